This is an optimization exercise on Yosys and OpenROAD, whose aim is small area, a short achievable clock period and few clock cycles, not a production implementation. Where RTL was checked, it was by simulation tests only, not by an equivalence proof against the original. The runs stand in the order in which they began. Some may have run side by side, so a run need not build on the results above it, and the first need not be the original design. Not every run is shown, and edits may drop behaviour that the tests do not exercise. Function not checked in runs 3 to 5: the RTL went through the layout flow alone. No activity file was given, so power comes from the tool's default toggle rates.

$ cat design/flow/design.v
module adder_24b ( Z, COUT, ACK, A, B, CIN, REQ);
  input [23:0] A,B;
  input CIN, REQ;
  output reg [23:0] Z;
  output reg COUT;
  output reg ACK;
always @(*)
begin
  {COUT,Z} = A + B + {23'd0, CIN};
  ACK = REQ;
end
endmodule
module exceptionChecker ( Data, Data_valid, Exc, ACK);
  input [31:0] Data;
  input Data_valid;
  output reg [2:0] Exc;
  output reg ACK;
always @(*)
begin
  Exc = 3'b000;
  if(Data[30:23]==8'hFF && Data[22:0]==0)
    Exc[2:0] = 3'b011; 
  else if(Data[30:23]==8'hFF && Data[22:0]!=0)
    Exc[2:0] = 3'b100; 
  else if(Data[30:23]==8'h00 && Data[22:0]!=0)
    Exc[2:0] = 3'b001; 
  ACK = Data_valid;
end
endmodule
module Adder_cntrl (
    CLK ,
	RSTn ,
	Datain1 ,
	Datain2 ,
	Data_valid ,
	Dataout ,
	Dataout_valid ,
	Exc ,
    Adder_datain1 ,
	Adder_datain2 ,
	Adder_cin ,
	Adder_valid ,
	Adder_dataout ,
	Adder_carryout ,
	Adder_ack  ,
    ExcCheck_valid ,
	ExcCheck_Datain,
	Exc_value,
	Exc_Ack
 ) ;
    input             CLK           ;
	input             RSTn          ;
	input      [31:0] Datain1       ;
	input      [31:0] Datain2       ;
	input             Data_valid    ;
	output reg [31:0] Dataout       ;
	output reg        Dataout_valid ;
	output reg [2:0]  Exc           ;
    output reg [23:0] Adder_datain1 ;
	output reg [23:0] Adder_datain2 ;
	output reg        Adder_cin     ;
	output reg        Adder_valid     ;
	input      [23:0] Adder_dataout   ;
	input             Adder_carryout  ;
	input             Adder_ack       ;
    output reg ExcCheck_valid ;
	output reg[31:0] ExcCheck_Datain;
	input [2:0] Exc_value;
	input Exc_Ack;
localparam [2:0] Idle = 3'd0, AdderState = 3'd1, EvaluateRes = 3'd2, RoundOff = 3'd3,
                 ExceptionChecker = 3'd4, SetOutput = 3'd5 ;
reg [2:0]  StateMC, next_StateMC ;
reg        Op1_Sign, Op1_Sign_reg, Op2_Sign, Op2_Sign_reg ;
reg [7:0]  Final_Exponent, Final_Exponent_reg ;
reg [23:0] Op1_Mantissa, Op1_Mantissa_reg, Op2_Mantissa, Op2_Mantissa_reg ;
reg [2:0]  exc_val, exc_reg ;
reg [26:0] Final_Mantissa, Final_Mantissa_reg ;
reg Final_Sign, Final_Sign_reg ;
reg carry, carry_reg ;
reg G_val, G_reg, R_val, R_reg, S_val, S_reg ;
reg  [31:0] op_big, op_small ;
reg  [7:0]  exp1, exp2, diff ;
reg         nan1, nan2, inf1, inf2 ;
reg  [53:0] aligned ;
reg  [2:0]  low3 ;
reg  [4:0]  lz, sh ;
reg  [7:0]  lim ;
reg  [24:0] rounded ;
wire EOP = Op1_Sign_reg ^ Op2_Sign_reg ;
   always @(posedge CLK) begin
   	if(RSTn!=1) begin
   		StateMC <= Idle ;
		Op1_Sign_reg         <=     0 ;
		Final_Exponent_reg   <=     0 ;
		Op1_Mantissa_reg     <=     0 ;
		Op2_Sign_reg         <=     0 ;
		Op2_Mantissa_reg     <=     0 ;
		exc_reg              <=     0 ;
		Final_Mantissa_reg   <=     0 ;
		Final_Sign_reg       <=     0 ;
		carry_reg            <=     0 ;
		G_reg                <=     0 ;
		R_reg                <=     0 ;
		S_reg                <=     0 ;
   	end
   	else begin
   		StateMC              <=     next_StateMC   ;
		Op1_Sign_reg         <=     Op1_Sign       ;
		Final_Exponent_reg   <=     Final_Exponent ;
		Op1_Mantissa_reg     <=     Op1_Mantissa   ;
		Op2_Sign_reg         <=     Op2_Sign       ;
		Op2_Mantissa_reg     <=     Op2_Mantissa   ;
		exc_reg              <=     exc_val        ;
		Final_Mantissa_reg   <=     Final_Mantissa ;
		Final_Sign_reg       <=     Final_Sign     ;
		carry_reg            <=     carry          ;
		G_reg                <=     G_val          ;
		R_reg                <=     R_val          ;
		S_reg                <=     S_val          ;
   	end
   end
   always@(*) begin
	    next_StateMC    =   StateMC            ;
		Op1_Sign        =   Op1_Sign_reg       ;
		Final_Exponent  =   Final_Exponent_reg ;
		Op1_Mantissa    =   Op1_Mantissa_reg   ;
		Op2_Sign        =   Op2_Sign_reg       ;
		Op2_Mantissa    =   Op2_Mantissa_reg   ;
		exc_val         =   exc_reg            ;
		Final_Mantissa  =   Final_Mantissa_reg ;
		Final_Sign      =   Final_Sign_reg     ;
		carry           =   carry_reg          ;
		G_val           =   G_reg              ;
		R_val           =   R_reg              ;
		S_val           =   S_reg              ;
		ExcCheck_Datain =   0                  ;
		ExcCheck_valid  =   0                  ;
		Dataout         =   0                  ;
		Dataout_valid   =   0                  ;
		Adder_datain1   =   0                  ;
		Adder_datain2   =   0                  ;
		Adder_cin       =   0                  ;
		Adder_valid     =   0                  ;
		Exc             =   0                  ;
		op_big = 0 ; op_small = 0 ; exp1 = 0 ; exp2 = 0 ; diff = 0 ;
		nan1 = 0 ; nan2 = 0 ; inf1 = 0 ; inf2 = 0 ;
		aligned = 0 ; low3 = 0 ; lz = 0 ; sh = 0 ; lim = 0 ; rounded = 0 ;
   	case(StateMC)
		Idle     :   begin
						exc_val  =  0 ;
						G_val    =  0 ;
						R_val    =  0 ;
						S_val    =  0 ;
						Dataout_valid = 0 ;
						if(Data_valid==1) begin  
							exp1 = (Datain1[30:23] == 0) ? 8'd1 : Datain1[30:23] ;
							exp2 = (Datain2[30:23] == 0) ? 8'd1 : Datain2[30:23] ;
							if(exp1 >= exp2) begin
								op_big = Datain1 ; op_small = Datain2 ;
								diff = exp1 - exp2 ;
								Final_Exponent = exp1 ;
							end
							else begin
								op_big = Datain2 ; op_small = Datain1 ;
								diff = exp2 - exp1 ;
								Final_Exponent = exp2 ;
							end
							Op1_Sign       =   op_big[31] ;
							Op2_Sign       =   op_small[31] ;
							Op1_Mantissa   =   {(op_big[30:23] != 0), op_big[22:0]} ;
							if(diff > 8'd27) diff = 8'd27 ;
							aligned        =   {(op_small[30:23] != 0), op_small[22:0], 3'b000, 27'd0} >> diff ;
							Op2_Mantissa   =   aligned[53:30] ;
							G_val          =   aligned[29] ;
							R_val          =   aligned[28] ;
							S_val          =   aligned[27] | (|aligned[26:0]) ;
							nan1 = (Datain1[30:23] == 8'hFF) && (Datain1[22:0] != 0) ;
							nan2 = (Datain2[30:23] == 8'hFF) && (Datain2[22:0] != 0) ;
							inf1 = (Datain1[30:23] == 8'hFF) && (Datain1[22:0] == 0) ;
							inf2 = (Datain2[30:23] == 8'hFF) && (Datain2[22:0] == 0) ;
							if(nan1 || nan2 || (inf1 && inf2 && (Datain1[31] != Datain2[31]))) begin
								exc_val        =   3'b100 ;
								Final_Sign     =   1'b0 ;
								Final_Exponent =   8'hFF ;
								Final_Mantissa =   {2'b11, 25'd0} ;
							end
							else if(inf1 || inf2) begin
								exc_val        =   3'b011 ;
								Final_Sign     =   inf1 ? Datain1[31] : Datain2[31] ;
								Final_Exponent =   8'hFF ;
								Final_Mantissa =   {1'b1, 26'd0} ;
							end
							next_StateMC = AdderState ;  
						end
						else next_StateMC = Idle ;
					 end
	AdderState   :	begin
						Adder_valid  =  1 ;
						Adder_datain1 = Op1_Mantissa_reg ;
						if(EOP == 1) begin
							Adder_datain2 = ~Op2_Mantissa_reg ;
							Adder_cin     = ({G_reg,R_reg,S_reg} == 3'b000) ;
							low3          = (~{G_reg,R_reg,S_reg}) + 1'b1 ;
						end
						else begin
							Adder_datain2 = Op2_Mantissa_reg ;
							low3          = {G_reg,R_reg,S_reg} ;
						end
						if(Adder_ack == 1) begin
							if ( exc_reg != 0 ) next_StateMC = SetOutput ;
							else begin
								Final_Mantissa = {Adder_dataout[23:0], low3} ;
								carry          = Adder_carryout ;
								next_StateMC   = EvaluateRes ;
							end
						end
						else                    next_StateMC = AdderState ;
					end
  EvaluateRes    :  begin
					   if(EOP == 0 && carry_reg == 1) begin
							Final_Sign     = Op1_Sign_reg ;
							Final_Mantissa = {carry_reg, Final_Mantissa_reg[26:2], Final_Mantissa_reg[1] | Final_Mantissa_reg[0]} ;
							if(Final_Exponent_reg == 8'hFE) begin
								exc_val        = 3'b010 ;
								Final_Exponent = 8'hFF ;
								Final_Mantissa = {1'b1, 26'd0} ;
							end
							else Final_Exponent = Final_Exponent_reg + 1'b1 ;
							next_StateMC = RoundOff ;
					   end
					   else if(EOP == 1 && carry_reg == 0) begin
							Final_Mantissa = ~(Final_Mantissa_reg) + 1'b1 ;
							Op1_Sign       = Op2_Sign_reg ;
							Op2_Sign       = Op1_Sign_reg ;
							carry          = 1'b1 ;
							next_StateMC   = EvaluateRes ;
					   end
					   else begin
							lz  = lzc27(Final_Mantissa_reg) ;
							lim = Final_Exponent_reg - 1'b1 ;
							sh  = ({3'd0, lz} <= lim) ? lz : lim[4:0] ;
							Final_Mantissa = Final_Mantissa_reg << sh ;
							Final_Exponent = Final_Exponent_reg - {3'd0, sh} ;
							if(Final_Mantissa_reg == 0) Final_Sign = Op1_Sign_reg & ~EOP ;
							else                        Final_Sign = Op1_Sign_reg ;
							next_StateMC = RoundOff ;
					   end
                    end
	RoundOff    :  begin
						carry = 0 ;
						Final_Mantissa[2:0] = 3'b000 ;
						if(Final_Mantissa_reg[2] & (Final_Mantissa_reg[3] | Final_Mantissa_reg[1] | Final_Mantissa_reg[0])) begin
							rounded = {1'b0, Final_Mantissa_reg[26:3]} + 1'b1 ;
							if(rounded[24]) begin
								Final_Mantissa = {1'b1, 26'd0} ;
								if(Final_Exponent_reg == 8'hFE) begin
									exc_val        = 3'b010 ;
									Final_Exponent = 8'hFF ;
								end
								else Final_Exponent = Final_Exponent_reg + 1'b1 ;
							end
							else Final_Mantissa = {rounded[23:0], 3'b000} ;
						end
						next_StateMC = ExceptionChecker ;
				   end
   ExceptionChecker : begin
						if(Final_Mantissa_reg[26] == 0) Final_Exponent = 8'h00 ;
   						ExcCheck_valid = 1'b1 ;
						ExcCheck_Datain = {Final_Sign_reg, Final_Exponent, Final_Mantissa_reg[25:3]};
						if(Exc_Ack == 1) begin
							if(exc_reg == 0) exc_val = Exc_value ;
						end
						next_StateMC = SetOutput ;
   					  end
	SetOutput   :  begin
						Exc  =  exc_reg ;
						Dataout = {Final_Sign_reg, Final_Exponent_reg, Final_Mantissa_reg[25:3]} ;
						Dataout_valid = 1'b1 ;
						next_StateMC = Idle ;
				   end
	default     :  next_StateMC = Idle ;
	endcase
   end
function automatic [4:0] lzc27(input [26:0] data);
integer i ;
reg found ;
begin
  lzc27 = 5'd27 ;
  found = 1'b0 ;
  for( i=26; i>=0; i=i-1) begin
  	if(!found && data[i]) begin
		lzc27 = 5'd26 - i[4:0] ;
		found = 1'b1 ;
	end
  end
end
endfunction
endmodule
module fpu_add (
    input             CLK ,
    input             RSTn ,
    input      [31:0] Datain1 ,
    input      [31:0] Datain2 ,
    input             Data_valid ,
    output     [31:0] Dataout ,
    output            Dataout_valid ,
    output     [2:0]  Exc
);
wire [23:0] adder_a, adder_b, adder_z ;
wire        adder_cin, adder_req, adder_cout, adder_ack ;
wire        exc_req, exc_ack ;
wire [31:0] exc_data ;
wire [2:0]  exc_value ;
Adder_cntrl u_cntrl (
    .CLK            (CLK),
    .RSTn           (RSTn),
    .Datain1        (Datain1),
    .Datain2        (Datain2),
    .Data_valid     (Data_valid),
    .Dataout        (Dataout),
    .Dataout_valid  (Dataout_valid),
    .Exc            (Exc),
    .Adder_datain1  (adder_a),
    .Adder_datain2  (adder_b),
    .Adder_cin      (adder_cin),
    .Adder_valid    (adder_req),
    .Adder_dataout  (adder_z),
    .Adder_carryout (adder_cout),
    .Adder_ack      (adder_ack),
    .ExcCheck_valid (exc_req),
    .ExcCheck_Datain(exc_data),
    .Exc_value      (exc_value),
    .Exc_Ack        (exc_ack)
);
adder_24b u_adder (
    .Z    (adder_z),
    .COUT (adder_cout),
    .ACK  (adder_ack),
    .A    (adder_a),
    .B    (adder_b),
    .CIN  (adder_cin),
    .REQ  (adder_req)
);
exceptionChecker u_exc (
    .Data       (exc_data),
    .Data_valid (exc_req),
    .Exc        (exc_value),
    .ACK        (exc_ack)
);
endmodule
$ cat design/flow/run.sh
#!/bin/bash
# synth_recipe.tcl (not shown) runs the flow's synth.tcl, then flattens the netlist and writes it again
# the make line also repeats each setting of config.mk as NAME=value (left out here)
make -C /OpenROAD-flow-scripts/flow DESIGN_CONFIG=/design/flow/config.mk WORK_HOME=/design/flow/orfs CLKGATE_MAP_FILE= SYNTH_SCRIPT=/design/flow/synth_recipe.tcl finish
$ cat design/flow/config.mk
export PLATFORM = sky130hd
export DESIGN_NAME = fpu_add
export DESIGN_NICKNAME = fpu_add
export VERILOG_FILES = /design/flow/design.v
export SDC_FILE = /design/flow/constraint.sdc
export NUM_CORES = 4
export LEC_CHECK = 0
export CAP_MARGIN = 20
export CORE_MARGIN = 2
export CORE_UTILIZATION = 40
export SLEW_MARGIN = 20
$ cat design/flow/constraint.sdc
create_clock -name core_clock -period 10.0 [get_ports {CLK}]
set_input_delay 2.0000 -clock core_clock [delete_from_list [all_inputs] [get_ports {CLK}]]
set_output_delay 2.0000 -clock core_clock [all_outputs]
set_load 0.01 [all_outputs]
==> results.txt, run 1 <==
* Status: timing/DRC/antenna clean
* Final Setup Violations at 0
* Clock tree sinks at 96
* Clk root buf: clkbuf_16
* Most common cell after layout, fill and taps aside: nand2_1
* Max Cap Viol at 0
* Drt total wl at 53100 um
* Seq cells post-synth at 96
* First-pass GRT wire length at approximately 80000 um
* Startpoint class of the critical path: primary input
* Setup TNS at 0 ns
* Fin nets at between 2000 and 2500
* Core Area at 33400 um2
* Slew Limit Fails at 0
* Slew @ Worst Pin at 1.02 ns
* Number of vias per cell at ~6.3
* Clock Path Buffers at 2
* Yosys cell types at 101
* Syn Area/Cell at just over 7 um2
* DR pass1 iterations at 6
* Worst-skew pair later-pin latency at ~0.36 ns
* Critical path type: in -> reg
* Leak pwr at 6.05 nW
* Drt wl/cell at ~23 um
* Share of cells above drive strength 1 at between 6 and 7%
* Io pins at just over 100
* Placer Congestion at roughly 0.97
* Share of flip-flops with an asynchronous set or reset at 0%
* Antenna-violating nets left at 0
* Largest net degree at the start of global routing at 82
* Syn Inst Count at 1914
* DRC at 0
* DIE AREA at ~35000 um2
* Ant diodes at 0
* Num CTS Buffers at 9
* Hold Path Class: reg -> reg
* Initial Utilization at about two fifths
* CTS tree: yes
* Area grow syn2layout at 10.8%
* FMAX at roughly 0.13 GHz
* Clock transition at path regs at 0.07 ns
* Die Span Y at between 150 and 200 um
* Placed cells at between 2000 and 2500
* Max reg flops at 27
* Filler instances at about 3400
* H-tree levels at 3
* Syn Nets at around 2000
* Final non-filler cell total at ~2300
* RSZ-0062 raised after global routing: no
* Hold buffer count at cts at 0
* Grt ovf at 0
* Row count at 67
* R2r worst-path depth at 26
* Most frequent cells in the layout: 195 x nand2_1, 182 x nor2_1, 113 x a21oi_1, 110 x mux2i_1, 102 x o21ai_0
* Post-synth EDFFs at 0
* Worst rel slew slack at 32.3%
* Yosys warnings at 3
* Register area share after synthesis at about 14%
* Hold path depth at 1
* DP HPWL at between 40000 and 50000 um
* Final hold violations at 0
* Final hold slack at ~0.50 ns
* Routed vias at ~15000
* Initial antenna violation count at 1
* Post-CTS setup buffers at 0
* Final Critical Period at 7.92 ns
* Crit path capture type: flop
* PortBufs at between 100 and 150
* CP Max Fanout at 19
* Peak VDD IR at 0.648 mV
* Cell taking the most area after synthesis: dfxtp_1
* Die Span X at roughly 190 um
* Top cells by area, synth: dfxtp_1 14%, mux2i_1 8.2%, nand2_1 5.4%, ha_1 5.2%, nor2_1 5.1%
* Pwr Density at 370 nW/um2
* Worst Clk Skew at approximately 0.0095 ns
* Post-synth top flop: dfxtp_1
* Starting DRT DRC Count at 1527
* Fin crit share at between 70% and 80%
* Post-CTS Resized at 0
* Tot GR Track Use at 29.3%
* Vias in the first global route at roughly 14000
* Crit path DAT at between 8 and 9 ns
* Mapped Area at 13500 um2
* Required time of the worst setup path at approximately 10 ns
* Area share of the largest cell type after synthesis at 14.2%
[report_power, final]
part | total [W] | switching, W | internal [W] | leakage, nW
logic | 0.00451 | 0.00287 | 0.00164 | 5.12
clock network | 0.000369 | 0.000172 | 0.000197 | 0.148
registers | 0.000662 | 0.000192 | 0.000469 | 0.784
[layer usage]
layer	track usage [%]	wire, um
met1	38.8	22800
met2	46.9	23900
met3	3.39	3560
met4	15.4	2900
met5	0	0
[Yosys cell counts, types with 23 or more instances]
master and n:
nand2_1 196, clkbuf_1 124, ha_1 56, a22oi_1 28
dfxtp_1 96, xor2_1 23, nor4_1 28, nor3_1 60
nand3_1 40, inv_1 48, a21oi_1 114, a221oi_1 32
nor2b_1 42, nor2_1 182, o211a_1 29, xnor2_1 68
o21ai_0 102, and2_1 43, and3_1 58, mux2i_1 111
[final cells by class]
class	count	area, um2	area share, %
Inverter	52	196	1.31
Tap cell	448	561	3.74
Timing Repair Buffer	136	1270	8.49
Multi-Input combinational cell	1596	10700	71.6
Clock buffer	9	225	1.50
Sequential cell	96	1920	12.8
Clock inverter	7	80.1	0.535
[worst max-delay path: stages]
cell	delay, ns
clkdlybuf4s50_1	0.55
nor4_1	0.32
nand2_1	0.11
nand2b_1	0.13
ha_1	0.19
inv_1	0.06
fa_1	0.41
a21o_1	0.22
a21oi_2	0.27
a211o_1	0.29
a311oi_2	0.16
a311oi_1	0.41
o21a_2	0.25
o211a_1	0.64
nand2_1	0.55
nand2_1	0.28
o22ai_1	0.10
a221o_1	0.30
or4_1	0.51
nor4_1	0.30
o31ai_1	0.10
[metrics by stage]
| step | setup WS [ns] | utilization, % | instance area, um2 | total power, W |
|---|---|---|---|---|
| 2_1_floorplan | 3.54 | - | 13500 | 0.00395 |
| 3_3_place_gp | 1.97 | 43.9 | 14700 | 0.00504 |
| 3_5_place_dp | 1.87 | 43.9 | 14700 | 0.00505 |
| 4_1_cts | 2.22 | 44.8 | 15000 | 0.00544 |
| 5_1_grt | 1.69 | 44.8 | 15000 | 0.00593 |
| 6_report | 2.08 | 44.8 | 15000 | 0.00554 |
[path summary, 6_finish.rpt]
path | endpoint | start | slack (ns)
min reg2reg | u_cntrl.Op1_Mantissa_reg[19] | u_cntrl.Op1_Mantissa_reg[19] | 0.50
min | u_cntrl.Op1_Mantissa_reg[19] | u_cntrl.Op1_Mantissa_reg[19] | 0.50
max | u_cntrl.S_reg | Datain2[24] | 2.08
max reg2reg | u_cntrl.Final_Exponent_reg[7] | u_cntrl.Final_Mantissa_reg[20] | 2.64
[kinds of logic after synthesis]
kind of cell | count (synthesis) | synth area share (%)
AOI/OAI and AO/OA | 567 | 29.9
and+or+nand+nor | 738 | 26.9
xor gates and xnor gates | 91 | 5.89
DFF | 96 | 14.2
muxes | 134 | 10.2
adders and majority gates | 66 | 6.29
buffers and inverters | 222 | 6.68
Testbench counts, summed over its fixed seeds: cycles 121,904.
==> run 2, diff against run 1 <==
==> design/flow/design.v (replaced) <==
module fp_add_align (
    input  [31:0] a ,
    input  [31:0] b ,
    output [27:0] f ,
    output [7:0]  e ,
    output        s ,
    output        zs ,
    output        nan ,
    output        inf ,
    output        infs
);
wire        a_nz = |a[30:23] ;
wire        b_nz = |b[30:23] ;
wire [7:0]  ea   = {a[30:24], a[23] | ~a_nz} ;
wire [7:0]  eb   = {b[30:24], b[23] | ~b_nz} ;
wire [7:0]  d_ab = ea - eb ;
wire [7:0]  d_ba = eb - ea ;
wire        swap = b[30:0] > a[30:0] ;
wire [23:0] mbig = swap ? {b_nz, b[22:0]} : {a_nz, a[22:0]} ;
wire [23:0] msml = swap ? {a_nz, a[22:0]} : {b_nz, b[22:0]} ;
wire [7:0]  d    = swap ? d_ba : d_ab ;
wire        sub  = a[31] ^ b[31] ;
assign e  = swap ? eb : ea ;
assign s  = swap ? b[31] : a[31] ;
assign zs = a[31] & b[31] ;
wire        dbig = |d[7:5] ;
wire [26:0] y0 = {msml, 3'b000} ;
wire [26:0] y1 = d[0] ? {1'd0,  y0[26:1]}  : y0 ;
wire [26:0] y2 = d[1] ? {2'd0,  y1[26:2]}  : y1 ;
wire [26:0] y3 = d[2] ? {4'd0,  y2[26:4]}  : y2 ;
wire [26:0] y4 = d[3] ? {8'd0,  y3[26:8]}  : y3 ;
wire [26:0] y5 = (d[4] | dbig) ? ((d[4] & ~dbig) ? {16'd0, y4[26:16]} : 27'd0) : y4 ;
reg  [23:0] lmask ;
integer i ;
always @(*)
  for (i = 0; i < 24; i = i + 1) lmask[i] = dbig | (d[4:0] > i + 3) ;
wire        lost = |(msml & lmask) ;
wire [26:0] y  = {y5[26:1], y5[0] | lost} ;
wire [26:0] x  = {mbig, 3'b000} ;
wire [27:0] fs = {1'b0, x} + {1'b0, y ^ {27{sub}}} + {27'd0, sub} ;
assign f = {fs[27] & ~sub, fs[26:0]} ;
wire nan_a = (&a[30:23]) & (|a[22:0]) ;
wire nan_b = (&b[30:23]) & (|b[22:0]) ;
wire inf_a = (&a[30:23]) & ~(|a[22:0]) ;
wire inf_b = (&b[30:23]) & ~(|b[22:0]) ;
assign nan  = nan_a | nan_b | (inf_a & inf_b & sub) ;
assign inf  = inf_a | inf_b ;
assign infs = inf_a ? a[31] : b[31] ;
endmodule
module fp_add_round (
    input      [27:0] f ,
    input      [7:0]  e ,
    input             s ,
    input             zs ,
    input             nan ,
    input             inf ,
    input             infs ,
    output reg [31:0] z ,
    output reg [2:0]  exc
);
wire        fr  = f[27] ;
wire        fl  = ~f[27] & ~f[26] & (e != 8'd1) ;
wire [26:0] m   = fr ? {1'b1, f[26:2], f[1] | f[0]} : fl ? {f[25:0], 1'b0} : f[26:0] ;
wire        rup = m[2] & (m[3] | m[1] | m[0]) ;
wire [24:0] r   = {1'b0, m[26:3]} + {24'd0, rup} ;
wire [8:0]  em1 = {1'b0, e} - 9'd1 ;
wire [8:0]  e0  = {1'b0, e} ;
wire [8:0]  ep1 = {1'b0, e} + 9'd1 ;
wire [8:0]  ep2 = {1'b0, e} + 9'd2 ;
wire [8:0]  fe  = r[24] ? (fr ? ep2 : fl ? e0 : ep1) : (fr ? ep1 : fl ? em1 : e0) ;
wire        fovf  = fe >= 9'd255 ;
wire        fnorm = r[24] | r[23] ;
wire        near = ~f[27] & ~f[26] & ~f[25] ;
reg  [24:0] mark ;
integer i ;
always @(*)
  for (i = 0; i < 25; i = i + 1) mark[i] = (e == 8'd25 - i) ;
wire [24:0] n  = f[26:2] ;
wire [31:0] nm = {n | mark, 7'h7F} ;
wire [4:0]  lz = lzc32(nm) ;
wire [24:0] n1 = lz[4] ? {n[8:0],   16'd0} : n ;
wire [24:0] n2 = lz[3] ? {n1[16:0],  8'd0} : n1 ;
wire [24:0] n3 = lz[2] ? {n2[20:0],  4'd0} : n2 ;
wire [24:0] n4 = lz[1] ? {n3[22:0],  2'd0} : n3 ;
wire [24:0] n5 = lz[0] ? {n4[23:0],  1'd0} : n4 ;
wire [7:0]  ne = e - {3'd0, lz} ;
always @(*) begin
  if (nan) begin
    z = 32'h7FC00000 ; exc = 3'b100 ;
  end
  else if (inf) begin
    z = {infs, 8'hFF, 23'd0} ; exc = 3'b011 ;
  end
  else if (near) begin
    z   = {(|n) ? s : zs, n5[24] ? ne : 8'd0, n5[23:1]} ;
    exc = (~n5[24] & (|n5[23:1])) ? 3'b001 : 3'b000 ;
  end
  else if (fovf) begin
    z = {s, 8'hFF, 23'd0} ; exc = 3'b010 ;
  end
  else begin
    z   = {s, fnorm ? fe[7:0] : 8'd0, r[22:0]} ;
    exc = (~fnorm & (|r[22:0])) ? 3'b001 : 3'b000 ;
  end
end
function automatic [4:0] lzc32(input [31:0] v);
  reg [15:0] h ; reg [7:0] q ; reg [3:0] o ; reg [1:0] t ;
  begin
    lzc32[4] = ~(|v[31:16]) ;
    h = lzc32[4] ? v[15:0] : v[31:16] ;
    lzc32[3] = ~(|h[15:8]) ;
    q = lzc32[3] ? h[7:0] : h[15:8] ;
    lzc32[2] = ~(|q[7:4]) ;
    o = lzc32[2] ? q[3:0] : q[7:4] ;
    lzc32[1] = ~(|o[3:2]) ;
    t = lzc32[1] ? o[1:0] : o[3:2] ;
    lzc32[0] = ~t[1] ;
  end
endfunction
endmodule
module fpu_add (
    input             CLK ,
    input             RSTn ,
    input      [31:0] Datain1 ,
    input      [31:0] Datain2 ,
    input             Data_valid ,
    output     [31:0] Dataout ,
    output            Dataout_valid ,
    output     [2:0]  Exc
);
wire [27:0] f_d ;
wire [7:0]  e_d ;
wire        s_d, zs_d, nan_d, inf_d, infs_d ;
reg  [27:0] f_q ;
reg  [7:0]  e_q ;
reg         s_q, zs_q, nan_q, inf_q, infs_q ;
reg         valid_q ;
fp_add_align u_align (
    .a     (Datain1),
    .b     (Datain2),
    .f     (f_d),
    .e     (e_d),
    .s     (s_d),
    .zs    (zs_d),
    .nan   (nan_d),
    .inf   (inf_d),
    .infs  (infs_d)
);
always @(posedge CLK) begin
  valid_q <= Data_valid & RSTn ;
  f_q     <= f_d ;
  e_q     <= e_d ;
  s_q     <= s_d ;
  zs_q    <= zs_d ;
  nan_q   <= nan_d ;
  inf_q   <= inf_d ;
  infs_q  <= infs_d ;
end
fp_add_round u_round (
    .f     (f_q),
    .e     (e_q),
    .s     (s_q),
    .zs    (zs_q),
    .nan   (nan_q),
    .inf   (inf_q),
    .infs  (infs_q),
    .z     (Dataout),
    .exc   (Exc)
);
assign Dataout_valid = valid_q ;
endmodule
==> results.txt, run 2 <==
* Antenna-violating nets left at 0 (unchanged)
* Ant diodes at 0 (unchanged)
* Clock Path Buffers at 2 (unchanged)
* Num CTS Buffers at 5 (-4)
* Syn Inst Count at 1712 (-11%)
* Fin crit share at 92.7% (+14 points)
* Crit path capture type: output pin
* Syn Nets at 1863 (-8.8%)
* DP Area at 12800 um2 (-13%)
* Routed vias at 13400 (-9.8%)
* Core Area at 28000 um2 (-16%)
* Hold Path Class: in -> reg
* Drt total wl at 45900 um (-13%)
* Register area share after synthesis at 7.33% (-6.9 points)
* Top cells by area, synth: mux2i_1 11%, ha_1 8.8%, dfxtp_1 7.3%, nand2_1 7.1%, a21oi_1 6.7%
* H-tree levels at 2 (-1)
* Largest net degree at the start of global routing at 42 (-49%)
* Final Setup Violations at 0 (unchanged)
* Synth cell count leaders: 217 x nand2_1, 153 x a21oi_1, 133 x o21ai_0, 132 x nor2_1, 125 x mux2i_1
* Placed cells at 2107 (-9.5%)
* Wire length on met1 at 18900 um (-17%)
* Cell taking the most area after synthesis: mux2i_1
* Worst rel slew slack at 31.0% (-1.2 points)
* Placer Congestion at 1.01 (+4.6%)
* DP HPWL at 36300 um (-9.9%)
* Tot GR Track Use at 29.7% (+0.34 points)
* Final non-filler cell total at 2115 (-9.8%)
* DIE AREA at 30100 um2 (-15%)
* Final hold slack at 2.27 ns (+1.77 ns)
* Slew Limit Fails at 0 (unchanged)
* Clock transition at path regs at 0.06 ns (about the same)
* RSZ-0062 raised after global routing: no
* CTS tree: yes
* Count leader, synth: nand2_1
* Most common cell after layout, fill and taps aside: nand2_1
* Final hold violations at 0 (unchanged)
* Design Area, Final at 12900 um2 (-14%)
* Critical path type: reg -> out
* Starting DRT DRC Count at 1493 (-2.2%)
* DR pass1 iterations at 6 (unchanged)
* Pwr Density at 232 nW/um2 (-37%)
* Yosys warnings at 3 (unchanged)
* Post-CTS setup buffers at 0 (unchanged)
* Drt wl/cell at 21.7 um (-4.1%)
* FMAX at 0.108 GHz (-15%)
* Seq cells post-synth at 42 (-56%)
* CP Max Fanout at 27 (+8)
* Filler instances at 2929 (-14%)
* Hold_sp: RSTn
* Post-CTS Resized at 0 (unchanged)
* Most frequent cells in the layout: 217 x nand2_1, 153 x a21oi_1, 133 x o21ai_0, 132 x nor2_1, 125 x mux2i_1
* First-pass GRT wire length at 72400 um (-12%)
* Grt ovf at 0 (unchanged)
* Die Span X at 173 um (-7.7%)
* WL met2 at 21300 um (-11%)
* Share of cells above drive strength 1 at 6.45% (-0.30 points)
* Hold buffer count at cts at 0 (unchanged)
* Crit path DAT at 7.27 ns (-0.89 ns)
* PortBufs at 102 (unchanged)
* Clk root buf: clkbuf_16
* Startpoint class of the critical path: flop
* Area share of the largest cell type after synthesis at 10.9% (-3.3 points)
* Post-synth top flop: dfxtp_1
* Clock tree sinks at 42 (-56%)
* Mapped Area at 11500 um2 (-15%)
* Initial Utilization at 41.0% (+0.52 points)
* Max Cap Viol at 0 (unchanged)
* Slew @ Worst Pin at 1.03 ns (+0.0183 ns)
* Number of vias per cell at 6.34 (about the same)
* Syn Area/Cell at 6.70 um2 (-5.2%)
* Worst Hold Path EP: valid_q
* Yosys cell types at 97 (-4.0%)
* Setup TNS at 0 ns (unchanged)
* Max layer used: met4
* Final Critical Period at 9.27 ns (+1.36 ns)
* Peak VDD IR at 0.105 mV (-84%)
* Hold path depth at 2 (+1)
* Leak pwr at 5.28 nW (-13%)
* Max reg flops at 28 (+3.7%)
* Metal3 WL at 3060 um (-14%)
* Required time of the worst setup path at 8.00 ns (-2.24 ns)
* Fin nets at 1887 (-6.5%)
* Initial antenna violation count at 0 (-1)
* Vias in the first global route at 12900 (-7.7%)
* DRC at 0 (unchanged)
* Status: timing/DRC/antenna clean
* Share of flip-flops with an asynchronous set or reset at 0% (unchanged)
* Row count at 61 (-9.0%)
* Io pins at 103 (unchanged)
* Post-synth EDFFs at 0 (unchanged)
* Die Span Y at 173 um (-7.7%)
* Area grow syn2layout at 12.7%
## run 2: cell types whose count changed in the layout (fill, tap and decap cells not counted), moves of 25 or more
| cell | change |
|---|---|
| dfxtp_1 | -55 |
| o211a_1 | -25 |
| ha_1 | +25 |
| a21oi_1 | +40 |
| inv_1 | +25 |
| and3_1 | -33 |
| nor2_1 | -50 |
| nor3_1 | -33 |
| o21ai_0 | +31 |
| nand3_1 | +25 |
## run 2: metal layers
| metal | track usage, % | vias to the layer above |
|---|---|---|
| met5 | 0 | - |
| met3 | 2.00 | 143 |
| met2 | 50.9 | 693 |
| li1 | - | 6328 |
| met4 | 16.0 | 0 |
| met1 | 37.1 | 6240 |
## run 2: kinds of logic (layout without fill, tap and decap cells)
group / after synthesis / count (layout) / share of synthesized area, %
compound gates: 515 / 515 / 28.8
xor+xnor: 87 / 87 / 6.64
fa+ha+maj: 86 / 86 / 9.53
buf+inv: 213 / 238 / 7.65
flops: 42 / 42 / 7.33
mux: 148 / 148 / 13.8
simple gates: 621 / 621 / 26.3
## run 2: cell type report
type                       count  area [um2]  share of cell area (%)
inverter                      81         307                    2.37
sequential                    42         842                    6.51
timing repair buffer         149        1370                    10.6
multi-input combinational   1457        9780                    75.6
tap                          378         473                    3.66
clock inverter                 3        28.8                   0.223
clock buffer                   5         125                   0.968
## run 2: worst max-delay path by stage
stage | end | from | cells after the start | slack, ns
floorplan | f_q[18] | Datain2[28] | 30 | 1.91
global placement | f_q[26] | Datain2[28] | 34 | 1.02
detailed placement | f_q[26] | Datain2[28] | 34 | 0.80
CTS | Exc[0] | e_q[1] | 19 | 0.87
global route | Dataout[29] | e_q[1] | 24 | 0.39
finish | Exc[0] | e_q[1] | 19 | 0.73
## run 2: report_power, final
group | total (W) | switching (W) | internal [W]
clock network | 0.000162 | 0.0000668 | 0.0000953
registers | 0.000406 | 0.000176 | 0.000230
logic | 0.00243 | 0.00141 | 0.00103
## run 2: critical path: stages (launching register included)
cell             delay (ns)
dfxtp_1                0.57
inv_1                  0.23
ha_1                   0.35
a31oi_4                0.28
buf_4                  0.41
nand3_1                0.27
a211oi_1               0.66
or2_1                  0.43
inv_2                  0.25
a22oi_1                0.27
o31ai_1                0.11
a2111o_1               0.37
a21bo_2                0.54
buf_4                  0.31
mux2i_1                0.24
o21ai_0                0.12
a211o_1                0.31
nor4_1                 0.56
o22ai_1                0.17
clkdlybuf4s50_1        0.51
## run 2: metrics by stage
step           setup WS (ns)  utilization [%]  total power, W
6_report               0.725             46.2         0.00300
3_3_place_gp            1.02             45.6         0.00278
3_5_place_dp           0.803             45.6         0.00278
2_1_floorplan           1.91                -         0.00200
4_1_cts                0.869             46.2         0.00296
5_1_grt                0.388             46.2         0.00322
Testbench counts for the RTL of run 2, summed over its fixed seeds: cycles 40,000.
==> run 3, diff against run 2 <==
==> design/flow/design.v (replaced) <==
module fp_add_align (
    input  [31:0] a ,
    input  [31:0] b ,
    output [27:0] f ,
    output [7:0]  e ,
    output        s ,
    output        nan ,
    output        inf
);
wire        a_z  = ~(|a[30:23]) ;
wire        b_z  = ~(|b[30:23]) ;
wire [23:0] ma   = a_z ? {a[22:0], 1'b0} : {1'b1, a[22:0]} ;
wire [23:0] mb   = b_z ? {b[22:0], 1'b0} : {1'b1, b[22:0]} ;
wire [8:0]  d_ab = {1'b0, a[30:23]} - {1'b0, b[30:23]} ;
wire [7:0]  d_ba = b[30:23] - a[30:23] ;
wire [7:0]  d    = d_ab[8] ? d_ba : d_ab[7:0] ;
wire        swap = b[30:0] > a[30:0] ;
wire        same = a[30:0] == b[30:0] ;
wire [23:0] mbig = swap ? mb : ma ;
wire [23:0] msml = swap ? ma : mb ;
wire        sub  = a[31] ^ b[31] ;
assign e  = swap ? b[30:23] : a[30:23] ;
wire        dbig = |d[7:5] ;
wire [26:0] y0 = {msml, 3'b000} ;
wire [26:0] y1 = d[0] ? {1'd0,  y0[26:1]}  : y0 ;
wire [26:0] y2 = d[1] ? {2'd0,  y1[26:2]}  : y1 ;
wire [26:0] y3 = d[2] ? {4'd0,  y2[26:4]}  : y2 ;
wire [26:0] y4 = d[3] ? {8'd0,  y3[26:8]}  : y3 ;
wire [26:0] y5 = (d[4] | dbig) ? ((d[4] & ~dbig) ? {16'd0, y4[26:16]} : 27'd0) : y4 ;
reg  [23:0] lmask ;
integer i ;
always @(*)
  for (i = 0; i < 24; i = i + 1) lmask[i] = dbig | (d[4:0] > i + 3) ;
wire        lost = |(msml & lmask) ;
wire [26:0] y  = {y5[26:1], y5[0] | lost} ;
wire [26:0] x  = {mbig, 3'b000} ;
wire [28:0] fs = {1'b0, x, 1'b1} + {1'b0, y ^ {27{sub}}, sub} ;
assign f = {fs[28] & ~sub, fs[27:1]} ;
wire nan_a = (&a[30:23]) & (|a[22:0]) ;
wire nan_b = (&b[30:23]) & (|b[22:0]) ;
wire inf_a = (&a[30:23]) & ~(|a[22:0]) ;
wire inf_b = (&b[30:23]) & ~(|b[22:0]) ;
assign nan = nan_a | nan_b | (inf_a & inf_b & sub) ;
assign inf = inf_a | inf_b ;
assign s   = inf ? (inf_a ? a[31] : b[31]) : (sub & same) ? 1'b0 : swap ? b[31] : a[31] ;
endmodule
module fp_add_round (
    input      [27:0] f ,
    input      [7:0]  e ,
    input             s ,
    input             nan ,
    input             inf ,
    output reg [31:0] z ,
    output reg [2:0]  exc
);
wire        ez  = (e == 8'd0) ;
wire        e1  = (e == 8'd1) ;
wire        fr  = f[27] | ez ;
wire        fl  = ~fr & ~f[26] & ~e1 ;
wire [26:0] m   = fr ? {f[27:2], f[1] | f[0]} : fl ? {f[25:0], 1'b0} : f[26:0] ;
wire        rup = m[2] & (m[3] | m[1] | m[0]) ;
wire [24:0] r   = {1'b0, m[26:3]} + {24'd0, rup} ;
wire [7:0]  fb  = fr ? e + 8'd1 : fl ? e - 8'd1 : e ;
wire [7:0]  fe  = r[24] ? fb + 8'd1 : fb ;
wire        fovf  = fr ? ((e >= 8'd254) | (r[24] & (e == 8'd253))) : (~fl & r[24] & (e >= 8'd254)) ;
wire        fnorm = r[24] | r[23] ;
wire        near = ~f[27] & ~f[26] & ~f[25] & ~ez ;
reg  [24:0] mark ;
integer i ;
always @(*)
  for (i = 0; i < 25; i = i + 1) mark[i] = (e == 8'd25 - i) ;
wire [24:0] n  = f[26:2] ;
wire [4:0]  lz = lzc32({n | mark, 7'h7F}) ;
wire [24:0] n1 = lz[4] ? {n[8:0],   16'd0} : n ;
wire [24:0] n2 = lz[3] ? {n1[16:0],  8'd0} : n1 ;
wire [24:0] n3 = lz[2] ? {n2[20:0],  4'd0} : n2 ;
wire [24:0] n4 = lz[1] ? {n3[22:0],  2'd0} : n3 ;
wire [24:0] n5 = lz[0] ? {n4[23:0],  1'd0} : n4 ;
wire [7:0]  ne = e - {3'd0, lz} ;
always @(*) begin
  if (nan) begin
    z = 32'h7FC00000 ; exc = 3'b100 ;
  end
  else if (inf) begin
    z = {s, 8'hFF, 23'd0} ; exc = 3'b011 ;
  end
  else if (near) begin
    z   = {s, n5[24] ? ne : 8'd0, n5[23:1]} ;
    exc = (~n5[24] & (|n5[23:1])) ? 3'b001 : 3'b000 ;
  end
  else if (fovf) begin
    z = {s, 8'hFF, 23'd0} ; exc = 3'b010 ;
  end
  else begin
    z   = {s, fnorm ? fe : 8'd0, r[22:0]} ;
    exc = (~fnorm & (|r[22:0])) ? 3'b001 : 3'b000 ;
  end
end
function automatic [4:0] lzc32(input [31:0] v);
  reg [15:0] v1 ; reg [15:0] c1 ;
  reg [7:0]  v2 ; reg [15:0] c2 ;
  reg [3:0]  v3 ; reg [11:0] c3 ;
  reg [1:0]  v4 ; reg [7:0]  c4 ;
  integer k ;
  begin
    for (k = 0; k < 16; k = k + 1) begin
      v1[k] = v[2*k+1] | v[2*k] ;
      c1[k] = ~v[2*k+1] ;
    end
    for (k = 0; k < 8; k = k + 1) begin
      v2[k] = v1[2*k+1] | v1[2*k] ;
      c2[2*k+:2] = v1[2*k+1] ? {1'b0, c1[2*k+1]} : {1'b1, c1[2*k]} ;
    end
    for (k = 0; k < 4; k = k + 1) begin
      v3[k] = v2[2*k+1] | v2[2*k] ;
      c3[3*k+:3] = v2[2*k+1] ? {1'b0, c2[2*(2*k+1)+:2]} : {1'b1, c2[2*(2*k)+:2]} ;
    end
    for (k = 0; k < 2; k = k + 1) begin
      v4[k] = v3[2*k+1] | v3[2*k] ;
      c4[4*k+:4] = v3[2*k+1] ? {1'b0, c3[3*(2*k+1)+:3]} : {1'b1, c3[3*(2*k)+:3]} ;
    end
    lzc32 = v4[1] ? {1'b0, c4[7:4]} : {1'b1, c4[3:0]} ;
  end
endfunction
endmodule
module fpu_add (
    input             CLK ,
    input             RSTn ,
    input      [31:0] Datain1 ,
    input      [31:0] Datain2 ,
    input             Data_valid ,
    output     [31:0] Dataout ,
    output            Dataout_valid ,
    output     [2:0]  Exc
);
wire [27:0] f_d ;
wire [7:0]  e_d ;
wire        s_d, nan_d, inf_d ;
reg  [27:0] f_q ;
reg  [7:0]  e_q ;
reg         s_q, nan_q, inf_q ;
reg         valid_q ;
fp_add_align u_align (
    .a     (Datain1),
    .b     (Datain2),
    .f     (f_d),
    .e     (e_d),
    .s     (s_d),
    .nan   (nan_d),
    .inf   (inf_d)
);
always @(posedge CLK) begin
  valid_q <= Data_valid & RSTn ;
  f_q     <= f_d ;
  e_q     <= e_d ;
  s_q     <= s_d ;
  nan_q   <= nan_d ;
  inf_q   <= inf_d ;
end
fp_add_round u_round (
    .f     (f_q),
    .e     (e_q),
    .s     (s_q),
    .nan   (nan_q),
    .inf   (inf_q),
    .z     (Dataout),
    .exc   (Exc)
);
assign Dataout_valid = valid_q ;
endmodule
==> results.txt, run 3 <==
* Design Area, Final at 12900 um2 (-0.33%)
* Core Area at 28500 um2 (+1.6%)
* RSZ-0062 raised after global routing: no
* Area grow syn2layout at 12.1%
* Slew @ Worst Pin at 0.962 ns (-0.0728 ns)
* Initial Utilization at 40.4% (-0.58 points)
* H-tree levels at 2 (unchanged)
* Pwr Density at 218 nW/um2 (-6.3%)
* Grt ovf at 0 (unchanged)
* DR pass1 iterations at 6 (unchanged)
* Die Span X at 174 um (about the same)
* Tot GR Track Use at 28.8% (-0.88 points)
* Switching fraction of total power at 55.7% (+0.64 points)
* Status: timing/DRC/antenna clean
* Die Span Y at 174 um (about the same)
* Most frequent cells in the layout: 187 x nand2_1, 172 x nor2_1, 144 x mux2i_1, 130 x a21oi_1, 102 x clkdlybuf4s50_1
* Yosys cell types at 90 (-7.2%)
* Num CTS Buffers at 5 (unchanged)
* Vias in the first global route at 12700 (-1.0%)
* Final Critical Period at 8.86 ns (-0.410 ns)
* Io pins at 103 (unchanged)
* Clock share of power at 5.5% (about the same)
* Combinational Power Share at 79.7% (-1.4 points)
* Clock Path Buffers at 2 (unchanged)
* DIE AREA at 30100 um2 (+0.19%)
* Final Setup Violations at 0 (unchanged)
* Worst path most repeated cell: nand3_1
* Crit path capture type: flop
* Clock transition at path regs at 0.06 ns (about the same)
* Register area share after synthesis at 6.97% (-0.36 points)
* Yosys warnings at 3 (unchanged)
* Drt wl/cell at 21.0 um (-3.2%)
* Fin crit share at 88.6% (-4.1 points)
* Worst Slack Setup Final at 1.14 ns (+0.410 ns)
* Starting DRT DRC Count at 1539 (+3.1%)
* Max reg flops at 28 (unchanged)
* DP Area at 12700 um2 (-0.26%)
* Critical Path Max Stage Delay at 0.56 ns (-0.10 ns)
* Syn Nets at 1859 (-0.21%)
* Final hold violations at 0 (unchanged)
* Worst rel slew slack at 35.6% (+4.6 points)
* Count leader, synth: nand2_1
* CTS tree: yes
* Mapped Area at 11500 um2 (+0.20%)
* First-pass GRT wire length at 70400 um (-2.8%)
* Max Cap Viol at 0 (unchanged)
* Number of vias per cell at 6.31 (-0.43%)
* Clock tree sinks at 40 (-4.8%)
* Routed vias at 13300 (-0.62%)
* Post-CTS setup buffers at 0 (unchanged)
* Crit path DAT at 9.07 ns (+1.80 ns)
* Crit-path slowest cell: or4_1
* Cell taking the most area after synthesis: mux2i_1
* DRC at 0 (unchanged)
* Setup TNS at 0 ns (unchanged)
* Post-synth top flop: dfxtp_1
* FMAX at 0.113 GHz (+4.6%)
* Share of flip-flops with an asynchronous set or reset at 0% (unchanged)
* Most common cell after layout, fill and taps aside: nand2_1
* Internal at 0.00124 W (-7.9%)
* P_sw at 0.00156 W (-5.5%)
* Area share of the largest cell type after synthesis at 12.5% (+1.6 points)
* Clk root buf: clkbuf_16
* Placer Congestion at 0.982 (-3.1%)
* Slew Limit Fails at 0 (unchanged)
* Startpoint class of the critical path: primary input
* Required time of the worst setup path at 10.21 ns (+2.21 ns)
* Post-synth EDFFs at 0 (unchanged)
* Hold Path Class: in -> reg
* Share of cells above drive strength 1 at 5.04% (-1.4 points)
* Initial antenna violation count at 0 (unchanged)
* Synth cell count leaders: 187 x nand2_1, 174 x nor2_1, 144 x mux2i_1, 130 x a21oi_1, 101 x o21ai_0
* Largest net degree at the start of global routing at 44 (+4.8%)
* Pwr Total at 0.00280 W (-6.6%)
* PortBufs at 102 (unchanged)
* Row count at 62 (+1.6%)
* Hold buffer count at cts at 0 (unchanged)
* Antenna-violating nets left at 0 (unchanged)
* Syn Area/Cell at 6.71 um2 (+0.20%)
* Fin nets at 1874 (-0.69%)
* Critical path type: in -> reg
* Peak VDD IR at 0.121 mV (+15%)
* Drt total wl at 44400 um (-3.4%)
* CP Max Fanout at 14 (-48%)
* Leak pwr at 5.35 nW (+1.3%)
* Final hold slack at 2.28 ns (+0.00785 ns)
* Seq cells post-synth at 40 (-4.8%)
* Sequential power share at 14.8% (+1.3 points)
* Top cells by area, synth: mux2i_1 13%, ha_1 8.4%, dfxtp_1 7.0%, nand2_1 6.1%, nor2_1 5.7%
* Post-Place Worst Slack at 0.972 ns (+0.170 ns)
* Syn Inst Count at 1712 (unchanged)
* DP HPWL at 35400 um (-2.7%)
* Post-CTS Resized at 0 (unchanged)
* Ant diodes at 0 (unchanged)
## run 3: area by class of cell
type                            instances  area [um2]
Sequential cell                        40         801
Clock buffer                            5         125
Multi-Input combinational cell       1472        9920
Clock inverter                          2        12.5
Timing Repair Buffer                  133        1270
Fill cell                            2973       15600
Inverter                               75         282
Tap cell                              384         480
## run 3: final timing paths
path / from / end / cells past startpoint
setup / recovery: Datain1[23] / f_q[27] / 29
hold / removal: RSTn / valid_q / 2
## run 3: per-layer routing
metal / routed length (um) / vias to the layer above / global-route usage [%]
li1: - / 6356 / -
met1: 19600 / 6223 / 39.5
met2: 19200 / 647 / 45.0
met3: 4250 / 95 / 6.27
met4: 1310 / 0 / 8.97
met5: 0 / - / 0
## run 3: critical path, delay by kind of cell
kind / cells / cell delay (ns)
fa+ha+maj: 3 / 0.83
buf+inv: 3 / 0.72
mux: 1 / 0.25
simple gates: 11 / 2.82
compound gates: 11 / 2.44
## run 3: per-stage QoR
step | cells | util, %
global placement | 2104 | 44.8
detailed placement | 2104 | 44.8
floorplan | 1712 | -
global route | 2111 | 45.3
finish | 2111 | 45.3
CTS | 2111 | 45.2
## run 3: logic make-up after synthesis
logic type,count (synthesis),synth area share [%]
xor+xnor,94,7.16
flops,40,6.97
simple gates,618,25.8
mux,157,14.1
compound gates,523,30.0
fa+ha+maj,80,8.90
buf+inv,200,7.10
## run 3: power by group through the flow
stage | registers, W | logic [W] | clock network (W)
final | 0.000416 | 0.00223 | 0.000154
after global routing | 0.000416 | 0.00243 | 0.000164
after CTS | 0.000400 | 0.00219 | 0.000157
after detailed placement | 0.000404 | 0.00218 | 0
after global placement | 0.000403 | 0.00218 | 0
after floorplan | 0.000268 | 0.00158 | 0
==> run 4, diff against run 3 <==
--- a/design/flow/config.mk
+++ b/design/flow/config.mk
@@ -8,4 +8,5 @@
 export CAP_MARGIN = 20
 export CORE_MARGIN = 2
 export CORE_UTILIZATION = 40
+export SETUP_SLACK_MARGIN = 1.5
 export SLEW_MARGIN = 20
==> results.txt, run 4 <==
* Status: timing/DRC/antenna clean
* Clk root buf: clkbuf_16
* Hold Path Class: in -> reg
* Clock tree sinks at 40 (unchanged)
* Area share of the largest cell type after synthesis at 12.5% (unchanged)
* Yosys cell types at 90 (unchanged)
* Die Span Y at 174 um (unchanged)
* Count leader, synth: nand2_1
* Core Area at 28500 um2 (unchanged)
* DIE AREA at 30100 um2 (unchanged)
* Routed vias at 13400 (+0.58%)
* Peak VDD IR at 0.121 mV (about the same)
* Ant diodes at 0 (unchanged)
* Required time of the worst setup path at 8.00 ns (-2.21 ns)
* Register area share after synthesis at 6.97% (unchanged)
* Filler instances at 2953 (-0.67%)
* Yosys warnings at 3 (unchanged)
* Crit path capture type: output pin
* Max reg flops at 28 (unchanged)
* Leak pwr at 5.45 nW (+2.0%)
* DRC at 0 (unchanged)
* CTS tree: yes
* DR pass1 iterations at 6 (unchanged)
* Final Setup Violations at 0 (unchanged)
* Largest net degree at the start of global routing at 44 (unchanged)
* Drt total wl at 44900 um (+1.2%)
* Fin crit share at 81.7% (-6.9 points)
* H-tree levels at 2 (unchanged)
* Fin nets at 1883 (+0.48%)
* Most common cell after layout, fill and taps aside: nand2_1
* Most frequent cells in the layout: 185 x nand2_1, 169 x nor2_1, 140 x mux2i_1, 126 x a21oi_1
* Slew @ Worst Pin at 0.884 ns (-0.0778 ns)
* Syn Area/Cell at 6.71 um2 (unchanged)
* Pwr Density at 215 nW/um2 (-1.2%)
* Post-Place Worst Slack at 0.972 ns (unchanged)
* Startpoint class of the critical path: flop
* Final hold slack at 2.06 ns (-0.216 ns)
* Crit-path slowest cell: nor4_1
* Internal at 0.00126 W (+1.3%)
* Post-synth top flop: dfxtp_1
* Critical-path cell list: nor4_4 -> buf_4 -> a31o_1 -> buf_4 -> nand2_1 -> a31oi_1 -> o31a_1 -> ha_1 -> ha_1 -> and2_1 -> o211ai_1 -> or3_1 -> nor3_1 -> xnor2_1 -> nor4_1 -> nand3_1 -> or4b_1 -> a41oi_1 -> a21oi_1 -> clkdlybuf4s50_1
* Antenna-violating nets left at 0 (unchanged)
* Num CTS Buffers at 5 (unchanged)
* Seq cells post-synth at 40 (unchanged)
* Clock share of power at 5.4% (about the same)
* Critical Path Max Stage Delay at 0.64 ns (+0.08 ns)
* Final non-filler cell total at 2120 (+0.43%)
* Cell taking the most area after synthesis: mux2i_1
* Grt ovf at 0 (unchanged)
* Area grow syn2layout at 14.9%
* Synth cell count leaders: 187 x nand2_1, 174 x nor2_1, 144 x mux2i_1, 130 x a21oi_1, 101 x o21ai_0
* Syn Inst Count at 1712 (unchanged)
* Slew Limit Fails at 0 (unchanged)
* Syn Nets at 1859 (unchanged)
* Starting DRT DRC Count at 1472 (-4.4%)
* Placer Congestion at 0.982 (unchanged)
* Crit path DAT at 6.17 ns (-2.90 ns)
* Sequential power share at 14.6% (-0.2 points)
* Final hold violations at 0 (unchanged)
* Number of vias per cell at 6.32 (+0.15%)
* Share of flip-flops with an asynchronous set or reset at 0% (unchanged)
* Clock transition at path regs at 0.05 ns (about the same)
* Switching fraction of total power at 55.6% (about the same)
* Worst Slack Setup Final at 1.83 ns (+0.691 ns)
* Post-synth EDFFs at 0 (unchanged)
* Initial antenna violation count at 0 (unchanged)
* Critical path type: reg -> out
* Io pins at 103 (unchanged)
* CP delay by family, top: simple AND/OR/NAND/NOR gates
* Die Span X at 174 um (unchanged)
* PortBufs at 102 (unchanged)
* Drt wl/cell at 21.2 um (+0.77%)
* Share of cells above drive strength 1 at 7.78% (+2.7 points)
* Clock Path Buffers at 2 (unchanged)
* Worst rel slew slack at 41.0% (+5.4 points)
* CP Max Fanout at 27 (+13)
* Core Util, Final at 46.4% (+1.1 points)
* Vias in the first global route at 12700 (+0.11%)
* Initial Utilization at 40.4% (unchanged)
* Mapped Area at 11500 um2 (unchanged)
* Final Critical Period at 8.17 ns (-0.691 ns)
* WP buf/inv at 3 (unchanged)
* Top cells by area, synth: mux2i_1 13%, ha_1 8.4%, dfxtp_1 7.0%, nand2_1 6.1%, nor2_1 5.7%
* Setup TNS at 0 ns (unchanged)
* Placed cells at 2104 (unchanged)
* FMAX at 0.122 GHz (+8.4%)
* Tot GR Track Use at 28.8% (about the same)
* Row count at 62 (unchanged)
* Max Cap Viol at 0 (unchanged)
* P_sw at 0.00158 W (+1.1%)
* First-pass GRT wire length at 70400 um (about the same)
* Combinational Power Share at 80.0% (+0.3 points)
* DP HPWL at 35400 um (unchanged)
* RSZ-0062 raised after global routing: yes
run 4: cell counts after synthesis:
No cell type changed its count.
run 4: cells by family after synthesis:
logic type	share of synthesized area [%]
and+or+nand+nor	25.8
AOI/OAI and AO/OA	30.0
buffers and inverters	7.10
muxes	14.1
xor gates and xnor gates	7.16
adders and majority gates	8.90
DFF	6.97
run 4: power by group through the flow:
| stage | Sequential, W | Clock (W) | Combinational [W] |
|---|---|---|---|
| floorplan | 0.000268 | 0 | 0.00158 |
| global placement | 0.000403 | 0 | 0.00218 |
| detailed placement | 0.000404 | 0 | 0.00218 |
| CTS | 0.000400 | 0.000157 | 0.00219 |
| global route | 0.000417 | 0.000164 | 0.00247 |
| finish | 0.000414 | 0.000154 | 0.00227 |
run 4: per-stage QoR:
step | total power [W] | area [um2]
floorplan | 0.00185 | 11500
global placement | 0.00258 | 12700
detailed placement | 0.00258 | 12700
CTS | 0.00275 | 12900
global route | 0.00305 | 13200
finish | 0.00284 | 13200
run 4: routing by layer:
layer	part of all wire, %	global-route usage, %	routed length, um	up-vias
li1	-	-	-	6385
met1	44	39.6	20000	6265
met2	44	45.1	19600	656
met3	9.2	6.16	4110	92
met4	2.8	8.86	1250	0
met5	0	0	0	-
run 4: layout make-up:
| type | count | area, um2 | share of cell area [%] |
|---|---|---|---|
| repair buffers | 141 | 1340 | 10.1 |
| clock buffers | 5 | 125 | 0.948 |
| clock inverters | 2 | 12.5 | 0.0948 |
| well taps | 384 | 480 | 3.64 |
| inverters | 75 | 282 | 2.13 |
| flip-flops and latches | 40 | 801 | 6.06 |
| multi-input cells | 1473 | 10200 | 77.0 |
run 4: path summary, 6_finish.rpt:
| kind | from | endpoint | slack (ns) | cells after the start |
|---|---|---|---|---|
| setup / recovery | e_q[4] | Exc[0] | 1.83 | 20 |
| hold / removal | Datain1[30] | e_q[7] | 2.06 | 3 |
run 4: what timing repair did:
| item | 4_1_cts | 5_1_grt |
|---|---|---|
| endpoints found under the setup margin | 5 | 43 |
| hold buffers | 0 | 0 |
| gates cloned | 0 | 1 |
| pin swaps | 0 | 10 |
| resized for setup | 8 | 52 |
| setup buffers | 0 | 8 |
==> run 5, diff against run 4 <==
--- a/design/flow/config.mk
+++ b/design/flow/config.mk
@@ -8,5 +8,5 @@
 export CAP_MARGIN = 20
 export CORE_MARGIN = 2
 export CORE_UTILIZATION = 40
-export SETUP_SLACK_MARGIN = 1.5
+export SETUP_SLACK_MARGIN = 3
 export SLEW_MARGIN = 20
==> results.txt, run 5 <==
* Most frequent cells in the layout: 179 x nand2_1, 161 x nor2_1, 153 x buf_4, 122 x mux2i_1, 112 x a21oi_1
* Die Span X at 174 um (unchanged)
* Tot GR Track Use at 29.9% (+1.0 points)
* Slew Limit Fails at 0 (unchanged)
* DP HPWL at 34900 um (-1.3%)
* Final Setup Violations at 0 (unchanged)
* Hold buffer count at cts at 0 (unchanged)
* Clock tree sinks at 40 (unchanged)
* Status: timing/DRC/antenna clean
* Vias in the first global route at 13300 (+4.5%)
* Mapped Area at 11500 um2 (unchanged)
* Peak VDD IR at 0.125 mV (+3.1%)
* Count leader, synth: nand2_1
* Hold Path Class: in -> reg
* Post-synth top flop: dfxtp_1
* Grt ovf at 0 (unchanged)
* Area grow syn2layout at 34.9%
* RSZ-0062 raised after global routing: yes
* Cell taking the most area after synthesis: mux2i_1
* Crit-path slowest cell: or4_1
* CTS tree: yes
* WL met2 at 21800 um (+11%)
* Wire length on met1 at 20300 um (+1.8%)
* FF/Latch Area at 823 um2 (+2.8%)
* Yosys cell types at 90 (unchanged)
* Metal3 WL at 4610 um (+12%)
* Clock Path Buffers at 2 (unchanged)
* Internal at 0.00152 W (+21%)
* Antenna-violating nets left at 0 (unchanged)
* Seq cells post-synth at 40 (unchanged)
* Filler instances at 2744 (-7.1%)
* Drt wl/cell at 21.4 um (+1.2%)
* Max layer used: met4
* Placer Congestion at 0.944 (-3.9%)
* Share of cells above drive strength 1 at 26.3% (+18 points)
* Area share of the largest cell type after synthesis at 12.5% (unchanged)
* Most common cell after layout, fill and taps aside: nand2_1
* DP Area at 12800 um2 (+0.81%)
* Drt total wl at 48500 um (+8.0%)
* Required time of the worst setup path at 10.23 ns (+2.23 ns)
* Final hold violations at 0 (unchanged)
* DRC at 0 (unchanged)
* Die Span Y at 174 um (unchanged)
* DR pass1 iterations at 6 (unchanged)
* Crit path DAT at 7.59 ns (+1.42 ns)
* Combinational Power Share at 81.0% (+1.0 points)
* Worst rel slew slack at 31.7% (-9.3 points)
* Top cells by area, synth: mux2i_1 13%, ha_1 8.4%, dfxtp_1 7.0%, nand2_1 6.1%, nor2_1 5.7%
* Syn Area/Cell at 6.71 um2 (unchanged)
* Io pins at 103 (unchanged)
* Multi-input gate area at 11300 um2 (+11%)
* Leak pwr at 6.38 nW (+17%)
* Synth cell count leaders: 187 x nand2_1, 174 x nor2_1, 144 x mux2i_1, 130 x a21oi_1, 101 x o21ai_0
* Post-synth EDFFs at 0 (unchanged)
* Clock transition at path regs at 0.06 ns (about the same)
* Hold path depth at 3 (unchanged)
* Setup TNS at 0 ns (unchanged)
* Initial Utilization at 40.4% (unchanged)
* Clk root buf: clkbuf_16
* PortBufs at 102 (unchanged)
* Num CTS Buffers at 5 (unchanged)
* Syn Inst Count at 1712 (unchanged)
* Yosys warnings at 3 (unchanged)
* Sequential power share at 13.1% (-1.5 points)
* Max reg flops at 28 (unchanged)
* Core Util, Final at 54.5% (+8.1 points)
* Design Area, Final at 15500 um2 (+17%)
* Slew @ Worst Pin at 1.02 ns (+0.139 ns)
* Starting DRT DRC Count at 1582 (+7.5%)
* Row count at 62 (unchanged)
* Pwr Density at 212 nW/um2 (-1.5%)
* DIE AREA at 30100 um2 (unchanged)
* Worst Hold Path EP: e_q[0]
* Crit path capture type: flop
* Initial antenna violation count at 0 (unchanged)
* Startpoint class of the critical path: primary input
* Clock share of power at 5.9% (+0.5 points)
* Syn Nets at 1859 (unchanged)
* Critical Path Max Stage Delay at 0.53 ns (-0.11 ns)
* CP startpoint: Datain2[23]
* Routed vias at 14300 (+7.0%)
* Fin nets at 2023 (+7.4%)
* Register area share after synthesis at 6.97% (unchanged)
* Core Area at 28500 um2 (unchanged)
* Share of flip-flops with an asynchronous set or reset at 0% (unchanged)
* Number of vias per cell at 6.34 (+0.35%)
* Post-Place Worst Slack at 1.14 ns (+0.169 ns)
* H-tree levels at 2 (unchanged)
* Final Critical Period at 7.35 ns (-0.822 ns)
* CP Max Fanout at 6 (-78%)
* Ant diodes at 0 (unchanged)
* Final non-filler cell total at 2261 (+6.7%)
* First-pass GRT wire length at 73200 um (+3.9%)
* Largest net degree at the start of global routing at 44 (unchanged)
* Max Cap Viol at 0 (unchanged)
* P_sw at 0.00176 W (+12%)
* Critical path type: in -> reg
* Worst Slack Setup Final at 2.65 ns (+0.822 ns)
* FMAX at 0.136 GHz (+11%)
* Hold_sp: Datain1[23]
* Placed cells at 2103 (-0.048%)
* Switching fraction of total power at 53.7% (-1.9 points)
* Fin crit share at 73.5% (-8.2 points)
-- run 5: cell counts after synthesis --
No cell type changed its count.
-- run 5: worst max-delay path by stage --
| stage | depth (start not counted) | slack (ns) | endpoint |
|---|---|---|---|
| after floorplan | 27 | 3.00 | f_q[23] |
| after global placement | 26 | 1.23 | f_q[23] |
| after detailed placement | 26 | 1.14 | f_q[23] |
| after CTS | 29 | 2.81 | f_q[23] |
| after global routing | 29 | 2.49 | f_q[23] |
| final | 29 | 2.65 | f_q[23] |
-- run 5: timing repair --
| action | in CTS | in global routing |
|---|---|---|
| pin swaps | 67 | 88 |
| resized for setup | 266 | 265 |
| cloned | 3 | 5 |
| hold endpoints to repair | 0 | 0 |
| setup endpoints to repair | 57 | 54 |
| setup buffers | 79 | 63 |
-- run 5: power groups by stage --
stage	sequential, W	combinational (W)	clock, W
6_report	0.000428	0.00266	0.000194
2_1_floorplan	0.000268	0.00160	0
4_1_cts	0.000411	0.00239	0.000198
3_3_place_gp	0.000417	0.00219	0
5_1_grt	0.000429	0.00286	0.000206
3_5_place_dp	0.000413	0.00219	0
-- run 5: logic make-up after synthesis --
logic type | after synthesis | share of synthesized area (%)
AOI/OAI and AO/OA | 523 | 30.0
muxes | 157 | 14.1
xor gates and xnor gates | 94 | 7.16
adders and majority gates | 80 | 8.90
DFF | 40 | 6.97
buffers and inverters | 200 | 7.10
and+or+nand+nor | 618 | 25.8
-- run 5: metrics by stage --
step / total power, W / hold WS (ns)
after global routing: 0.00349 / 1.96
after CTS: 0.00300 / 2.00
after floorplan: 0.00186 / 2.11
after global placement: 0.00261 / 2.57
after detailed placement: 0.00261 / 2.58
final: 0.00328 / 1.95
-- run 5: cell type report --
type	instances	area share, %
clock buffers	5	0.807
clock inverters	3	0.298
inverters	75	1.94
multi-input cells	1476	73.1
flip-flops and latches	40	5.31
well taps	384	3.10
repair buffers	278	15.5
-- run 5: critical path, delay by kind of cell --
kind,cells,cell delay [ns]
multiplexers,1,0.19
AO/OA/AOI/OAI,12,2.23
adder cells (fa/ha/maj),3,0.70
buffers and inverters,3,0.19
AND/OR/NAND/NOR,10,2.29
-- run 5: routing by layer --
layer | GRT usage, % | up-vias
met5 | 0 | -
met4 | 10.6 | 0
met3 | 5.31 | 135
met2 | 47.9 | 746
met1 | 40.2 | 6795
li1 | - | 6663
==> run 6, diff against run 5 <==
--- a/design/flow/design.v
+++ b/design/flow/design.v
@@ -11,10 +11,13 @@
 wire        b_z  = ~(|b[30:23]) ;
 wire [23:0] ma   = a_z ? {a[22:0], 1'b0} : {1'b1, a[22:0]} ;
 wire [23:0] mb   = b_z ? {b[22:0], 1'b0} : {1'b1, b[22:0]} ;
-wire [8:0]  d_ab = {1'b0, a[30:23]} - {1'b0, b[30:23]} ;
-wire [7:0]  d_ba = b[30:23] - a[30:23] ;
-wire [7:0]  d    = d_ab[8] ? d_ba : d_ab[7:0] ;
-wire        swap = b[30:0] > a[30:0] ;
+wire [7:0]  d_ab, d_ba ;
+wire        a_ge, b_ge, swap ;
+wire [30:0] unused ;
+pfx_add #(8)  u_dab (.a(a[30:23]), .b(~b[30:23]), .cin(1'b1), .s(d_ab), .cout(a_ge)) ;
+pfx_add #(8)  u_dba (.a(b[30:23]), .b(~a[30:23]), .cin(1'b1), .s(d_ba), .cout(b_ge)) ;
+pfx_add #(31) u_cmp (.a(b[30:0]), .b(~a[30:0]), .cin(1'b0), .s(unused), .cout(swap)) ;
+wire [7:0]  d    = a_ge ? d_ab : d_ba ;
 wire        same = a[30:0] == b[30:0] ;
 wire [23:0] mbig = swap ? mb : ma ;
 wire [23:0] msml = swap ? ma : mb ;
@@ -33,9 +36,12 @@
   for (i = 0; i < 24; i = i + 1) lmask[i] = dbig | (d[4:0] > i + 3) ;
 wire        lost = |(msml & lmask) ;
 wire [26:0] y  = {y5[26:1], y5[0] | lost} ;
-wire [26:0] x  = {mbig, 3'b000} ;
-wire [28:0] fs = {1'b0, x, 1'b1} + {1'b0, y ^ {27{sub}}, sub} ;
-assign f = {fs[28] & ~sub, fs[27:1]} ;
+wire [26:0] fsum ;
+wire        fco ;
+wire        cin3 = sub & ~(|y[2:0]) ;
+pfx_add #(24) u_add (.a(mbig), .b(y[26:3] ^ {24{sub}}), .cin(cin3), .s(fsum[26:3]), .cout(fco)) ;
+assign fsum[2:0] = sub ? 3'd0 - y[2:0] : y[2:0] ;
+assign f = {fco & ~sub, fsum} ;
 wire nan_a = (&a[30:23]) & (|a[22:0]) ;
 wire nan_b = (&b[30:23]) & (|b[22:0]) ;
 wire inf_a = (&a[30:23]) & ~(|a[22:0]) ;
@@ -59,7 +65,8 @@
 wire        fl  = ~fr & ~f[26] & ~e1 ;
 wire [26:0] m   = fr ? {f[27:2], f[1] | f[0]} : fl ? {f[25:0], 1'b0} : f[26:0] ;
 wire        rup = m[2] & (m[3] | m[1] | m[0]) ;
-wire [24:0] r   = {1'b0, m[26:3]} + {24'd0, rup} ;
+wire [24:0] r ;
+pfx_add #(24) u_inc (.a(m[26:3]), .b(24'd0), .cin(rup), .s(r[23:0]), .cout(r[24])) ;
 wire [7:0]  fb  = fr ? e + 8'd1 : fl ? e - 8'd1 : e ;
 wire [7:0]  fe  = r[24] ? fb + 8'd1 : fb ;
 wire        fovf  = fr ? ((e >= 8'd254) | (r[24] & (e == 8'd253))) : (~fl & r[24] & (e >= 8'd254)) ;
@@ -123,6 +130,68 @@
   end
 endfunction
 endmodule
+module pfx_add #(parameter W = 8, parameter S = 0) (
+    input  [W-1:0] a ,
+    input  [W-1:0] b ,
+    input          cin ,
+    output [W-1:0] s ,
+    output         cout
+);
+localparam L = (W > 16) ? 5 : (W > 8) ? 4 : (W > 4) ? 3 : (W > 2) ? 2 : 1 ;
+wire [W-1:0] p0 = a ^ b ;
+wire [W-1:0] g0 = a & b ;
+reg  [W-1:0] g, p, gn, pn ;
+integer l, i, j ;
+always @(*) begin
+  g = g0 ; p = p0 ;
+  if (S == 0) begin
+    for (l = 0; l < L; l = l + 1) begin
+      gn = g ; pn = p ;
+      for (i = 0; i < W; i = i + 1)
+        if (i[l]) begin
+          j = ((i >> l) << l) - 1 ;
+          gn[i] = g[i] | (p[i] & g[j]) ;
+          pn[i] = p[i] & p[j] ;
+        end
+      g = gn ; p = pn ;
+    end
+  end
+  else if (S == 1) begin
+    for (l = 0; l < L; l = l + 1) begin
+      gn = g ; pn = p ;
+      for (i = 0; i < W; i = i + 1)
+        if (i >= (1 << l)) begin
+          gn[i] = g[i] | (p[i] & g[i - (1 << l)]) ;
+          pn[i] = p[i] & p[i - (1 << l)] ;
+        end
+      g = gn ; p = pn ;
+    end
+  end
+  else begin
+    for (l = 0; l < L; l = l + 1) begin
+      gn = g ; pn = p ;
+      for (i = 0; i < W; i = i + 1)
+        if (((i + 1) % (2 << l)) == 0) begin
+          gn[i] = g[i] | (p[i] & g[i - (1 << l)]) ;
+          pn[i] = p[i] & p[i - (1 << l)] ;
+        end
+      g = gn ; p = pn ;
+    end
+    for (l = L - 2; l >= 0; l = l - 1) begin
+      gn = g ; pn = p ;
+      for (i = 0; i < W; i = i + 1)
+        if (((i + 1) % (2 << l)) == (1 << l) && i >= (2 << l)) begin
+          gn[i] = g[i] | (p[i] & g[i - (1 << l)]) ;
+          pn[i] = p[i] & p[i - (1 << l)] ;
+        end
+      g = gn ; p = pn ;
+    end
+  end
+end
+wire [W:0] c = {g | (p & {W{cin}}), cin} ;
+assign s    = p0 ^ c[W-1:0] ;
+assign cout = c[W] ;
+endmodule
 module fpu_add (
     input             CLK ,
     input             RSTn ,
--- a/design/flow/config.mk
+++ b/design/flow/config.mk
@@ -5,8 +5,9 @@
 export SDC_FILE = /design/flow/constraint.sdc
 export NUM_CORES = 4
 export LEC_CHECK = 0
+export ABC_AREA = 1
 export CAP_MARGIN = 20
 export CORE_MARGIN = 2
 export CORE_UTILIZATION = 40
-export SETUP_SLACK_MARGIN = 3
+export SETUP_SLACK_MARGIN = 3.0
 export SLEW_MARGIN = 20
==> results.txt, run 6 <==
* Cell taking the most area after synthesis: nand2_1
* Number of vias per cell at 5.62 (-11%)
* Post-synth top flop: dfxtp_1
* Final hold violations at 0 (unchanged)
* Final hold slack at 2.20 ns (+0.256 ns)
* Fin crit share at 66.9% (-6.6 points)
* Most common cell after layout, fill and taps aside: nand2_1
* Clock transition at path regs at 0.05 ns (about the same)
* Slew @ Worst Pin at 0.791 ns (-0.232 ns)
* Status: timing/DRC/antenna clean
* Tot GR Track Use at 29.2% (-0.64 points)
* Worst path most repeated cell: nor2_1
* Filler instances at 3062 (+12%)
* Critical Path Max Stage Delay at 0.55 ns (+0.02 ns)
* Register area share after synthesis at 6.99% (+0.020 points)
* Most frequent cells in the layout: 734 x nand2_1, 302 x nand3_1, 198 x inv_1, 175 x nor2_1, 146 x o21ai_0
* Routed vias at 14900 (+3.8%)
* Yosys warnings at 6 (+3)
* Io pins at 103 (unchanged)
* DIE AREA at 30000 um2 (-0.28%)
* Clk root buf: clkbuf_16
* Area grow syn2layout at 20.8%
* Syn Area/Cell at 5.24 um2 (-22%)
* Mapped Area at 11500 um2 (-0.28%)
* Max reg flops at 28 (unchanged)
* Area share of the largest cell type after synthesis at 24.6% (+12 points)
* Crit-path slowest cell: clkdlybuf4s50_1
* Initial antenna violation count at 0 (unchanged)
* Critical path type: reg -> out
* Required time of the worst setup path at 8.00 ns (-2.23 ns)
* Count leader, synth: nand2_1
* Top cells by area, synth: nand2_1 25%, nand3_1 14%, ha_1 8.5%, dfxtp_1 7.0%, inv_1 6.9%
* Core Util, Final at 49.4% (-5.1 points)
* Crit path capture type: output pin
* Leak pwr at 6.69 nW (+4.9%)
* Worst rel slew slack at 47.2% (+15 points)
* Row count at 61 (-1.6%)
* Hold path depth at 3 (unchanged)
* Crit path DAT at 4.69 ns (-2.90 ns)
* DR pass1 iterations at 6 (unchanged)
* DRC at 0 (unchanged)
* Die Span Y at 173 um (-0.14%)
* Largest net degree at the start of global routing at 46 (+4.5%)
* WP buf/inv at 6 (+3)
* First-pass GRT wire length at 71400 um (-2.4%)
* Clock Path Buffers at 2 (unchanged)
* Vias in the first global route at 13700 (+3.1%)
* Fin nets at 2418 (+20%)
* Peak VDD IR at 0.0988 mV (-21%)
* PortBufs at 102 (unchanged)
* Slew Limit Fails at 0 (unchanged)
* Worst Hold Path EP: e_q[0]
* Yosys cell types at 56 (-38%)
* Core Area at 28000 um2 (-1.6%)
* Setup TNS at 0 ns (unchanged)
* Post-synth EDFFs at 0 (unchanged)
* Pwr Total at 0.00307 W (-6.4%)
* Final Critical Period at 6.69 ns (-0.665 ns)
* Critical-path cell list: inv_1 -> ha_2 -> nand2_1 -> o21ai_1 -> nor2_1 -> nand2_1 -> nor2_2 -> buf_8 -> nand2_1 -> buf_6 -> inv_2 -> a21oi_4 -> ha_1 -> inv_1 -> fa_1 -> a21oi_1 -> nor2_1 -> nor2_1 -> nor2_1 -> nor3_1 -> or2_2 -> nand4_1 -> nand3_1 -> clkdlybuf4s50_1
* Antenna-violating nets left at 0 (unchanged)
* Starting DRT DRC Count at 1373 (-13%)
* Initial Utilization at 40.9% (+0.55 points)
* Die Span X at 173 um (-0.14%)
* Hold Path Class: in -> reg
* H-tree levels at 2 (unchanged)
* Seq cells post-synth at 40 (unchanged)
* Num CTS Buffers at 5 (unchanged)
* Final Setup Violations at 0 (unchanged)
* Design Area, Final at 13800 um2 (-11%)
* Placer Congestion at 0.988 (+4.7%)
* DP HPWL at 35700 um (+2.3%)
* CP delay by family, top: simple AND/OR/NAND/NOR gates
* Hold_sp: Datain2[23]
* Clock tree sinks at 40 (unchanged)
* Syn Inst Count at 2186 (+28%)
* DP Area at 12700 um2 (-1.5%)
* Startpoint class of the critical path: flop
* Drt total wl at 46100 um (-4.8%)
* Ant diodes at 0 (unchanged)
* Share of flip-flops with an asynchronous set or reset at 0% (unchanged)
* FMAX at 0.150 GHz (+9.9%)
* CTS tree: yes
* Synth cell count leaders: 750 x nand2_1, 313 x nand3_1, 211 x inv_1, 183 x nor2_1, 158 x o21ai_0
* CP Max Fanout at 30 (+24)
* Pwr Density at 222 nW/um2 (+4.9%)
* Syn Nets at 2333 (+25%)
* Drt wl/cell at 17.4 um (-19%)
* Max Cap Viol at 0 (unchanged)
* Share of cells above drive strength 1 at 10.7% (-16 points)
* Grt ovf at 0 (unchanged)
* RSZ-0062 raised after global routing: no
-- run 6: cell families after synthesis --
group,count (synthesis),synth area share (%)
AND/OR/NAND/NOR,1382,53.2
AO/OA/AOI/OAI,312,15.1
buffers and inverters,312,11.2
adder cells (fa/ha/maj),80,8.86
XOR/XNOR,60,4.58
flip-flops,40,6.99
-- run 6: final cells by class --
class,count,area (um2),share of cell area (%)
Tap cell,378,473,3.42
Timing Repair Buffer,160,1630,11.8
Inverter,223,861,6.22
Multi-Input combinational cell,1838,9900,71.5
Timing Repair inverter,3,15.0,0.108
Sequential cell,40,805,5.81
Clock inverter,2,35.0,0.253
Clock buffer,6,129,0.931
-- run 6: what timing repair did --
item / CTS / global route
gates resized for setup: 46 / 98
cloned: 6 / 5
setup buffers: 15 / 23
endpoints found under the setup margin: 45 / 53
hold buffers: 0 / 0
pin swaps: 6 / 19
endpoints found under the hold margin: 0 / 0
-- run 6: worst min-delay path, cell delays in order --
cell and delay (ns):
dlymetal6s2s_1 0.21, nand2_1 0.10, o21ai_0 0.12
-- run 6: how the worst max path moves through the flow --
| stage | start | cells after the start | slack (ns) | to |
|---|---|---|---|---|
| floorplan | Datain1[23] | 29 | 3.63 | f_q[18] |
| global placement | Datain1[23] | 31 | 1.91 | f_q[27] |
| detailed placement | Datain1[23] | 31 | 1.80 | f_q[27] |
| CTS | Datain1[30] | 35 | 3.00 | f_q[27] |
| global route | Datain1[29] | 36 | 2.96 | f_q[27] |
| finish | e_q[0] | 24 | 3.31 | Dataout[29] |
-- run 6: per-layer routing --
layer / vias to the layer above / routed length (um) / GRT usage (%)
met1: 6788 / 18800 / 35.6
li1: 7349 / - / -
met3: 122 / 3120 / 2.92
met2: 626 / 21600 / 51.0
met4: 0 / 2620 / 15.0
met5: - / 0 / 0
-- run 6: stage by stage --
| stage | setup slack (ns) | std cells |
|---|---|---|
| floorplan | 3.63 | 2186 |
| global placement | 1.91 | 2593 |
| detailed placement | 1.80 | 2593 |
| CTS | 3.00 | 2622 |
| global route | 2.96 | 2650 |
| finish | 3.31 | 2650 |
-- run 6: report_power, final --
part	total, W	leakage (nW)	internal (W)	switching [W]
Combinational	0.00257	6.28	0.000942	0.00163
Clock	0.000184	0.0808	0.000117	0.0000661
Sequential	0.000319	0.336	0.000220	0.0000986
Total	0.00307	6.69	0.00128	0.00179
Testbench counts for the RTL of run 6, summed over its fixed seeds: cycles 40,000.

==> afterwards: timing with drivers on the ports <==
In the flow no input, the clock included, has a driving cell. The finished layouts below were timed again as built, in two steps.
Step 1: set_driving_cell puts a clkbuf_16 on CLK and a buf_2 on each other input, an assumption about the parent block.
Step 2 times the ports against the registers' clock, not the clock port: input delays grow and output delays shrink by t, the midpoint of the rising clock arrivals with the driver on.
Three values: ideal, step 1, step 2; two values: the first two.
run | t (ns) | setup slack, ns | worst setup path at the end | cell pins on the clock port's net
run 1 | 0.407 | 2.084 / 2.109 / 1.702 | input to register | 1
run 2 | 0.323 | 0.725 / 0.686 / 0.642 | input to register | 1
run 3 | 0.326 | 1.135 / 1.158 / 0.832 | input to register | 1
run 4 | 0.326 | 1.826 / 1.781 / 1.560 | input to register | 1
run 5 | 0.337 | 2.648 / 2.645 / 2.308 | input to register | 1
run 6 | 0.333 | 3.313 / 3.266 / 3.015 | input to register | 1
After both steps setup and hold are still met in every run listed. For run 1, which loses most, drivers alone change the setup slack by +0.025 ns; drivers and shift together by -0.382 ns.
